This design comes from an exercise in tuning for small area, a short achievable clock period and few clock cycles per item on the open sky130 flow, not from production work.
RTL that was checked went through simulation tests only; none was proved equivalent to the original.
Runs are listed by start time; runs that overlapped did not see each other's results, and the first one shown may already differ from the original design.
Not every run is shown, and edits may drop behaviour that the tests do not exercise.
The RTL of runs 3 to 8 was laid out without a check of its function.
Power and IR drop assume default switching activity.

**config.mk**
```make
export PLATFORM = sky130hd
export DESIGN_NAME = div_iter
export DESIGN_NICKNAME = div_iter
export VERILOG_FILES = /design/flow/design.v
export SDC_FILE = /design/flow/constraint.sdc
export NUM_CORES = 4
export LEC_CHECK = 0
export CAP_MARGIN = 20
export CORE_MARGIN = 2
export CORE_UTILIZATION = 40
export SLEW_MARGIN = 20
```
**constraint.sdc**
```tcl
create_clock -name core_clock -period 5.0 [get_ports {div_clk}]
set_input_delay 1.0000 -clock core_clock [delete_from_list [all_inputs] [get_ports {div_clk}]]
set_output_delay 1.0000 -clock core_clock [all_outputs]
set_load 0.01 [all_outputs]
```
**design.v**
```verilog
`timescale 1ns / 1ps
module div_iter (
  input div_clk,
  input resetn,
  input div,
  input div_signed,
  input [31:0] x,
  input [31:0] y,
  output [31:0]s,
  output [31:0] r,
  output reg complete
  );
  wire s_sign;
  wire r_sign;
  wire [31:0] x_abs;
  wire [31:0] y_abs;
  assign s_sign = div_signed ? (x[31] ^ y[31]) : 1'b0;
  assign r_sign = div_signed ? x[31] : 1'b0;
  assign x_abs  = div_signed ? (x[31] ? ~x + 32'd1 : x) : x;
  assign y_abs  = div_signed ? (y[31] ? ~y + 32'd1 : y) : y;
  wire [63:0] op_x_tmp;
  wire [32:0] op_x_high;
  wire        op_x_update;
  wire [32:0] sub_res;
  wire [31:0] r_tmp;
  wire [31:0] s_tmp1;
  reg  [63:0] op_x;
  reg  [32:0] op_y;
  reg  [5:0]  count;
  reg  [31:0] s_tmp;
  always @ ( posedge div_clk )
  begin
    if(!resetn)
    begin
      complete <= 1'b0;
      count    <= 6'd0;
      s_tmp    <= 32'd0;
    end
    else if(div&&!complete)
    begin
      if(count == 6'd0)
      begin
        op_x <= {32'd0,x_abs};
        op_y <= {1'b0,y_abs};
      end
      else if(op_x_update)
      begin
        op_x <= {sub_res,op_x_tmp[30:0]};
      end
      else if(!op_x_update)
        op_x <= op_x_tmp;
      count <= count == 6'd32 ? 6'd0 : count + 6'd1;
      complete <= count == 6'd32 ? 1'b1 : complete;
      s_tmp <= {s_tmp1[31:1],op_x_update};
    end
    else if(complete)
      complete <= 1'b0;
  end
assign s_tmp1 = (count == 6'd0) ? s_tmp : s_tmp << 1;
assign op_x_tmp = (count == 6'd0 || count == 6'd1) ? op_x : op_x << 1;
assign op_x_high = op_x_tmp[63:31];
assign sub_res = op_x_high + ~op_y + 1;
assign op_x_update = ~sub_res[32];
assign r_tmp = complete ? op_x[62:31] : 32'd0;
assign s = div_signed ? (s_sign ? ~s_tmp + 32'd1 : s_tmp) : s_tmp;
assign r = div_signed ? (r_sign ? ~r_tmp + 32'd1 : r_tmp) : r_tmp;
endmodule  
```
**run.sh**
```bash
#!/bin/bash
# synth_recipe.tcl (not shown) runs the flow's synth.tcl, then flattens the netlist and writes it again
# the make line also repeats each setting of config.mk as NAME=value (left out here)
make -C /OpenROAD-flow-scripts/flow DESIGN_CONFIG=/design/flow/config.mk WORK_HOME=/design/flow/orfs CLKGATE_MAP_FILE= SYNTH_SCRIPT=/design/flow/synth_recipe.tcl finish
```
==> results_dict.tcl, run 1 <==
set metrics [dict create \
    grt_usage_pct 20.5 \
    finalHoldViolCount 0 \
    drc 0 \
    core_area_mm2 0.0253 \
    routabilityCongestion 0.904 \
    synth_cells 1236 \
    std_cell_rows 58 \
    reg2reg_depth 16 \
    cts_root_buf "clkbuf_16" \
    path_clk_slew_ns 0.06 \
    syn_nets 1344 \
    synth-seq-cells 135 \
    die_w_um 165 \
    yosysUniqueCellTypes 60 \
    final_nets 1459 \
    diodes 0 \
    multi_input_area_mm2 0.00624 \
    tightestPinTransition_ns 1.05 \
    required_ns 5.17 \
    grtUsageMet1_pct 30.4 \
    cts_buffer_depth 2 \
    grt-ovfl-total 0 \
    initial_utilization_pct 40.9 \
    cts_max_level 4 \
    grt_pass1_vias 8561 \
    timing.rr.start "count[0]$_SDFFE_PN0P_" \
    ys_seq_area_share_pct 35.4 \
    synthFlopType "edfxtp_1" \
    grt_use_met3_pct 3.59 \
    insertion_delay_ns 0.42 \
    post_route_cells_drive_above_1_share_pct 7.84 \
    synth-async-reset-ratio_pct 0 \
    p_switching_mw 1.32 \
    critPathCaptureType "register" \
    area.sequential_mm2 0.00366 \
    grt_max_degree 58 \
    seqPwrFrac_pct 35.0 \
    dieHeight_um 165 \
    startpoint_type "register" \
    rsz0062_at_grt "no" \
    ir_drop_mv 0.215 \
    pwr-share-comb_pct 33.7 \
    grt_pass1_wl_um 44600 \
    syn_avg_cell_area_um2 8.36 \
    cts_tree "done" \
    cts_buffers 17 \
    min_period_ns 4.63 \
    finalSetupTns_ns 0 \
    antenna_found_initial 0 \
    cap_violations 0 \
    finalMaxSlewViolations 0 \
    synth-edff-count 96 \
    wl_um 27500 \
    gr-usage-met2_pct 31.1 \
    dr.pass1.iters 5 \
    drt_first_iter_violations 765 \
    crit_start "count[0]$_SDFFE_PN0P_" \
    cp_max_fo 20 \
    hold_buffers 0 \
    crit_arrival_ns 4.80 \
    r2r_end "op_x[60]$_SDFFCE_PP0P_" \
    finClkSkew_ns 0.0115 \
    ios 133 \
    fmax_mhz 216 \
    clkPwrFrac_pct 31.3 \
    syn_to_final_growth_pct 22.3 \
    avgRoutedWirePerCell_um 16.2 \
    grt-busiest-layer "met2" \
    status "no timing/DRC/antenna violations" \
    nFillCells 2466 \
    dieArea_mm2 0.0271 \
    finalSetupViolations 0 \
    p_leak_nw 4.71 \
    min_path_type "register to register" \
    crit_end "op_x[60]$_SDFFCE_PP0P_" \
    p_per_area_mw_per_mm2 306 \
    ant_nets 0 \
    vias_per_cell 5.46 \
    critPathKind "register to register" \
    hold_ws_ns 0.489 \
    numPortBuffers 132 \
    reg2reg_slack_ns 0.37 \
    p_sw_share_pct 34.2 \
    clkSinkCount 135 \
    p_int_mw 2.55 \
    slew_headroom_pct 28.5 \
    dpl.hpwl_um 20500 \
    dr_total_vias 9242 \
    yosys_warnings 1 \
    syn-cell-area_mm2 0.0103 \
    min_period_over_period_pct 92.5 \
]
## cell families (layout without fill, tap and decap cells)
family	count (synthesis)	count (layout)	synth area share, %
buffers and inverters	117	245	4.48
AOI/OAI and AO/OA	315	315	18.6
muxes	51	51	5.51
xor gates and xnor gates	135	135	11.4
adders and majority gates	40	40	4.92
and+or+nand+nor	443	443	19.6
DFF	135	135	35.4
## layer usage
metal | part of all wire (%) | routed length (um) | vias to the layer above
li1 | - | - | 4648
met1 | 50 | 13700 | 4309
met2 | 43 | 11800 | 265
met3 | 5.9 | 1620 | 20
met4 | 1.2 | 324 | 0
met5 | 0 | 0 | -
## cell usage after synthesis (all sizes together), types with 9 or more instances
master | n | area share (%)
a21boi | 32 | 2.3
a21oi | 103 | 5.0
a31oi | 14 | 0.85
clkbuf | 54 | 2.0
dfxtp | 39 | 7.6
edfxtp | 96 | 28
ha | 39 | 4.7
inv | 55 | 2.0
mux2 | 34 | 3.7
mux2i | 17 | 1.8
nand2 | 173 | 6.3
nand2b | 12 | 0.73
nand3 | 35 | 1.7
nand4 | 9 | 0.54
nor2 | 116 | 4.2
nor3 | 21 | 1.1
nor4 | 19 | 1.2
o21ai | 84 | 4.1
o31ai | 25 | 1.8
o41ai | 14 | 1.2
or3 | 13 | 0.79
xnor2 | 70 | 5.9
xor2 | 65 | 5.5
## flip-flops by register name (all words and copies together) (netlist names)
| name | cells |
|---|---|
| s_tmp | 32 |
| count | 6 |
| complete | 1 |
| op_x | 64 |
| op_y | 32 |
## critical path, stage by stage, from the launching register on
cell,delay [ns]
dfxtp_1,0.41
inv_1,0.07
ha_1,0.24
nand3b_1,0.12
and2_4,0.32
buf_4,0.22
mux2_2,0.36
ha_1,0.36
o211ai_1,0.12
a21o_1,0.20
a31o_2,0.23
a2111oi_0,0.93
o21a_1,0.25
a31o_2,0.16
a21oi_1,0.07
xnor2_1,0.16
o2bb2ai_1,0.14
## cell usage in the layout (no fill, tap or decap), types with 55 or more instances in the layout
cell	count
nand2_1	173
clkdlybuf4s50_1	132
nor2_1	111
a21oi_1	103
edfxtp_1	96
o21ai_0	78
xnor2_1	70
xor2_1	65
inv_1	55
## cell type report
cell class	instances	share of cell area (%)
clock inverters	11	0.673
well taps	330	3.27
multi-input cells	984	49.4
repair buffers	158	12.3
flip-flops and latches	135	29.0
inverters	55	1.63
clock buffers	21	3.82
## power groups by stage
stage,combinational (mW),sequential [mW],clock [mW]
after floorplan,0.915,1.36,0
after detailed placement,1.28,1.38,0
after global placement,1.27,1.37,0
after global routing,1.45,1.36,1.29
after CTS,1.29,1.35,1.25
final,1.31,1.35,1.21
## through the flow
step	area, um2	worst slack [ns]	total power [mW]	instances	util, %
after global routing	12600	0.0673	4.10	1694	50.0
after global placement	12000	0.299	2.64	1661	47.6
after detailed placement	12000	0.218	2.65	1661	47.6
final	12600	0.373	3.87	1694	50.0
after CTS	12600	0.158	3.89	1693	49.9
after floorplan	10300	0.437	2.27	1236	-
## worst min path at each step
stage | start | endpoint | slack (ns) | cells past startpoint
global route | s_tmp[31]$_SDFFE_PN0P_ | s_tmp[31]$_SDFFE_PN0P_ | 0.52 | 2
floorplan | s_tmp[31]$_SDFFE_PN0P_ | s_tmp[31]$_SDFFE_PN0P_ | 0.46 | 2
global placement | s_tmp[31]$_SDFFE_PN0P_ | s_tmp[31]$_SDFFE_PN0P_ | 0.47 | 2
finish | s_tmp[31]$_SDFFE_PN0P_ | s_tmp[31]$_SDFFE_PN0P_ | 0.49 | 2
CTS | s_tmp[31]$_SDFFE_PN0P_ | s_tmp[31]$_SDFFE_PN0P_ | 0.49 | 2
detailed placement | s_tmp[31]$_SDFFE_PN0P_ | s_tmp[31]$_SDFFE_PN0P_ | 0.48 | 2
## timing repair
item	4_1_cts	5_1_grt
setup endpoints to repair	0	13
endpoints found under the hold margin	0	0
buffers inserted	0	0
resized for setup	0	3
Testbench counts, summed over its fixed seeds: cycles 163,192, divs 4,800.
==> run 2, diff against run 1 <==
==> design.v (replaced) <==
`timescale 1ns / 1ps
module div_iter (
  input div_clk,
  input resetn,
  input div,
  input div_signed,
  input [31:0] x,
  input [31:0] y,
  output [31:0] s,
  output [31:0] r,
  output reg complete
  );
  localparam IDLE = 2'd0, ALIGN = 2'd1, ITER = 2'd2, FIX = 2'd3;
  reg [1:0]  st;
  reg [31:0] R;
  reg [31:0] Q;
  reg [32:0] D;
  reg [5:0]  xl;
  reg [5:0]  yl;
  reg [4:0]  cnt;
  wire xneg = div_signed & x[31];
  wire yneg = div_signed & y[31];
  wire sneg = xneg ^ yneg;
  wire [31:0] x_abs = xneg ? (~x + 32'd1) : x;
  wire [31:0] y_abs = yneg ? (~y + 32'd1) : y;
  wire [31:0] x_c   = xneg ? ~x : x;
  wire [31:0] y_c   = yneg ? ~y : y;
  function [5:0] blen;
    input [31:0] v;
    integer i;
    begin
      blen = 6'd0;
      for (i = 0; i < 32; i = i + 1)
        if (v[i]) blen = i + 1;
    end
  endfunction
  wire [5:0] xl_in = blen(x_c) + {5'd0, xneg};
  wire [5:0] yl_in = blen(y_c) | {5'd0, yneg & ~|y_c};
  wire [6:0] kdiff = {1'b0, xl} - {1'b0, yl};
  wire       q_zero = kdiff[6];
  wire       y_zero = (yl == 6'd0) & ~yneg;
  wire [4:0] k = kdiff[4:0];
  wire [33:0] t = {2'b00, R} - {1'b0, D};
  wire        qbit = ~t[33];
  wire [31:0] r_neg = ~R + 32'd1;
  wire [31:0] q_neg = ~Q + 32'd1;
  always @(posedge div_clk) begin
    if (!resetn) begin
      st       <= IDLE;
      complete <= 1'b0;
    end else begin
      complete <= 1'b0;
      case (st)
        IDLE: begin
          if (div) begin
            R  <= x_abs;
            D  <= {1'b0, y_abs};
            xl <= xl_in;
            yl <= yl_in;
            st <= ALIGN;
          end
        end
        ALIGN: begin
          Q   <= 32'd0;
          cnt <= k;
          if (y_zero) begin
            R        <= x;
            Q        <= sneg ? 32'd1 : 32'hffffffff;
            complete <= 1'b1;
            st       <= IDLE;
          end else if (q_zero) begin
            R        <= x;
            complete <= 1'b1;
            st       <= IDLE;
          end else begin
            D  <= D << k;
            st <= ITER;
          end
        end
        ITER: begin
          if (qbit) R <= t[31:0];
          Q   <= {Q[30:0], qbit};
          D   <= D >> 1;
          cnt <= cnt - 5'd1;
          if (cnt == 5'd0) begin
            if (xneg | sneg) st <= FIX;
            else begin
              complete <= 1'b1;
              st       <= IDLE;
            end
          end
        end
        FIX: begin
          if (xneg) R <= r_neg;
          if (sneg) Q <= q_neg;
          complete <= 1'b1;
          st       <= IDLE;
        end
      endcase
    end
  end
  assign s = Q;
  assign r = R;
endmodule
==> run 2 against run 1 <==
  * Still clean
  * Power rose by 42%
  * Design area rose by 19%
  * Non-clock buffer count rose by 4
  * Synthesized cell count rose by 31%
  * Clock-buffer cell count did not move
  * Critical endpoint is now R[24]$_DFFE_PP_
  * Largest power group is now combinational cells
==> results_dict.tcl, run 2 <==
set metrics [dict create \
    grt_pass1_vias 11900 \
    layout_common_cells "161 x nand2_1, 145 x a21oi_1, 139 x nor2_1" \
    ir_drop_mv 0.297 \
    grt_pass1_wl_um 64100 \
    hold_buffers 0 \
    status "no timing/DRC/antenna violations" \
    ios 133 \
    path_clk_slew_ns 0.07 \
    final_nets 1796 \
    cts_root_buf "clkbuf_16" \
    min_period_ns 4.14 \
    antenna_found_initial 0 \
    dr.pass1.iters 6 \
    std_cell_rows 65 \
    required_ns 5.28 \
    drc 0 \
    post_route_cells_drive_above_1_share_pct 6.28 \
    dieArea_mm2 0.0335 \
    grt_max_degree 88 \
    grt-ovfl-total 0 \
    avgRoutedWirePerCell_um 19.4 \
    critPathKind "register to register" \
    ctsResizeCount 0 \
    finalHoldViolCount 0 \
    layout_commonest_cell "nand2_1" \
    initial_utilization_pct 40.7 \
    yosysUniqueCellTypes 73 \
    syn_nets 1745 \
    yosys_warnings 1 \
    final_cells 2091 \
    diodes 0 \
    crit_arrival_ns 4.42 \
    reg2reg_slack_ns 0.86 \
    cp_max_fo 5 \
    setup_ws_ns 0.864 \
    tightestPinTransition_ns 0.971 \
    dr_total_vias 12800 \
    syn_to_final_growth_pct 17.5 \
    largest_register_ffs 33 \
    top_register "D" \
    synth-edff-count 114 \
    clkSinkCount 117 \
    cts_buffers 17 \
    p_int_mw 3.21 \
    finalMaxSlewViolations 0 \
    synth_cells 1625 \
    syn-cell-area_mm2 0.0128 \
    min_to "st[0]$_SDFFE_PN0P_" \
    fmax_mhz 242 \
    synth.area.top_cells "edfxtp_1 27%, xnor2_1 6.7%, a21oi_1 5.7%" \
    min_path_cells 1 \
    core_area_mm2 0.0316 \
    dpl.hpwl_um 30100 \
    place_ws_ns 0.703 \
    synthFlopType "edfxtp_1" \
    ant_nets 0 \
    syn_avg_cell_area_um2 7.90 \
    wl_um 40500 \
    r2r_end "R[24]$_DFFE_PP_" \
    finClkSkew_ns 0.0171 \
    cts_max_level 4 \
    die_w_um 183 \
    synth_commonest_cells "161 x nand2_1, 146 x a21oi_1, 140 x nor2_1, 118 x o21ai_0, 116 x clkbuf_1" \
    min_period_over_period_pct 82.7 \
    min_path_type "register to register" \
    critPathCaptureType "register" \
    timing.rr.start "R[0]$_DFFE_PP_" \
    reg2reg_depth 15 \
    synth-seq-cells 117 \
    drt_first_iter_violations 1035 \
    p_switching_mw 2.30 \
    synth.most_common_cell "nand2_1" \
    finalSetupViolations 0 \
    vias_per_cell 6.11 \
    p_per_area_mw_per_mm2 365 \
    clkPwrFrac_pct 23.3 \
    pwr-share-comb_pct 48.7 \
    rsz0062_at_grt "no" \
    routabilityCongestion 0.931 \
    grt_usage_pct 23.8 \
    largestRegisters "D (33), Q (32), R (32)" \
    p_sw_share_pct 41.8 \
    p_leak_nw 5.56 \
    insertion_delay_ns 0.44 \
    startpoint_type "register" \
    hp-start "st[0]$_SDFFE_PN0P_" \
    seqPwrFrac_pct 28.0 \
    cts_tree "done" \
    dieHeight_um 183 \
    dp_cells 2059 \
    synth-async-reset-ratio_pct 0 \
    slew_headroom_pct 35.2 \
    ys_seq_area_share_pct 27.1 \
    cap_violations 0 \
    post-route-util_pct 47.8 \
    post-synth-top-area-fraction_pct 26.7 \
    cts_buffer_depth 2 \
    numPortBuffers 132 \
    finalSetupTns_ns 0 \
    yosysTopAreaCell "edfxtp_1" \
    cts_setup_buffers 0 \
]
## run 2: worst max-delay path, stage by stage, from the launching register on
cell       delay [ns]
edfxtp_1         0.44
inv_1            0.12
ha_1             0.18
inv_1            0.06
fa_1             0.39
a21o_1           0.20
a21oi_1          0.21
o21ai_0          0.11
a21oi_1          0.33
o21ai_0          0.23
a221oi_1         0.45
o21ai_0          0.31
a2111oi_0        0.47
a41o_1           0.14
o21ai_0          0.14
a22oi_1          0.22
## run 2: power by group through the flow
stage / logic, mW / clock network, mW / registers, mW
after global routing: 2.95 / 1.34 / 1.57
after CTS: 2.65 / 1.29 / 1.55
after floorplan: 1.83 / 0 / 1.51
final: 2.68 / 1.28 / 1.54
after global placement: 2.61 / 0 / 1.56
after detailed placement: 2.63 / 0 / 1.57
## run 2: worst max-delay path by stage
stage                         startpoint              end  slack [ns]  cells after the start
after global placement             x[31]  xl[4]$_DFFE_PP_        0.72                     14
final                     R[0]$_DFFE_PP_  R[24]$_DFFE_PP_        0.86                     15
after floorplan                    x[31]   R[0]$_DFFE_PP_        0.36                     10
after detailed placement           x[31]  xl[4]$_DFFE_PP_        0.70                     14
after global routing      R[0]$_DFFE_PP_  R[24]$_DFFE_PP_        0.42                     15
after CTS                 R[0]$_DFFE_PP_  R[24]$_DFFE_PP_        0.88                     15
## run 2: routing by layer
| metal | vias to the layer above | track usage (%) | share of wire [%] |
|---|---|---|---|
| met5 | - | 0 | 0 |
| met4 | 0 | 5.98 | 1.7 |
| met3 | 41 | 3.18 | 5.1 |
| met2 | 415 | 40.3 | 48 |
| met1 | 6155 | 32.2 | 45 |
| li1 | 6160 | - | - |
## run 2: per-stage QoR
stage                     hold slack, ns  area, um2  power, mW
final                              0.609      15100       5.50
after global routing               0.639      15100       5.85
after CTS                          0.603      15100       5.49
after detailed placement           0.588      14500       4.20
after global placement             0.561      14500       4.17
after floorplan                    0.527      12800       3.34
## run 2: final cells by class
class	instances	area, um2
Clock inverter	11	153
Sequential cell	117	3480
Tap cell	402	503
Clock buffer	21	440
Inverter	89	334
Timing Repair Buffer	162	1550
Fill cell	3122	16500
Multi-Input combinational cell	1289	8620
## run 2: cell families after synthesis
kind of cell | synth area share (%)
compound gates | 26.6
simple gates | 19.8
buf+inv | 6.42
xor+xnor | 9.62
fa+ha+maj | 5.19
flops | 27.1
mux | 5.23
Testbench counts for the RTL of run 2, summed over its fixed seeds: cycles 40,093, divs 4,800.
==> run 3, diff against run 2 <==
==> design.v (replaced) <==
`timescale 1ns / 1ps
module div_iter (
  input div_clk,
  input resetn,
  input div,
  input div_signed,
  input [31:0] x,
  input [31:0] y,
  output [31:0] s,
  output [31:0] r,
  output reg complete
  );
  localparam IDLE = 3'd0, ALIGN = 3'd1, ITER = 3'd2, FIX1 = 3'd3, FIX2 = 3'd4;
  reg [2:0]  st;
  reg [31:0] R;
  reg [31:0] Q;
  reg [32:0] D;      
  reg [5:0]  xl;
  reg [5:0]  yl;
  reg [4:0]  cnt;
  reg        xn;     
  reg        sn;     
  reg        yp;     
  reg        sp;     
  wire xneg = div_signed & x[31];
  wire yneg = div_signed & y[31];
  wire [31:0] x_c = xneg ? ~x : x;
  wire [31:0] y_c = yneg ? ~y : y;
  function [5:0] blen;
    input [31:0] v;
    integer i;
    begin
      blen = 6'd0;
      for (i = 0; i < 32; i = i + 1)
        if (v[i]) blen = i + 1;
    end
  endfunction
  wire [5:0] xl_in = blen(x_c);
  wire [5:0] yl_in = blen(y_c) | {5'd0, yneg & ~|y_c};
  wire [6:0] kdiff = {1'b0, xl} - {1'b0, yl};
  wire       q_zero = kdiff[6] & ~(xn & (&kdiff));    
  wire       k_neg = kdiff[6];
  wire       y_zero = (yl == 6'd0) & yp;
  wire [4:0] k = kdiff[4:0];
  wire [32:0] d1 = k[0] ? {D[31:0], yp}         : D;
  wire [32:0] d2 = k[1] ? {d1[30:0], {2{yp}}}   : d1;
  wire [32:0] d3 = k[2] ? {d2[28:0], {4{yp}}}   : d2;
  wire [32:0] d4 = k[3] ? {d3[24:0], {8{yp}}}   : d3;
  wire [32:0] d5 = k[4] ? {d4[16:0], {16{yp}}}  : d4;
  wire [33:0] t = {2'b00, R} + {1'b1, D} + {33'd0, yp};
  wire        qbit = ~t[33];
  wire        special = &t;
  wire [31:0] q_fix = (Q ^ {32{sn}}) + {31'd0, sn ^ sp};
  always @(posedge div_clk) begin
    if (!resetn) begin
      st       <= IDLE;
      complete <= 1'b0;
    end else begin
      complete <= 1'b0;
      case (st)
        IDLE: begin
          if (div) begin
            R  <= x_c;
            D  <= {1'b1, y ^ {32{~yneg}}};
            xl <= xl_in;
            yl <= yl_in;
            xn <= xneg;
            sn <= xneg ^ yneg;
            yp <= ~yneg;
            sp <= 1'b0;
            st <= ALIGN;
          end
        end
        ALIGN: begin
          Q   <= 32'd0;
          cnt <= k;
          if (y_zero) begin
            R        <= x;
            Q        <= sn ? 32'd1 : 32'hffffffff;
            complete <= 1'b1;
            st       <= IDLE;
          end else if (q_zero) begin
            R        <= x;
            complete <= 1'b1;
            st       <= IDLE;
          end else if (k_neg) begin
            st <= FIX1;
          end else begin
            D  <= d5;
            st <= ITER;
          end
        end
        ITER: begin
          if (qbit) R <= t[31:0];
          Q   <= {Q[30:0], qbit};
          cnt <= cnt - 5'd1;
          if (cnt != 5'd0)
            D <= {1'b1, D[32:1]};
          else if (xn)
            st <= FIX1;
          else if (sn)
            st <= FIX2;
          else begin
            complete <= 1'b1;
            st       <= IDLE;
          end
        end
        FIX1: begin
          R  <= special ? 32'd0 : ~R;
          sp <= special;
          if (special | sn)
            st <= FIX2;
          else begin
            complete <= 1'b1;
            st       <= IDLE;
          end
        end
        default: begin
          Q        <= q_fix;
          complete <= 1'b1;
          st       <= IDLE;
        end
      endcase
    end
  end
  assign s = Q;
  assign r = R;
endmodule
--- a/config.mk
+++ b/config.mk
@@ -9,3 +9,4 @@
 export CORE_MARGIN = 2
 export CORE_UTILIZATION = 40
+export SETUP_SLACK_MARGIN = 2.5
 export SLEW_MARGIN = 20
==> run 3 against run 2 <==
  * Die area increased by 2.9%
  * Combinational power increased by about 20%
  * Largest cell class unchanged
  * Highest routed layer unchanged
  * Sequential power decreased by 4%
==> results_dict.tcl, run 3 <==
set metrics [dict create \
    grt-ovfl-total 0 \
    rsz0062_at_grt "yes" \
    ios 133 \
    synth-edff-count 118 \
    p_leak_nw 7.21 \
    critPathCaptureType "register" \
    largest_register_ffs 33 \
    met1_length_um 22400 \
    initial_utilization_pct 40.6 \
    final_nets 1991 \
    finClkSkew_ns 0.0140 \
    yosysUniqueCellTypes 82 \
    p_switching_mw 2.52 \
    setup_ws_ns 0.652 \
    ant_nets 0 \
    fmax_mhz 230 \
    status "no timing/DRC/antenna violations" \
    fin_area_mm2 0.0187 \
    grt_usage_pct 28.8 \
    finalSetupViolations 0 \
    min_path_type "register to register" \
    p_per_area_mw_per_mm2 321 \
    cp_max_fo 9 \
    grt_max_degree 40 \
    syn_avg_cell_area_um2 8.01 \
    antenna_found_initial 0 \
    std_cell_rows 66 \
    synth_cells 1649 \
    min_period_over_period_pct 87.0 \
    path_clk_slew_ns 0.07 \
    syn_to_final_growth_pct 41.4 \
    cts_max_level 4 \
    grt_pass1_vias 13100 \
    cap_violations 0 \
    nFillCells 2947 \
    critPathTopFamily "compound AO/OA/AOI/OAI gates" \
    cts_root_buf "clkbuf_16" \
    die_w_um 186 \
    synth.most_common_cell "nand2_1" \
    syn-cell-area_mm2 0.0132 \
    finalMaxSlewViolations 0 \
    yosys_warnings 1 \
    cts_buffers 17 \
    insertion_delay_ns 0.44 \
    slowest_stage "or4_4" \
    vias_per_cell 6.14 \
    yosysTopAreaCell "edfxtp_1" \
    crit_chain "fa_2, inv_2, fa_2, nor2b_4, o21ai_2, a21oi_2, o211ai_2, a21oi_2, o2111a_2, o31a_4, or2_4, xnor2_2, or4_4, nor4_4, buf_6, buf_6, buf_12, o31ai_1" \
    synth_commonest_cells "170 x nand2_1, 151 x nor2_1, 148 x a21oi_1, 121 x clkbuf_1, 118 x edfxtp_1" \
    ir_drop_mv 0.281 \
    routed-wl-met3_um 4200 \
    required_ns 5.17 \
    max_stage_delay_ns 0.54 \
    slew_headroom_pct 29.7 \
    drc 0 \
    cts_tree "done" \
    place_ws_ns 0.683 \
    seqPwrFrac_pct 24.8 \
    top_register "D" \
    startpoint_type "register" \
    tightestPinTransition_ns 1.05 \
    synth-async-reset-ratio_pct 0 \
    pwr-share-comb_pct 53.7 \
    synth-seq-cells 122 \
    avgRoutedWirePerCell_um 22.0 \
    clkPwrFrac_pct 21.5 \
    grt_pass1_wl_um 76300 \
    synth.area.top_cells "edfxtp_1 27%, xnor2_1 6.0%, a21oi_1 5.6%" \
    hold_buffers 0 \
    post_route_cells_drive_above_1_share_pct 30.8 \
    crit_arrival_ns 4.52 \
    cts_buffer_depth 2 \
    dr_total_vias 14300 \
    synthFlopType "edfxtp_1" \
    syn_nets 1761 \
    p_int_mw 3.47 \
    layout_commonest_cell "buf_4" \
    dieHeight_um 186 \
    finalSetupTns_ns 0 \
    finalPower_mw 5.99 \
    post-synth-top-area-fraction_pct 26.8 \
    drt_first_iter_violations 1447 \
    post-route-util_pct 57.4 \
    ys_seq_area_share_pct 27.4 \
    numPortBuffers 132 \
    routabilityCongestion 0.965 \
    largestRegisters "D (33), Q (32), R (32)" \
    dr.pass1.iters 6 \
    highest_layer "met4" \
    critical_path_buf_inv_count 4 \
    layout_common_cells "160 x buf_4, 142 x nand2_1, 128 x nor2_1" \
    wl_um 51500 \
    critPathKind "register to register" \
    finalHoldViolCount 0 \
    min_period_ns 4.35 \
    dieArea_mm2 0.0345 \
    clkSinkCount 122 \
    p_sw_share_pct 42.0 \
    wl_met2_um 23100 \
    dpl.hpwl_um 33600 \
    core_area_mm2 0.0325 \
    placed_cell_area_mm2 0.0151 \
]
[run 3: cell count changes after synthesis, sizes merged, moves of 10 or more]
cell and delta:
o31ai +25, a22oi +18, and3 +15, mux2i +10, a221oi -23, o32a +24, inv -53, mux2 +10
nor2 +11, a221o -18, nor4 -11
[run 3: final timing paths]
path | endpoint | slack [ns] | depth (start not counted) | from
min | cnt[0]$_DFFE_PP_ | 0.65 | 1 | cnt[0]$_DFFE_PP_
max reg2reg | R[31]$_DFFE_PP_ | 0.65 | 18 | yp$_DFFE_PP_
max | R[31]$_DFFE_PP_ | 0.65 | 18 | yp$_DFFE_PP_
min reg2reg | cnt[0]$_DFFE_PP_ | 0.65 | 1 | cnt[0]$_DFFE_PP_
[run 3: per-stage QoR]
stage	hold slack, ns	std cells
floorplan	0.578	1649
global placement	0.612	2110
detailed placement	0.638	2111
CTS	0.647	2272
global route	0.671	2334
finish	0.652	2335
[run 3: power groups by stage]
| stage | registers (mW) | clock network, mW | logic [mW] |
|---|---|---|---|
| 2_1_floorplan | 1.46 | 0 | 1.73 |
| 3_3_place_gp | 1.53 | 0 | 2.41 |
| 3_5_place_dp | 1.53 | 0 | 2.41 |
| 4_1_cts | 1.48 | 1.30 | 2.86 |
| 5_1_grt | 1.50 | 1.34 | 3.43 |
| 6_report | 1.48 | 1.29 | 3.22 |
[run 3: metal layers]
| metal | up-vias | track usage (%) |
|---|---|---|
| met1 | 6880 | 41.0 |
| met5 | - | 0 |
| li1 | 6632 | - |
| met4 | 0 | 9.23 |
| met3 | 116 | 3.50 |
| met2 | 707 | 45.2 |
[run 3: final cells by class]
class,count,area [um2],area share [%]
Inverter,38,184,0.984
Multi-Input combinational cell,1350,10400,55.7
Timing Repair Buffer,348,3320,17.7
Antenna cell,1,2.50,0.0134
Sequential cell,122,3620,19.4
Tap cell,442,553,2.96
Timing Repair inverter,2,17.5,0.0937
Clock buffer,18,429,2.30
Clock inverter,14,160,0.857
[run 3: repair_timing]
action                                 in CTS  in global routing
buffers inserted                          120                 59
setup endpoints to repair                 229                196
resized for setup                         333                190
endpoints found under the hold margin       0                  0
pin swaps                                  77                 97
cloned                                      9                  3
[run 3: cell families after synthesis]
logic type	synth area share, %
and+or+nand+nor	20.7
buffers and inverters	5.35
xor gates and xnor gates	8.62
muxes	5.33
AOI/OAI and AO/OA	28.3
DFF	27.4
adders and majority gates	4.34
==> run 4, diff against run 3 <==
--- a/config.mk
+++ b/config.mk
@@ -6,7 +6,7 @@
 export NUM_CORES = 4
 export LEC_CHECK = 0
+export ABC_CLOCK_PERIOD_IN_PS = 2500
 export CAP_MARGIN = 20
 export CORE_MARGIN = 2
 export CORE_UTILIZATION = 40
-export SETUP_SLACK_MARGIN = 2.5
 export SLEW_MARGIN = 20
==> run 4 against run 3 <==
  * Critical endpoint is now R[27]$_DFFE_PP_
  * Area after synthesis is the same
  * First-iteration DRC count shrank 15%
  * Register-to-register slack lost 0.19 ns
  * Clock skew shrank 0.0019 ns
  * Largest power group unchanged
  * Clock-buffer cell count shrank 1
  * Via count shrank 9.2%
  * Fmax shrank 4.3%
==> results_dict.tcl, run 4 <==
set metrics [dict create \
    ant_nets 0 \
    drt_first_iter_violations 1235 \
    p_per_area_mw_per_mm2 338 \
    yosys_warnings 1 \
    place_ws_ns 0.502 \
    ys_seq_area_share_pct 27.4 \
    rsz0062_at_grt "no" \
    synth_cells 1649 \
    grt_pass1_vias 11900 \
    setup_ws_ns 0.459 \
    reg2reg_slack_ns 0.46 \
    slowest_stage "or4_4" \
    syn_avg_cell_area_um2 8.01 \
    synth-seq-cells 122 \
    finalPower_mw 5.23 \
    cp_max_fo 35 \
    pwr-share-comb_pct 45.7 \
    dieArea_mm2 0.0345 \
    vias_per_cell 6.07 \
    startpoint_type "register" \
    max_stage_delay_ns 0.57 \
    slew_headroom_pct 24.4 \
    status "no timing/DRC/antenna violations" \
    clkPwrFrac_pct 25.4 \
    grt_max_degree 71 \
    critPathTopFamily "compound AO/OA/AOI/OAI gates" \
    tightestPinTransition_ns 1.13 \
    path_clk_slew_ns 0.06 \
    fmax_mhz 220 \
    grt_pass1_wl_um 69600 \
    initial_utilization_pct 40.6 \
    p_int_mw 3.08 \
    layout_common_cells "170 x nand2_1, 148 x nor2_1, 148 x a21oi_1" \
    critPathCaptureType "register" \
    hold_buffers 0 \
    ir_drop_mv 0.250 \
    synth.area.top_cells "edfxtp_1 27%, xnor2_1 6.0%, a21oi_1 5.6%" \
    finalMaxSlewViolations 0 \
    largest_register_ffs 33 \
    drc 0 \
    yosysUniqueCellTypes 82 \
    crit_chain "fa_1, inv_1, fa_1, nor2b_4, o21ai_2, a21oi_2, o211ai_2, a21oi_2, o2111a_2, o31a_4, or2_4, xnor2_1, or4_4, nor4_4, buf_12, o311ai_0" \
    numPortBuffers 132 \
    top_register "D" \
    cap_violations 0 \
    ctsResizeCount 0 \
    min_path_type "register to register" \
    diodes 0 \
    synth-async-reset-ratio_pct 0 \
    cts_max_level 4 \
    antenna_found_initial 0 \
    post-route-util_pct 47.5 \
    seqPwrFrac_pct 28.9 \
    core_area_mm2 0.0325 \
    synth_commonest_cells "170 x nand2_1, 151 x nor2_1, 148 x a21oi_1, 121 x clkbuf_1, 118 x edfxtp_1" \
    ios 133 \
    std_cell_rows 66 \
    grt-ovfl-total 0 \
    grt_usage_pct 26.0 \
    cts_buffers 17 \
    avgRoutedWirePerCell_um 21.1 \
    dpl.hpwl_um 32700 \
    dr_total_vias 13000 \
    cts_setup_buffers 0 \
    yosysTopAreaCell "edfxtp_1" \
    finClkSkew_ns 0.0121 \
    synth-edff-count 118 \
    cts_buffer_depth 2 \
    crit_arrival_ns 4.70 \
    p_sw_share_pct 41.1 \
    final_nets 1800 \
    p_leak_nw 5.64 \
    synthFlopType "edfxtp_1" \
    largestRegisters "D (33), Q (32), R (32)" \
    hold_ws_ns 0.625 \
    post-synth-top-area-fraction_pct 26.8 \
    finalSetupTns_ns 0 \
    routabilityCongestion 0.931 \
    p_switching_mw 2.15 \
    layout_commonest_cell "nand2_1" \
    insertion_delay_ns 0.44 \
    syn-cell-area_mm2 0.0132 \
    finalHoldViolCount 0 \
    wl_um 45300 \
    syn_nets 1761 \
    critPathKind "register to register" \
    min_period_over_period_pct 90.8 \
    critical_path_buf_inv_count 2 \
    cts_root_buf "clkbuf_16" \
    syn_to_final_growth_pct 17.1 \
    nFillCells 3227 \
    post_route_cells_drive_above_1_share_pct 9.05 \
    min_period_ns 4.54 \
    required_ns 5.16 \
    synth.most_common_cell "nand2_1" \
    dieHeight_um 186 \
    clkSinkCount 122 \
    finalSetupViolations 0 \
    die_w_um 186 \
    cts_tree "done" \
    dr.pass1.iters 7 \
]
==> run 4: cell counts after synthesis <==
No cell type changed its count.
==> run 4: worst reg2reg max path: cells and delay by family, from the launching register on <==
| family | cells | cell delay, ns |
|---|---|---|
| fa+ha+maj | 2 | 0.72 |
| flops | 1 | 0.52 |
| xor+xnor | 1 | 0.15 |
| compound gates | 7 | 1.28 |
| buf+inv | 2 | 0.38 |
| simple gates | 4 | 1.20 |
==> run 4: final cells by class <==
| type | count | area, um2 | area share (%) |
|---|---|---|---|
| inverter | 38 | 143 | 0.922 |
| tap | 442 | 553 | 3.57 |
| clock inverter | 15 | 185 | 1.20 |
| sequential | 122 | 3620 | 23.4 |
| clock buffer | 17 | 425 | 2.75 |
| multi-input combinational | 1345 | 8950 | 57.9 |
| timing repair buffer | 164 | 1590 | 10.3 |
==> run 4: power by group through the flow <==
stage | clock (mW) | combinational, mW | sequential, mW
after floorplan | 0 | 1.64 | 1.46
after global placement | 0 | 2.33 | 1.53
after detailed placement | 0 | 2.33 | 1.53
after CTS | 1.34 | 2.35 | 1.51
after global routing | 1.39 | 2.60 | 1.53
final | 1.33 | 2.39 | 1.51
==> run 4: path summary, 6_finish.rpt <==
check | start | end | cells after the start
worst max-delay path | D[0]$_DFFE_PP_ | R[27]$_DFFE_PP_ | 16
worst min-delay path | cnt[0]$_DFFE_PP_ | cnt[0]$_DFFE_PP_ | 1
worst max register to register | D[0]$_DFFE_PP_ | R[27]$_DFFE_PP_ | 16
worst min register to register | cnt[0]$_DFFE_PP_ | cnt[0]$_DFFE_PP_ | 1
==> run 4: metal layers <==
metal / up-vias / track usage, % / part of all wire [%]
met4: 0 / 8.54 / 2.8
met1: 6191 / 36.0 / 45
met2: 508 / 41.6 / 46
met3: 85 / 3.60 / 5.6
li1: 6234 / - / -
met5: - / 0 / 0
==> run 4: kinds of logic after synthesis <==
logic type               Yosys count  synth area share [%]
buffers and inverters            182                  5.35
adder cells (fa/ha/maj)           44                  4.34
multiplexers                      60                  5.33
XOR/XNOR                         130                  8.62
AO/OA/AOI/OAI                    544                  28.3
flip-flops                       122                  27.4
AND/OR/NAND/NOR                  567                  20.7
==> run 4: stage by stage <==
step           instance area (um2)  instances
2_1_floorplan                13200       1649
3_3_place_gp                 14900       2111
3_5_place_dp                 14900       2111
4_1_cts                      15500       2143
5_1_grt                      15500       2143
6_report                     15500       2143
==> run 5, diff against run 4 <==
--- a/design.v
+++ b/design.v
@@ -48,8 +48,42 @@
   wire [32:0] d4 = k[3] ? {d3[24:0], {8{yp}}}   : d3;
   wire [32:0] d5 = k[4] ? {d4[16:0], {16{yp}}}  : d4;
-  wire [33:0] t = {2'b00, R} + {1'b1, D} + {33'd0, yp};
+  wire [34:0] pa = {1'b1, D, 1'b0} ^ {2'b00, R, 1'b0};
+  wire [34:0] ga = ({1'b1, D, 1'b0} & {2'b00, R, 1'b0}) | {34'd0, yp};
+  wire [34:0] gl [0:6];
+  wire [34:0] pl [0:6];
+  assign gl[0] = ga;
+  assign pl[0] = pa;
+  genvar l, i;
+  generate
+    for (l = 0; l < 6; l = l + 1) begin : lvl
+      for (i = 0; i < 35; i = i + 1) begin : b_
+        if ((i >> l) & 1) begin : comb
+          assign gl[l+1][i] = gl[l][i] | (pl[l][i] & gl[l][((i >> l) << l) - 1]);
+          assign pl[l+1][i] = pl[l][i] & pl[l][((i >> l) << l) - 1];
+        end else begin : pass
+          assign gl[l+1][i] = gl[l][i];
+          assign pl[l+1][i] = pl[l][i];
+        end
+      end
+    end
+  endgenerate
+  wire [33:0] t = pa[34:1] ^ gl[6][33:0];
   wire        qbit = ~t[33];
   wire        special = &t;
-  wire [31:0] q_fix = (Q ^ {32{sn}}) + {31'd0, sn ^ sp};
+  wire [31:0] qv = Q ^ {32{sn}};
+  wire [32:0] al [0:5];
+  assign al[0] = {qv, sn ^ sp};
+  generate
+    for (l = 0; l < 5; l = l + 1) begin : ilvl
+      for (i = 0; i < 33; i = i + 1) begin : ib_
+        if ((i >> l) & 1) begin : comb
+          assign al[l+1][i] = al[l][i] & al[l][((i >> l) << l) - 1];
+        end else begin : pass
+          assign al[l+1][i] = al[l][i];
+        end
+      end
+    end
+  endgenerate
+  wire [31:0] q_fix = qv ^ al[5][31:0];
   always @(posedge div_clk) begin
     if (!resetn) begin
@@ -107,14 +141,9 @@
         end
         FIX1: begin
-          R  <= special ? 32'd0 : ~R;
           sp <= special;
-          if (special | sn)
-            st <= FIX2;
-          else begin
-            complete <= 1'b1;
-            st       <= IDLE;
-          end
+          st <= FIX2;
         end
         default: begin
+          if (xn) R <= sp ? 32'd0 : ~R;
           Q        <= q_fix;
           complete <= 1'b1;
==> run 5 against run 4 <==
  * First-iteration DRC count down 11%
  * Critical path type unchanged
  * Global-route usage up 0.58 points
  * Power down 7.5%
  * Sequential cell count unchanged
==> results_dict.tcl, run 5 <==
set metrics [dict create \
    finalPower_mw 4.84 \
    grt_max_degree 61 \
    p_leak_nw 5.32 \
    grt_usage_pct 26.6 \
    dieArea_mm2 0.0314 \
    fmax_mhz 212 \
    dr.pass1.iters 5 \
    synth_cells 1438 \
    place_ws_ns 0.109 \
    ir_drop_mv 0.245 \
    post-route-util_pct 48.5 \
    startpoint_type "register" \
    grt_use_met3_pct 2.90 \
    syn_to_final_growth_pct 19.7 \
    yosysTopAreaCell "edfxtp_1" \
    vias_per_cell 6.08 \
    critPathCaptureType "register" \
    syn_avg_cell_area_um2 8.35 \
    slowest_stage "fa_1" \
    p_sw_share_pct 40.2 \
    largest_register_ffs 33 \
    diodes 0 \
    ant_nets 0 \
    cts_buffers 17 \
    layout_commonest_cell "nand2_1" \
    synth-async-reset-ratio_pct 0 \
    grtUsageMet1_pct 35.5 \
    dr_total_vias 11700 \
    cp_max_fo 4 \
    p_per_area_mw_per_mm2 337 \
    cts_root_buf "clkbuf_16" \
    area.sequential_mm2 0.00362 \
    syn-cell-area_mm2 0.0120 \
    numPortBuffers 132 \
    drc 0 \
    setup_ws_ns 0.285 \
    dieHeight_um 177 \
    finalSetupViolations 0 \
    cts_tree "done" \
    synth.most_common_cell "nand2_1" \
    crit_chain "fa_2, a21o_1, a21o_1, a21o_1, a21o_1, a21oi_2, o21ai_2, nand4_1, a21oi_1, a211o_1, and2_1, nor2_2, fa_1, nor4_2, nand3_1, nor4_2, nand4_1, nor4_1, nand4_1, nor4_2" \
    dpl.hpwl_um 31000 \
    ios 133 \
    fin_area_mm2 0.0144 \
    multi_input_area_mm2 0.00789 \
    cap_violations 0 \
    crit_top_cell "a21o_1" \
    critPathTopFamily "simple AND/OR/NAND/NOR gates" \
    tightestPinTransition_ns 1.03 \
    synth-edff-count 118 \
    hold_ws_ns 0.634 \
    syn_nets 1556 \
    top_register "D" \
    avgRoutedWirePerCell_um 21.8 \
    synth_commonest_cells "138 x nand2_1, 132 x a21oi_1, 118 x edfxtp_1, 118 x o21ai_0, 112 x nor2_1" \
    finalHoldViolCount 0 \
    nFillCells 2905 \
    routabilityCongestion 0.943 \
    std_cell_rows 63 \
    clkPwrFrac_pct 26.7 \
    p_int_mw 2.90 \
    synthFlopType "edfxtp_1" \
    largestRegisters "D (33), Q (32), R (32)" \
    hold_buffers 0 \
    path_clk_slew_ns 0.07 \
    max_stage_delay_ns 0.47 \
    cts_max_level 4 \
    die_w_um 177 \
    placed_cell_area_mm2 0.0137 \
    cts_buffer_depth 2 \
    required_ns 5.25 \
    grt_pass1_wl_um 64300 \
    drt_first_iter_violations 1095 \
    clkSinkCount 122 \
    slew_headroom_pct 30.8 \
    grt-ovfl-total 0 \
    grt-busiest-layer "met2" \
    grt_pass1_vias 11000 \
    ys_seq_area_share_pct 30.2 \
    synth.area.top_cells "edfxtp_1 30%, a21oi_1 5.5%, xnor2_1 5.0%" \
    yosysUniqueCellTypes 85 \
    yosys_warnings 1 \
    post_route_cells_drive_above_1_share_pct 8.58 \
    synth-seq-cells 122 \
    initial_utilization_pct 40.5 \
    antenna_found_initial 0 \
    min_period_over_period_pct 94.3 \
    finalMaxSlewViolations 0 \
    p_switching_mw 1.94 \
    seqPwrFrac_pct 30.3 \
    critPathKind "register to register" \
    post-synth-top-area-fraction_pct 29.5 \
    critical_path_buf_inv_count 0 \
    min_path_type "register to register" \
    pwr-share-comb_pct 43.0 \
    status "no timing/DRC/antenna violations" \
    wl_um 42000 \
    insertion_delay_ns 0.44 \
    gr-usage-met2_pct 44.0 \
    finClkSkew_ns 0.0129 \
    final_nets 1643 \
    crit_arrival_ns 4.96 \
    layout_common_cells "138 x nand2_1, 132 x clkdlybuf4s50_1, 130 x a21oi_1" \
    core_area_mm2 0.0296 \
    min_period_ns 4.71 \
]
-- run 5: area by class of cell --
| class | instances | area share [%] |
|---|---|---|
| Clock buffer | 18 | 2.99 |
| Clock inverter | 14 | 1.12 |
| Sequential cell | 122 | 25.2 |
| Tap cell | 390 | 3.39 |
| Multi-Input combinational cell | 1173 | 54.9 |
| Inverter | 35 | 0.914 |
| Timing Repair Buffer | 176 | 11.5 |
-- run 5: power by group through the flow --
stage / logic, mW / clock network (mW) / registers (mW)
floorplan: 1.32 / 0 / 1.45
global placement: 2.02 / 0 / 1.48
detailed placement: 2.01 / 0 / 1.49
CTS: 2.03 / 1.30 / 1.47
global route: 2.26 / 1.34 / 1.48
finish: 2.08 / 1.29 / 1.47
-- run 5: worst register-to-register path, cell delays in order (launching register included) --
cell,delay [ns]
edfxtp_1,0.44
fa_2,0.39
a21o_1,0.16
a21o_1,0.20
a21o_1,0.18
a21o_1,0.20
a21oi_2,0.20
o21ai_2,0.11
nand4_1,0.17
a21oi_1,0.11
a211o_1,0.31
and2_1,0.21
nor2_2,0.13
fa_1,0.47
nor4_2,0.17
nand3_1,0.13
nor4_2,0.15
nand4_1,0.14
nor4_1,0.25
nand4_1,0.15
nor4_2,0.26
-- run 5: cell families (layout without fill, tap and decap cells) --
kind of cell | count (synthesis) | after routing | synth area share, %
buf+inv | 143 | 243 | 4.80
compound gates | 479 | 479 | 25.6
mux | 65 | 65 | 6.56
fa+ha+maj | 50 | 50 | 5.65
simple gates | 472 | 472 | 19.4
xor+xnor | 107 | 107 | 7.80
flops | 122 | 122 | 30.2
-- run 5: final timing paths --
kind                   startpoint          endpoint  slack (ns)  cells after the start
hold reg to reg   Q[26]$_DFFE_PP_   Q[27]$_DFFE_PP_        0.63                      2
setup / recovery   R[0]$_DFFE_PP_  sp$_SDFFCE_PN0P_        0.29                     20
hold / removal    Q[26]$_DFFE_PP_   Q[27]$_DFFE_PP_        0.63                      2
setup reg to reg   R[0]$_DFFE_PP_  sp$_SDFFCE_PN0P_        0.29                     20
-- run 5: what timing repair did --
action                     4_1_cts  5_1_grt
setup endpoints to repair        0        1
setup buffers                    0        9
gates resized for setup          0        8
-- run 5: through the flow --
step,instances,setup TNS (ns)
6_report,1928,0
5_1_grt,1928,-0.0660
4_1_cts,1919,0
3_5_place_dp,1887,0
3_3_place_gp,1887,0
2_1_floorplan,1438,0
-- run 5: routing by layer --
metal	up-vias	part of all wire [%]
met3	67	4.9
li1	5602	-
met5	-	0
met4	0	3.7
met1	5649	44
met2	398	48
==> run 6, diff against run 5 <==
--- a/config.mk
+++ b/config.mk
@@ -10,3 +10,4 @@
 export CORE_MARGIN = 2
 export CORE_UTILIZATION = 40
+export SETUP_SLACK_MARGIN = 2.2
 export SLEW_MARGIN = 20
==> run 6 against run 5 <==
  * Clock power up 3%
  * Design area increased by 21%
  * Critical path type unchanged
  * Fmax increased by 2.9%
  * Die area unchanged
  * Highest routed layer unchanged
  * Sequential share of layout area shrank 4.3 points
  * First-iteration DRC count up 23%
  * Wire length grew 14%
  * Still clean
  * Sequential cell count stayed put
  * Register-to-register slack better by 0.13 ns
  * Global-route usage up 2.0 points
  * Via count grew 11%
  * Combinational power increased by 48%
==> results_dict.tcl, run 6 <==
set metrics [dict create \
    status "no timing/DRC/antenna violations" \
    finClkSkew_ns 0.0109 \
    cp_max_fo 4 \
    syn_nets 1556 \
    synth-async-reset-ratio_pct 0 \
    synthAdderAreaFrac_pct 5.65 \
    reg2reg_slack_ns 0.42 \
    grt-ovfl-total 0 \
    min_to "cnt[0]$_DFFE_PP_" \
    core_area_mm2 0.0296 \
    synth.most_common_cell "nand2_1" \
    nFillCells 2560 \
    synth.area.top_cells "edfxtp_1 30%, a21oi_1 5.5%, xnor2_1 5.0%" \
    synthFlopType "edfxtp_1" \
    critPathKind "register to register" \
    min_period_ns 4.58 \
    yosys.area_share.simple_pct 19.4 \
    synth-seq-cells 122 \
    cts_root_buf "clkbuf_16" \
    finalSetupTns_ns 0 \
    yosys_warnings 1 \
    path_clk_slew_ns 0.06 \
    cts_buffer_depth 2 \
    synth_top_family_by_area "compound AO/OA/AOI/OAI gates" \
    synth-xor-area-share_pct 7.80 \
    avgRoutedWirePerCell_um 22.9 \
    cts_tree "done" \
    min_period_over_period_pct 91.6 \
    dieArea_mm2 0.0314 \
    slew_headroom_pct 35.8 \
    ios 133 \
    drc 0 \
    hold_ws_ns 0.626 \
    reg2reg_depth 20 \
    grt_usage_pct 28.6 \
    syn_to_final_growth_pct 44.3 \
    std_cell_rows 63 \
    top_register "D" \
    timing.rr.start "D[6]$_DFFE_PP_" \
    cts_max_level 4 \
    dr.pass1.iters 6 \
    final_cells 2087 \
    cts_buffers 17 \
    synth_commonest_cells "138 x nand2_1, 132 x a21oi_1, 118 x edfxtp_1, 118 x o21ai_0, 112 x nor2_1" \
    largest_register_ffs 33 \
    dpl.hpwl_um 30300 \
    finalSetupViolations 0 \
    initial_utilization_pct 40.5 \
    numPortBuffers 132 \
    post_route_cells_drive_above_1_share_pct 28.9 \
    yosysTopAreaCell "edfxtp_1" \
    p_leak_nw 6.62 \
    rsz0062_at_grt "yes" \
    syn_avg_cell_area_um2 8.35 \
    post-synth-top-area-fraction_pct 29.5 \
    p_per_area_mw_per_mm2 339 \
    finalMaxSlewViolations 0 \
    layout_common_cells "128 x nand2_1, 118 x edfxtp_1, 114 x buf_4" \
    ant_nets 0 \
    synth_cells 1438 \
    dieHeight_um 177 \
    synth-edff-count 118 \
    clkSinkCount 122 \
    min_path_type "register to register" \
    crit_arrival_ns 4.83 \
    synth_compound_area_share_pct 25.6 \
    min_path_cells 1 \
    tightestPinTransition_ns 0.964 \
    critPathCaptureType "register" \
    startpoint_type "register" \
    insertion_delay_ns 0.44 \
    fin_area_mm2 0.0173 \
    antenna_found_initial 0 \
    layout_commonest_cell "nand2_1" \
    cap_violations 0 \
    largestRegisters "D (33), Q (32), R (32)" \
    die_w_um 177 \
    diodes 0 \
    ys_seq_area_share_pct 30.2 \
    syn-cell-area_mm2 0.0120 \
    dr_total_vias 13000 \
    grt_pass1_wl_um 69300 \
    placed_cell_area_mm2 0.0138 \
    ir_drop_mv 0.251 \
    grt_pass1_vias 11900 \
    fmax_mhz 218 \
    vias_per_cell 6.22 \
    r2r_end "sp$_SDFFCE_PN0P_" \
    hp-start "cnt[0]$_DFFE_PP_" \
    yosysUniqueCellTypes 85 \
    grt_max_degree 65 \
    dp_cells 1886 \
    required_ns 5.25 \
    wl_um 47800 \
    drt_first_iter_violations 1350 \
    final_nets 1802 \
    routabilityCongestion 0.974 \
    finalHoldViolCount 0 \
    synth_mux_area_share_pct 6.56 \
]
==> run 6: cells by family after synthesis <==
kind of cell,after synthesis
compound gates,479
xor+xnor,107
fa+ha+maj,50
buf+inv,143
flops,122
mux,65
simple gates,472
==> run 6: timing repair <==
action	in CTS	in global routing
cloned	7	4
resized for setup	245	232
setup endpoints to repair	188	166
hold buffers	0	0
setup buffers	100	58
pin swaps	76	92
==> run 6: critical path, cell delays in order (launching register included) <==
cell      delay, ns
edfxtp_1       0.50
ha_1           0.27
a21o_1         0.18
a21o_1         0.17
a21o_1         0.21
a21o_1         0.19
a21oi_2        0.19
o21ai_4        0.10
nand4_1        0.14
a21oi_2        0.09
a211o_1        0.26
and2_4         0.16
nor2_4         0.10
fa_1           0.45
nor4_1         0.21
nand3_1        0.15
nor4_2         0.23
nand4_1        0.18
nor4_2         0.24
nand4_1        0.16
nor4_1         0.24
==> run 6: worst max-delay path by stage <==
stage	endpoint	from	depth (start not counted)	slack, ns
5_1_grt	sp$_SDFFCE_PN0P_	R[0]$_DFFE_PP_	20	0.28
3_5_place_dp	sp$_SDFFCE_PN0P_	D[0]$_DFFE_PP_	20	0.21
3_3_place_gp	sp$_SDFFCE_PN0P_	D[0]$_DFFE_PP_	20	0.31
2_1_floorplan	sp$_SDFFCE_PN0P_	yp$_DFFE_PP_	20	0.81
6_report	sp$_SDFFCE_PN0P_	D[6]$_DFFE_PP_	20	0.42
4_1_cts	sp$_SDFFCE_PN0P_	yp$_DFFE_PP_	20	0.57
==> run 6: where the power goes <==
group | internal, mW | switching (mW)
clock | 0.796 | 0.538
combinational | 1.40 | 1.67
sequential | 1.31 | 0.161
==> run 6: cell type report <==
cell class / count / area [um2] / share of cell area, %
Inverter: 35 / 150 / 0.866
Clock buffer: 18 / 429 / 2.48
Clock inverter: 14 / 183 / 1.05
Sequential cell: 122 / 3630 / 20.9
Multi-Input combinational cell: 1180 / 9240 / 53.3
Timing Repair Buffer: 328 / 3210 / 18.5
Tap cell: 390 / 488 / 2.82
==> run 6: per-layer routing <==
layer	vias up	track usage (%)	wire length [um]	part of all wire (%)
li1	5928	-	-	-
met1	6219	37.8	19200	40
met2	673	45.6	22300	47
met3	161	3.91	3650	7.6
met4	0	14.7	2660	5.6
met5	-	0	0	0
==> run 6: metrics by stage <==
| stage | total power [mW] | worst slack [ns] | utilization (%) |
|---|---|---|---|
| 4_1_cts | 5.30 | 0.567 | 54.0 |
| 3_5_place_dp | 3.51 | 0.205 | 46.5 |
| 2_1_floorplan | 2.81 | 0.806 | - |
| 5_1_grt | 6.09 | 0.285 | 58.5 |
| 3_3_place_gp | 3.51 | 0.306 | 46.5 |
| 6_report | 5.87 | 0.420 | 58.5 |
==> run 7, diff against run 6 <==
--- a/config.mk
+++ b/config.mk
@@ -6,8 +6,7 @@
 export NUM_CORES = 4
 export LEC_CHECK = 0
-export ABC_CLOCK_PERIOD_IN_PS = 2500
+export ABC_CLOCK_PERIOD_IN_PS = 1500
 export CAP_MARGIN = 20
 export CORE_MARGIN = 2
 export CORE_UTILIZATION = 40
-export SETUP_SLACK_MARGIN = 2.2
 export SLEW_MARGIN = 20
==> run 7 against run 6 <==
  * Highest routed layer unchanged
  * Fmax fell by 2.9%
  * Wire length fell by 12%
  * Clock skew rose by 0.0020 ns
  * First-iteration DRC count fell by 19%
  * Global-route usage fell by 2.0 points
  * Non-clock buffer count fell by 152
  * Sequential cell count did not move
  * Area after synthesis did not move
  * Register-to-register slack got worse by 0.13 ns
  * Synthesized cell count did not move
  * Die area did not move
  * Clock power fell by 3%
  * Still clean on timing, DRC and antenna
==> results_dict.tcl, run 7 <==
set metrics [dict create \
    routabilityCongestion 0.943 \
    critPathKind "register to register" \
    cts_buffers 17 \
    cp_max_fo 4 \
    grt_pass1_vias 11000 \
    yosys_warnings 1 \
    yosysUniqueCellTypes 85 \
    critPathTopFamily "simple AND/OR/NAND/NOR gates" \
    drt_first_iter_violations 1095 \
    min_path_cells 2 \
    finalHoldViolCount 0 \
    synth-edff-count 118 \
    antenna_found_initial 0 \
    p_int_mw 2.90 \
    synth.area.top_cells "edfxtp_1 30%, a21oi_1 5.5%, xnor2_1 5.0%" \
    drc 0 \
    critical_path_buf_inv_count 0 \
    p_per_area_mw_per_mm2 337 \
    die_w_um 177 \
    nFillCells 2905 \
    vias_per_cell 6.08 \
    crit_arrival_ns 4.96 \
    min_period_over_period_pct 94.3 \
    dp_cells 1887 \
    ant_nets 0 \
    largestRegisters "D (33), Q (32), R (32)" \
    synth_cells 1438 \
    yosysTopAreaCell "edfxtp_1" \
    tightestPinTransition_ns 1.03 \
    critPathCaptureType "register" \
    clkSinkCount 122 \
    p_sw_share_pct 40.2 \
    required_ns 5.25 \
    synth-async-reset-ratio_pct 0 \
    ir_drop_mv 0.245 \
    final_cells 1928 \
    slowest_stage "fa_1" \
    post-synth-top-area-fraction_pct 29.5 \
    fmax_mhz 212 \
    core_area_mm2 0.0296 \
    synth_commonest_cells "138 x nand2_1, 132 x a21oi_1, 118 x edfxtp_1, 118 x o21ai_0, 112 x nor2_1" \
    pwr-share-comb_pct 43.0 \
    finalSetupViolations 0 \
    grt_max_degree 61 \
    hold_buffers 0 \
    layout_commonest_cell "nand2_1" \
    dpl.hpwl_um 31000 \
    hold_ws_ns 0.634 \
    grt_usage_pct 26.6 \
    finClkSkew_ns 0.0129 \
    dieArea_mm2 0.0314 \
    syn_nets 1556 \
    grt-ovfl-total 0 \
    post_route_cells_drive_above_1_share_pct 8.58 \
    finalMaxSlewViolations 0 \
    dr.pass1.iters 5 \
    avgRoutedWirePerCell_um 21.8 \
    syn_to_final_growth_pct 19.7 \
    largest_register_ffs 33 \
    startpoint_type "register" \
    p_leak_nw 5.32 \
    min_period_ns 4.71 \
    crit_top_cell "a21o_1" \
    ys_seq_area_share_pct 30.2 \
    syn_avg_cell_area_um2 8.35 \
    top_register "D" \
    status "no timing/DRC/antenna violations" \
    area.sequential_mm2 0.00362 \
    synth-seq-cells 122 \
    reg2reg_depth 20 \
    cap_violations 0 \
    max_stage_delay_ns 0.47 \
    cts_buffer_depth 2 \
    worst-path-stages 20 \
    synthFlopType "edfxtp_1" \
    dr_total_vias 11700 \
    p_switching_mw 1.94 \
    layout_common_cells "138 x nand2_1, 132 x clkdlybuf4s50_1, 130 x a21oi_1" \
    multi_input_area_mm2 0.00789 \
    insertion_delay_ns 0.44 \
    path_clk_slew_ns 0.07 \
    final_nets 1643 \
    finalPower_mw 4.84 \
    initial_utilization_pct 40.5 \
    place_ws_ns 0.109 \
    seqPwrFrac_pct 30.3 \
    synth.most_common_cell "nand2_1" \
    ios 133 \
    numPortBuffers 132 \
    syn-cell-area_mm2 0.0120 \
    cts_root_buf "clkbuf_16" \
    dieHeight_um 177 \
    clkPwrFrac_pct 26.7 \
    wl_um 42000 \
    grt_pass1_wl_um 64300 \
    std_cell_rows 63 \
    crit_chain "fa_2, a21o_1, a21o_1, a21o_1, a21o_1, a21oi_2, o21ai_2, nand4_1, a21oi_1, a211o_1, and2_1, nor2_2, fa_1, nor4_2, nand3_1, nor4_2, nand4_1, nor4_1, nand4_1, nor4_2" \
    finalSetupTns_ns 0 \
    cts_tree "done" \
    min_path_type "register to register" \
    cts_max_level 4 \
    slew_headroom_pct 30.8 \
    setup_ws_ns 0.285 \
    diodes 0 \
]
## run 7: cell types whose count changed in the layout (fill, tap and decap cells not counted), sizes merged, moves of 2 or more
cell / before / now
dlygate4sd2: 10 / 0
clkdlybuf4s15: 3 / 0
clkdlybuf4s50: 96 / 132
buf: 200 / 44
xnor2: 71 / 69
o21a: 9 / 6
dlymetal6s2s: 7 / 0
clkbuf: 30 / 18
## run 7: layer usage
metal / global-route usage (%) / part of all wire [%] / routed length, um / vias to the layer above
li1: - / - / - / 5602
met1: 35.5 / 44 / 18300 / 5649
met2: 44.0 / 48 / 20100 / 398
met3: 2.90 / 4.9 / 2080 / 67
met4: 10.4 / 3.7 / 1540 / 0
met5: 0 / 0 / 0 / -
## run 7: cell type report
cell class / count / area share (%)
clock inverter: 14 / 1.12
multi-input combinational: 1173 / 54.9
clock buffer: 18 / 2.99
timing repair buffer: 176 / 11.5
tap: 390 / 3.39
inverter: 35 / 0.914
sequential: 122 / 25.2
## run 7: tightest hold or removal path, cell delays in order (launching register included)
cell and delay, ns:
edfxtp_1 0.39, a21oi_1 0.08, o21ai_0 0.06
## run 7: logic make-up (layout without fill, tap and decap cells)
family | after synthesis | after routing | synth area share, %
AO/OA/AOI/OAI | 479 | 479 | 25.6
XOR/XNOR | 107 | 107 | 7.80
adder cells (fa/ha/maj) | 50 | 50 | 5.65
buffers and inverters | 143 | 243 | 4.80
flip-flops | 122 | 122 | 30.2
multiplexers | 65 | 65 | 6.56
AND/OR/NAND/NOR | 472 | 472 | 19.4
## run 7: path summary, 6_finish.rpt
check / startpoint / to / slack [ns]
setup / recovery: R[0]$_DFFE_PP_ / sp$_SDFFCE_PN0P_ / 0.29
hold / removal: Q[26]$_DFFE_PP_ / Q[27]$_DFFE_PP_ / 0.63
setup reg to reg: R[0]$_DFFE_PP_ / sp$_SDFFCE_PN0P_ / 0.29
hold reg to reg: Q[26]$_DFFE_PP_ / Q[27]$_DFFE_PP_ / 0.63
## run 7: power groups by stage
stage	registers, mW	logic [mW]	clock network, mW
after floorplan	1.45	1.32	0
after global placement	1.48	2.02	0
after detailed placement	1.49	2.01	0
after CTS	1.47	2.03	1.30
after global routing	1.48	2.26	1.34
final	1.47	2.08	1.29
## run 7: repair_timing
item | in CTS | in global routing
buffers inserted | 0 | 9
gates resized for setup | 0 | 8
endpoints found under the setup margin | 0 | 1
## run 7: per-stage QoR
stage	instance area (um2)	util, %
after floorplan	12000	-
after global placement	13700	46.2
after detailed placement	13700	46.2
after CTS	14300	48.2
after global routing	14400	48.5
final	14400	48.5
==> run 8, diff against run 7 <==
--- a/config.mk
+++ b/config.mk
@@ -6,5 +6,5 @@
 export NUM_CORES = 4
 export LEC_CHECK = 0
-export ABC_CLOCK_PERIOD_IN_PS = 1500
+export ABC_CLOCK_PERIOD_IN_PS = 1000
 export CAP_MARGIN = 20
 export CORE_MARGIN = 2
==> run 8 against run 7 <==
  * Critical endpoint unchanged
  * Wire length unchanged
  * Highest routed layer unchanged
  * Design area stayed put
  * Combinational power about the same
  * Clock skew did not move
==> results_dict.tcl, run 8 <==
set metrics [dict create \
    setup_ws_ns 0.285 \
    final_nets 1643 \
    drt_first_iter_violations 1095 \
    ant_nets 0 \
    vias_per_cell 6.08 \
    post-synth-top-area-fraction_pct 29.5 \
    insertion_delay_ns 0.44 \
    critical_path_buf_inv_count 0 \
    synthAdderAreaFrac_pct 5.65 \
    syn_avg_cell_area_um2 8.35 \
    numPortBuffers 132 \
    grt_usage_pct 26.6 \
    synth-async-reset-ratio_pct 0 \
    dpl.hpwl_um 31000 \
    path_clk_slew_ns 0.07 \
    yosys.area_share.simple_pct 19.4 \
    min_period_ns 4.71 \
    cts_buffer_depth 2 \
    grt-ovfl-total 0 \
    synth-seq-cells 122 \
    crit_top_cell "a21o_1" \
    post-route-util_pct 48.5 \
    hold_buffers 0 \
    crit_arrival_ns 4.96 \
    post_route_cells_drive_above_1_share_pct 8.58 \
    layout_common_cells "138 x nand2_1, 132 x clkdlybuf4s50_1, 130 x a21oi_1" \
    synth.area.top_cells "edfxtp_1 30%, a21oi_1 5.5%, xnor2_1 5.0%" \
    dr.pass1.iters 5 \
    cts_buffers 17 \
    slowest_stage "fa_1" \
    yosysUniqueCellTypes 85 \
    synthFlopType "edfxtp_1" \
    yosys_warnings 1 \
    grt_pass1_wl_um 64300 \
    cp_max_fo 4 \
    die_w_um 177 \
    place_ws_ns 0.109 \
    critPathKind "register to register" \
    cts_root_buf "clkbuf_16" \
    antenna_found_initial 0 \
    largestRegisters "D (33), Q (32), R (32)" \
    synth.most_common_cell "nand2_1" \
    cts_tree "done" \
    fmax_mhz 212 \
    synth-xor-area-share_pct 7.80 \
    tightestPinTransition_ns 1.03 \
    slew_headroom_pct 30.8 \
    largest_register_ffs 33 \
    cap_violations 0 \
    dieArea_mm2 0.0314 \
    hold_ws_ns 0.634 \
    initial_utilization_pct 40.5 \
    finalSetupViolations 0 \
    max_stage_delay_ns 0.47 \
    synth_commonest_cells "138 x nand2_1, 132 x a21oi_1, 118 x edfxtp_1, 118 x o21ai_0, 112 x nor2_1" \
    layout_commonest_cell "nand2_1" \
    critPathCaptureType "register" \
    yosysTopAreaCell "edfxtp_1" \
    syn_nets 1556 \
    dr_total_vias 11700 \
    critPathTopFamily "simple AND/OR/NAND/NOR gates" \
    syn-cell-area_mm2 0.0120 \
    core_area_mm2 0.0296 \
    synth_cells 1438 \
    synth-edff-count 118 \
    cts_max_level 4 \
    std_cell_rows 63 \
    dieHeight_um 177 \
    synth_compound_area_share_pct 25.6 \
    min_path_type "register to register" \
    avgRoutedWirePerCell_um 21.8 \
    finalHoldViolCount 0 \
    wl_um 42000 \
    finalMaxSlewViolations 0 \
    required_ns 5.25 \
    syn_to_final_growth_pct 19.7 \
    ir_drop_mv 0.245 \
    synth_mux_area_share_pct 6.56 \
    startpoint_type "register" \
    p_leak_nw 5.32 \
    grt_max_degree 61 \
    clkSinkCount 122 \
    routabilityCongestion 0.943 \
    grt_pass1_vias 11000 \
    crit_chain "fa_2, a21o_1, a21o_1, a21o_1, a21o_1, a21oi_2, o21ai_2, nand4_1, a21oi_1, a211o_1, and2_1, nor2_2, fa_1, nor4_2, nand3_1, nor4_2, nand4_1, nor4_1, nand4_1, nor4_2" \
    top_register "D" \
    ys_seq_area_share_pct 30.2 \
    p_per_area_mw_per_mm2 337 \
    diodes 0 \
    synth_top_family_by_area "compound AO/OA/AOI/OAI gates" \
    ios 133 \
    status "no timing/DRC/antenna violations" \
    drc 0 \
    min_period_over_period_pct 94.3 \
    finClkSkew_ns 0.0129 \
]
[run 8: cell counts in the layout (fill, tap and decap cells not counted)]
No cell type changed its count.
[run 8: routing by layer]
metal	wire length (um)	global-route usage [%]	vias to the layer above
met3	2080	2.90	67
met5	0	0	-
met4	1540	10.4	0
met2	20100	44.0	398
li1	-	-	5602
met1	18300	35.5	5649
[run 8: tightest hold or removal path: cells and delay by family (launching register included)]
| kind | cells | cell delay (ns) |
|---|---|---|
| DFF | 1 | 0.39 |
| AOI/OAI and AO/OA | 2 | 0.14 |
[run 8: through the flow]
step | TNS (ns) | cells | area, um2 | power, mW
floorplan | 0 | 1438 | 12000 | 2.77
global route | -0.0660 | 1928 | 14400 | 5.09
global placement | 0 | 1887 | 13700 | 3.50
finish | 0 | 1928 | 14400 | 4.84
detailed placement | 0 | 1887 | 13700 | 3.50
CTS | 0 | 1919 | 14300 | 4.80
[run 8: cells by family (layout without fill, tap and decap cells)]
| family | count (synthesis) | after routing |
|---|---|---|
| AO/OA/AOI/OAI | 479 | 479 |
| AND/OR/NAND/NOR | 472 | 472 |
| flip-flops | 122 | 122 |
| adder cells (fa/ha/maj) | 50 | 50 |
| buffers and inverters | 143 | 243 |
| XOR/XNOR | 107 | 107 |
| multiplexers | 65 | 65 |
[run 8: cell type report]
cell class | instances | area [um2]
flip-flops and latches | 122 | 3620
clock buffers | 18 | 429
inverters | 35 | 131
well taps | 390 | 488
fillers | 2905 | 15300
repair buffers | 176 | 1650
multi-input cells | 1173 | 7890
clock inverters | 14 | 161
[run 8: power breakdown]
part           total [mW]  switching, mW  internal [mW]
clock network        1.29          0.547          0.747
logic                2.08           1.24          0.842
registers            1.47          0.159           1.31
total                4.84           1.94           2.90
[run 8: what timing repair did]
action	4_1_cts	5_1_grt
setup endpoints to repair	0	1
resized for setup	0	8
endpoints found under the hold margin	0	0
buffers inserted	0	9
[run 8: path summary, 6_finish.rpt]
path	end	start	slack [ns]	cells after the start
worst max-delay path	sp$_SDFFCE_PN0P_	R[0]$_DFFE_PP_	0.29	20
worst min-delay path	Q[27]$_DFFE_PP_	Q[26]$_DFFE_PP_	0.63	2
worst max register to register	sp$_SDFFCE_PN0P_	R[0]$_DFFE_PP_	0.29	20
worst min register to register	Q[27]$_DFFE_PP_	Q[26]$_DFFE_PP_	0.63	2
==> run 9, diff against run 8 <==
--- a/design.v
+++ b/design.v
@@ -12,40 +12,40 @@
   );
   localparam IDLE = 3'd0, ALIGN = 3'd1, ITER = 3'd2, FIX1 = 3'd3, FIX2 = 3'd4;
+  genvar l, i;
   reg [2:0]  st;
   reg [31:0] R;
   reg [31:0] Q;
   reg [32:0] D;      
-  reg [5:0]  xl;
-  reg [5:0]  yl;
-  reg [4:0]  cnt;
+  reg [5:0]  cnt;    
   reg        xn;     
   reg        sn;     
   reg        yp;     
+  reg        yz;     
   reg        sp;     
   wire xneg = div_signed & x[31];
   wire yneg = div_signed & y[31];
-  wire [31:0] x_c = xneg ? ~x : x;
-  wire [31:0] y_c = yneg ? ~y : y;
+  wire [31:0] x_c = x ^ {32{xneg}};
+  wire [31:0] y_c = y ^ {32{yneg}};
   function [5:0] blen;
     input [31:0] v;
-    integer i;
+    integer j;
     begin
       blen = 6'd0;
-      for (i = 0; i < 32; i = i + 1)
-        if (v[i]) blen = i + 1;
+      for (j = 0; j < 32; j = j + 1)
+        if (v[j]) blen = j + 1;
     end
   endfunction
-  wire [5:0] xl_in = blen(x_c);
-  wire [5:0] yl_in = blen(y_c) | {5'd0, yneg & ~|y_c};
+  wire [5:0] xl = blen(x_c);
+  wire [5:0] yl = blen(y_c) | {5'd0, yneg & ~|y_c};
   wire [6:0] kdiff = {1'b0, xl} - {1'b0, yl};
-  wire       q_zero = kdiff[6] & ~(xn & (&kdiff));    
-  wire       k_neg = kdiff[6];
-  wire       y_zero = (yl == 6'd0) & yp;
-  wire [4:0] k = kdiff[4:0];
-  wire [32:0] d1 = k[0] ? {D[31:0], yp}         : D;
-  wire [32:0] d2 = k[1] ? {d1[30:0], {2{yp}}}   : d1;
-  wire [32:0] d3 = k[2] ? {d2[28:0], {4{yp}}}   : d2;
-  wire [32:0] d4 = k[3] ? {d3[24:0], {8{yp}}}   : d3;
-  wire [32:0] d5 = k[4] ? {d4[16:0], {16{yp}}}  : d4;
+  wire [6:0] kq    = {1'b0, xl} + {6'd0, xneg} - {1'b0, yl};
+  wire [4:0]  k  = cnt[4:0] & {5{~cnt[5]}};
+  wire        yf = ~yneg;
+  wire [32:0] d0 = {1'b1, y ^ {32{yf}}};
+  wire [32:0] d1 = k[0] ? {d0[31:0], yf}        : d0;
+  wire [32:0] d2 = k[1] ? {d1[30:0], {2{yf}}}   : d1;
+  wire [32:0] d3 = k[2] ? {d2[28:0], {4{yf}}}   : d2;
+  wire [32:0] d4 = k[3] ? {d3[24:0], {8{yf}}}   : d3;
+  wire [32:0] d5 = k[4] ? {d4[16:0], {16{yf}}}  : d4;
   wire [34:0] pa = {1'b1, D, 1'b0} ^ {2'b00, R, 1'b0};
   wire [34:0] ga = ({1'b1, D, 1'b0} & {2'b00, R, 1'b0}) | {34'd0, yp};
@@ -54,5 +54,4 @@
   assign gl[0] = ga;
   assign pl[0] = pa;
-  genvar l, i;
   generate
     for (l = 0; l < 6; l = l + 1) begin : lvl
@@ -95,39 +94,40 @@
         IDLE: begin
           if (div) begin
-            R  <= x_c;
-            D  <= {1'b1, y ^ {32{~yneg}}};
-            xl <= xl_in;
-            yl <= yl_in;
-            xn <= xneg;
-            sn <= xneg ^ yneg;
-            yp <= ~yneg;
-            sp <= 1'b0;
-            st <= ALIGN;
+            R   <= x;
+            Q   <= 32'd0;
+            cnt <= kdiff[5:0];
+            xn  <= xneg;
+            sn  <= xneg ^ yneg;
+            yp  <= ~yneg;
+            yz  <= ~|y;
+            sp  <= 1'b0;
+            if (kq[6]) begin
+              complete <= 1'b1;
+              st       <= IDLE;
+            end else
+              st <= ALIGN;
           end
         end
         ALIGN: begin
-          Q   <= 32'd0;
-          cnt <= k;
-          if (y_zero) begin
-            R        <= x;
-            Q        <= sn ? 32'd1 : 32'hffffffff;
-            complete <= 1'b1;
-            st       <= IDLE;
-          end else if (q_zero) begin
-            R        <= x;
-            complete <= 1'b1;
-            st       <= IDLE;
-          end else if (k_neg) begin
+          R <= x_c;
+          D <= d5;
+          if (yz) begin
+            Q <= 32'hffffffff;
+            if (sn)
+              st <= FIX2;
+            else begin
+              complete <= 1'b1;
+              st       <= IDLE;
+            end
+          end else if (cnt[5])
             st <= FIX1;
-          end else begin
-            D  <= d5;
+          else
             st <= ITER;
-          end
         end
         ITER: begin
           if (qbit) R <= t[31:0];
           Q   <= {Q[30:0], qbit};
-          cnt <= cnt - 5'd1;
-          if (cnt != 5'd0)
+          cnt <= cnt - 6'd1;
+          if (cnt != 6'd0)
             D <= {1'b1, D[32:1]};
           else if (xn)
--- a/config.mk
+++ b/config.mk
@@ -6,7 +6,7 @@
 export NUM_CORES = 4
 export LEC_CHECK = 0
-export ABC_CLOCK_PERIOD_IN_PS = 1000
 export CAP_MARGIN = 20
 export CORE_MARGIN = 2
 export CORE_UTILIZATION = 40
+export SETUP_SLACK_MARGIN = 1.5
 export SLEW_MARGIN = 20
==> run 9 against run 8 <==
  * Now fails the layout checks on negative setup slack
  * Register-to-register slack worse by 0.39 ns
  * Die area is 2.7% lower
  * Clock skew is 0.0047 ns higher
  * Via count is 2.0% higher
  * Core utilization is 6.0 points higher
  * Sequential power is 11% lower
  * First-iteration DRC count is 14% lower
  * Combinational power is 2% higher
  * Non-clock buffer count is 172 higher
  * Critical path depth is 2 higher
  * Cell count is 8.0% higher
  * Critical endpoint unchanged
==> results_dict.tcl, run 9 <==
set metrics [dict create \
    cp_max_fo 2 \
    largest_register_ffs 33 \
    syn_to_final_growth_pct 33.9 \
    dieArea_mm2 0.0306 \
    synth.area.top_cells "edfxtp_1 28%, a21oi_1 8.2%, xnor2_1 6.2%" \
    post_route_cells_drive_above_1_share_pct 21.3 \
    yosys_warnings 1 \
    synth_commonest_cells "192 x a21oi_1, 158 x nand2_1, 142 x nor2_1, 108 x edfxtp_1, 97 x clkbuf_1" \
    std_cell_rows 62 \
    finalMaxSlewViolations 0 \
    avgRoutedWirePerCell_um 18.3 \
    cts_max_level 3 \
    crit_end "sp$_SDFFCE_PN0P_" \
    wl_um 38100 \
    reg2reg_slack_ns -0.11 \
    diodes 0 \
    finalSetupViolations 1 \
    synth_cells 1451 \
    synthFlopType "edfxtp_1" \
    synth.most_common_cell "a21oi_1" \
    grt_max_degree 48 \
    yosysUniqueCellTypes 75 \
    insertion_delay_ns 0.37 \
    cap_violations 0 \
    max_stage_delay_ns 0.50 \
    finalSetupTns_ns -0.109 \
    timing.rr.start "D[0]$_DFFE_PP_" \
    reg2reg_depth 22 \
    p_leak_nw 6.00 \
    vias_per_cell 5.74 \
    cts_buffer_depth 2 \
    drt_first_iter_violations 937 \
    setup_ws_ns -0.109 \
    layout_common_cells "187 x a21oi_1, 171 x buf_4, 155 x nand2_1" \
    core_area_mm2 0.0287 \
    ys_seq_area_share_pct 28.5 \
    routabilityCongestion 0.908 \
    critical_path_buf_inv_count 1 \
    numPortBuffers 132 \
    fmax_mhz 196 \
    ant_nets 0 \
    path_clk_slew_ns 0.08 \
    critPathTopFamily "compound AO/OA/AOI/OAI gates" \
    initial_utilization_pct 40.7 \
    top_register "D" \
    slew_headroom_pct 34.6 \
    slowest_stage "fa_2" \
    status "finished with violations" \
    grt_pass1_wl_um 59500 \
    startpoint_type "register" \
    r2r_end "sp$_SDFFCE_PN0P_" \
    synth-edff-count 108 \
    dr.pass1.iters 8 \
    grt_usage_pct 24.1 \
    largestRegisters "D (33), Q (32), R (32)" \
    clkSinkCount 112 \
    grt-ovfl-total 0 \
    min_period_ns 5.11 \
    syn_avg_cell_area_um2 8.05 \
    dieHeight_um 175 \
    syn_nets 1577 \
    cts_buffers 9 \
    critPathKind "register to register" \
    cts_root_buf "clkbuf_16" \
    crit_chain "fa_2, a21o_1, a21o_1, a21oi_2, o21ai_2, a21oi_4, o41ai_4, a41oi_2, o21ai_2, o31a_1, o21ai_2, nor2b_4, fa_2, nor4_2, buf_4, nand4_1, nor4_1, nand4_1, nor4_2, nand4_1, nor3_2, and4_4" \
    syn-cell-area_mm2 0.0117 \
    dp_cells 2020 \
    die_w_um 175 \
    drc 0 \
    placed_cell_area_mm2 0.0144 \
    crit_arrival_ns 5.32 \
    layout_commonest_cell "a21oi_1" \
    dpl.hpwl_um 27700 \
    p_per_area_mw_per_mm2 265 \
    post-synth-top-area-fraction_pct 27.8 \
    tightestPinTransition_ns 0.979 \
    yosysTopAreaCell "edfxtp_1" \
    fin_area_mm2 0.0156 \
    dr_total_vias 12000 \
    critPathCaptureType "register" \
    finalHoldViolCount 0 \
    rsz0062_at_grt "yes" \
    crit_start "D[0]$_DFFE_PP_" \
    finClkSkew_ns 0.0176 \
    so.violations "negative setup slack" \
    min_period_over_period_pct 102 \
    cts_tree "done" \
    required_ns 5.21 \
    synth-seq-cells 112 \
    worst-path-stages 22 \
    synth-async-reset-ratio_pct 0 \
    min_path_type "register to register" \
    ios 133 \
    final_nets 1820 \
    grt_pass1_vias 11100 \
    hold_ws_ns 0.588 \
    antenna_found_initial 1 \
    final_cells 2083 \
    ir_drop_mv 0.229 \
]
-- run 9: cell types whose count changed after synthesis, moves of 10 or more --
cell and delta:
nor2_1 +30, a22oi_1 -14, a21oi_1 +60, a221o_1 -21
o21ai_0 -26, edfxtp_1 -10, xnor2_1 +14, mux4_2 +10
nand2_1 +20, and3_1 -12, mux2i_1 -24
-- run 9: power breakdown --
group	leakage (nW)	total [mW]	switching, mW	internal [mW]
registers	1.05	1.31	0.116	1.20
clock network	0.127	0.706	0.364	0.342
logic	4.83	2.12	1.13	0.986
total	6.00	4.14	1.61	2.53
-- run 9: layout make-up --
cell class	count	area (um2)
clock buffer	10	229
clock inverter	6	45.0
fill	2702	13100
multi-input combinational	1188	8280
tap	384	480
timing repair buffer	348	3140
inverter	35	136
sequential	112	3320
-- run 9: worst min-delay path by stage --
stage	startpoint	endpoint	slack (ns)	cells after the start
2_1_floorplan	D[6]$_DFFE_PP_	D[5]$_DFFE_PP_	0.52	2
3_3_place_gp	D[4]$_DFFE_PP_	D[3]$_DFFE_PP_	0.56	2
3_5_place_dp	D[5]$_DFFE_PP_	D[4]$_DFFE_PP_	0.57	1
4_1_cts	D[5]$_DFFE_PP_	D[4]$_DFFE_PP_	0.59	1
5_1_grt	D[5]$_DFFE_PP_	D[4]$_DFFE_PP_	0.61	1
6_report	D[4]$_DFFE_PP_	D[3]$_DFFE_PP_	0.59	2
-- run 9: metrics by stage --
step	total power [mW]	util (%)	setup slack, ns
final	4.14	54.5	-0.109
after global routing	4.38	54.5	-0.301
after CTS	4.04	53.2	-0.0448
after detailed placement	3.21	50.1	-0.846
after global placement	3.18	50.1	-0.800
after floorplan	2.49	-	0.438
-- run 9: tightest hold or removal path: cells and delay by family (launching register included) --
family           cells  cell delay (ns)
AO/OA/AOI/OAI        1             0.06
AND/OR/NAND/NOR      1             0.05
flip-flops           1             0.37
-- run 9: timing repair --
action | in CTS | in global routing
gates resized for setup | 159 | 54
cloned | 0 | 2
endpoints found under the setup margin | 69 | 51
pin swaps | 65 | 46
hold buffers | 0 | 0
buffers inserted | 31 | 14
-- run 9: per-layer routing --
| layer | up-vias | track usage [%] | share of wire (%) |
|---|---|---|---|
| li1 | 5844 | - | - |
| met1 | 5726 | 33.7 | 46 |
| met2 | 333 | 39.4 | 47 |
| met3 | 50 | 2.74 | 5.2 |
| met4 | 2 | 6.70 | 2.3 |
| met5 | - | 0 | 0.034 |
-- run 9: cell families after synthesis --
logic type                 after synthesis  synth area share (%)
and+or+nand+nor                        492                  20.0
AOI/OAI and AO/OA                      469                  24.5
buffers and inverters                  151                  4.93
adders and majority gates               58                  6.86
DFF                                    112                  28.5
muxes                                   42                  5.76
xor gates and xnor gates               127                  9.53
Testbench counts for the RTL of run 9, summed over its fixed seeds: cycles 37,988, divs 4,800.
==> run 10, diff against run 9 <==
==> flow/run.sh (new file) <==
#!/bin/bash
# The standard layout, with the synthesis left to map adders as plain
# logic (no half/full adder cells), so that abc sees whole carry paths.
set -euo pipefail
bash standard.sh ADDER_MAP_FILE= finish > standard.log 2>&1
==> standard.sh (new file) <==
#!/bin/bash
# synth_recipe.tcl (not shown) runs the flow's synth.tcl, then flattens the netlist and writes it again
# the make line also repeats each setting of config.mk as NAME=value (left out here)
make -C /OpenROAD-flow-scripts/flow DESIGN_CONFIG=/design/flow/config.mk WORK_HOME=/design/flow/orfs CLKGATE_MAP_FILE= SYNTH_SCRIPT=/design/flow/synth_recipe.tcl "${@:-finish}"
removed: run.sh
==> run 10 against run 9 <==
  * Worst hold slack gained 0.085 ns
  * Sequential share of layout area is essentially flat
  * Setup slack gained 1.2 ns
  * Register-to-register slack gained 1.2 ns
  * Critical path depth shrank 10
  * Clock skew grew 0.0063 ns
  * Cell count grew 4.6%
  * Fmax grew 31%
  * Now clean on timing, DRC and antenna
  * Combinational power shrank 14%
==> results_dict.tcl, run 10 <==
set metrics [dict create \
    status "no timing/DRC/antenna violations" \
    avgRoutedWirePerCell_um 19.4 \
    nFillCells 2964 \
    synth_commonest_cells "227 x a21oi_1, 190 x nor2_1, 145 x nand2_1, 134 x o21ai_0" \
    dpl.hpwl_um 30200 \
    hold_buffers 0 \
    grt_pass1_wl_um 66800 \
    slew_headroom_pct 43.2 \
    grt_pass1_vias 12100 \
    path_clk_slew_ns 0.09 \
    synth-seq-cells 112 \
    synth-edff-count 108 \
    grt-ovfl-total 0 \
    min_period_ns 3.90 \
    cts_buffers 9 \
    rsz0062_at_grt "yes" \
    layout_commonest_cell "a21oi_1" \
    ios 133 \
    dieHeight_um 180 \
    required_ns 5.19 \
    cts_max_level 3 \
    seqPwrFrac_pct 34.0 \
    post-synth-top-area-fraction_pct 26.2 \
    drt_first_iter_violations 1372 \
    finalSetupTns_ns 0 \
    cts_buffer_depth 2 \
    core_area_mm2 0.0305 \
    p_switching_mw 1.59 \
    grt_max_degree 48 \
    crit_arrival_ns 4.08 \
    fmax_mhz 257 \
    layout_common_cells "214 x a21oi_1, 179 x nor2_1, 142 x nand2_1" \
    synth.area.top_cells "edfxtp_1 26%, a21oi_1 9.2%, xnor2_1 6.8%" \
    numPortBuffers 132 \
    synthFlopType "edfxtp_1" \
    antenna_found_initial 0 \
    yosys_warnings 1 \
    syn_avg_cell_area_um2 7.45 \
    dr.pass1.iters 5 \
    p_int_mw 2.33 \
    final_cells 2178 \
    syn_to_final_growth_pct 26.1 \
    cts_tree "done" \
    dr_total_vias 13300 \
    clkSinkCount 112 \
    ys_seq_area_share_pct 26.9 \
    initial_utilization_pct 40.6 \
    synth.most_common_cell "a21oi_1" \
    finClkSkew_ns 0.0239 \
    ir_drop_mv 0.177 \
    std_cell_rows 64 \
    finalMaxSlewViolations 0 \
    vias_per_cell 6.12 \
    dp_cells 2084 \
    p_leak_nw 5.53 \
    dieArea_mm2 0.0324 \
    min_period_over_period_pct 78.0 \
    yosysUniqueCellTypes 84 \
    top_register "D" \
    critPathCaptureType "register" \
    routabilityCongestion 0.930 \
    tightestPinTransition_ns 0.852 \
    pwr-share-comb_pct 46.6 \
    post_route_cells_drive_above_1_share_pct 16.3 \
    cp_max_fo 4 \
    startpoint_type "register" \
    insertion_delay_ns 0.38 \
    p_sw_share_pct 40.5 \
    die_w_um 180 \
    finalHoldViolCount 0 \
    synth_cells 1660 \
    wl_um 42400 \
    syn_nets 1728 \
    synth-async-reset-ratio_pct 0 \
    final_nets 1845 \
    drc 0 \
    grt_usage_pct 25.2 \
    largest_register_ffs 33 \
    p_per_area_mw_per_mm2 251 \
    largestRegisters "D (33), Q (32), R (32)" \
    reg2reg_slack_ns 1.10 \
    cts_root_buf "clkbuf_16" \
    yosysTopAreaCell "edfxtp_1" \
    syn-cell-area_mm2 0.0124 \
    finalSetupViolations 0 \
    clkPwrFrac_pct 19.4 \
    diodes 0 \
    cap_violations 0 \
    min_path_type "register to register" \
    ant_nets 0 \
    critPathKind "register to register" \
]
==> run 10: power groups by stage <==
| stage | clock network (mW) | logic [mW] | registers, mW |
|---|---|---|---|
| 2_1_floorplan | 0 | 1.14 | 1.30 |
| 3_3_place_gp | 0 | 1.58 | 1.35 |
| 3_5_place_dp | 0 | 1.59 | 1.36 |
| 4_1_cts | 0.773 | 1.74 | 1.33 |
| 5_1_grt | 0.804 | 2.00 | 1.35 |
| 6_report | 0.762 | 1.83 | 1.34 |
==> run 10: worst max-delay path, cell delays in order, from the launching register on <==
cell	delay, ns
edfxtp_1	0.43
maj3_2	0.34
o211a_4	0.26
o2111a_2	0.32
o311ai_4	0.33
a21oi_4	0.07
or3_4	0.38
a21o_1	0.21
xnor2_2	0.16
or4_4	0.53
nor4_4	0.31
nand4bb_1	0.15
nor4_2	0.23
==> run 10: final cells by class <==
class                           count  area, um2  area share, %
Multi-Input combinational cell   1376       9150           58.6
Sequential cell                   112       3320           21.3
Timing Repair Buffer              247       2220           14.2
Tap cell                          396        495           3.17
Clock buffer                        9        225           1.44
Inverter                           31        118          0.754
Clock inverter                      7       72.6          0.465
==> run 10: timing repair <==
action / 4_1_cts / 5_1_grt
gates cloned: 2 / 0
buffers inserted: 56 / 20
gates resized for setup: 179 / 79
endpoints found under the setup margin: 74 / 63
pin swaps: 50 / 47
==> run 10: cell families (layout without fill, tap and decap cells) <==
group	after synthesis	count (layout)	share of synthesized area, %
multiplexers	38	38	4.41
XOR/XNOR	145	145	10.3
AND/OR/NAND/NOR	579	580	22.3
flip-flops	112	112	26.9
buffers and inverters	173	294	5.51
AO/OA/AOI/OAI	601	601	29.6
adder cells (fa/ha/maj)	12	12	0.991
==> run 10: final timing paths <==
kind              cells after the start            from            endpoint
setup / recovery                     12  R[0]$_DFFE_PP_    sp$_SDFFCE_PN0P_
hold / removal                        3    xn$_DFFE_PP_  st[2]$_SDFFE_PN0P_
setup reg to reg                     12  R[0]$_DFFE_PP_    sp$_SDFFCE_PN0P_
hold reg to reg                       3    xn$_DFFE_PP_  st[2]$_SDFFE_PN0P_
==> run 10: layer usage <==
metal	GRT usage, %	routed length (um)	part of all wire [%]	vias to the layer above
met5	0	0	0	-
li1	-	-	-	6397
met3	2.53	3020	7.1	51
met2	39.9	19100	45	536
met1	36.9	19500	46	6355
met4	6.05	760	1.8	0
==> run 10: stage by stage <==
stage | hold WS [ns] | util, % | setup slack (ns) | area [um2] | power, mW
finish | 0.673 | 51.2 | 1.10 | 15600 | 3.92
global route | 0.717 | 51.2 | 0.984 | 15600 | 4.15
CTS | 0.657 | 49.6 | 1.19 | 15100 | 3.84
detailed placement | 0.649 | 46.0 | 0.302 | 14000 | 2.95
global placement | 0.645 | 46.0 | 0.386 | 14000 | 2.93
floorplan | 0.576 | - | 1.00 | 12500 | 2.44
==> run 11, diff against run 10 <==
--- a/design.v
+++ b/design.v
@@ -69,5 +69,5 @@
   wire [33:0] t = pa[34:1] ^ gl[6][33:0];
   wire        qbit = ~t[33];
-  wire        special = &t;
+  wire        special = &(pa[34:1] ^ ga[33:0]);
   wire [31:0] qv = Q ^ {32{sn}};
   wire [32:0] al [0:5];
--- a/config.mk
+++ b/config.mk
@@ -8,5 +8,5 @@
 export CAP_MARGIN = 20
 export CORE_MARGIN = 2
-export CORE_UTILIZATION = 40
+export CORE_UTILIZATION = 60
 export SETUP_SLACK_MARGIN = 1.5
 export SLEW_MARGIN = 20
==> run 11 against run 10 <==
  * Fmax is 5.3% higher
  * First-iteration DRC count is 33% higher
  * Cell count is 7.1% lower
  * Power is 2.4% higher
  * Wire length is 2.5% higher
  * Worst hold slack better by 0.019 ns
  * Sequential cell count stayed put
==> results_dict.tcl, run 11 <==
set metrics [dict create \
    status "no timing/DRC/antenna violations" \
    synth.most_common_cell "a21oi_1" \
    synth-edff-count 108 \
    initial_utilization_pct 60.9 \
    core_area_mm2 0.0202 \
    cts_buffer_depth 2 \
    clkSinkCount 112 \
    drt_first_iter_violations 1825 \
    post-synth-top-area-fraction_pct 26.4 \
    grt_pass1_vias 12000 \
    seqPwrFrac_pct 34.3 \
    p_switching_mw 1.66 \
    grt_usage_pct 37.0 \
    pwr-share-comb_pct 47.9 \
    synthAdderAreaFrac_pct 1.60 \
    yosysUniqueCellTypes 86 \
    avgRoutedWirePerCell_um 21.5 \
    finalPower_mw 4.02 \
    grt_pass1_wl_um 64900 \
    dr_total_vias 13900 \
    min_path_type "register to register" \
    antenna_found_initial 0 \
    finalSetupTns_ns 0 \
    crit_top_cell "maj3_2" \
    layout_common_cells "223 x a21oi_1, 197 x nor2_1, 130 x nand2_1" \
    clkPwrFrac_pct 17.8 \
    synth_top_family_by_area "compound AO/OA/AOI/OAI gates" \
    dr.pass1.iters 6 \
    critPathTopFamily "compound AO/OA/AOI/OAI gates" \
    min_path_cells 1 \
    vias_per_cell 6.86 \
    synth_cells 1642 \
    min_period_ns 3.70 \
    diodes 0 \
    ir_drop_mv 0.150 \
    synth-xor-area-share_pct 11.5 \
    post_route_cells_drive_above_1_share_pct 16.7 \
    cp_max_fo 8 \
    path_clk_slew_ns 0.08 \
    layout_commonest_cell "a21oi_1" \
    dieHeight_um 147 \
    yosysTopAreaCell "edfxtp_1" \
    synth_compound_area_share_pct 30.0 \
    synth-async-reset-ratio_pct 0 \
    synthFlopType "edfxtp_1" \
    synth_commonest_cells "232 x a21oi_1, 202 x nor2_1, 133 x nand2_1, 132 x clkbuf_1, 120 x o21ai_0" \
    die_w_um 147 \
    min_to "D[4]$_DFFE_PP_" \
    reg2reg_depth 13 \
    ant_nets 0 \
    std_cell_rows 52 \
    syn_nets 1710 \
    slowest_stage "edfxtp_1" \
    wl_um 43400 \
    min_period_over_period_pct 74.0 \
    finClkSkew_ns 0.0117 \
    timing.rr.start "yp$_DFFE_PP_" \
    post-route-util_pct 75.4 \
    r2r_end "R[31]$_DFFE_PP_" \
    fmax_mhz 270 \
    syn-cell-area_mm2 0.0123 \
    grt_max_degree 45 \
    cap_violations 0 \
    synth_mux_area_share_pct 3.76 \
    syn_avg_cell_area_um2 7.49 \
    cts_root_buf "clkbuf_16" \
    p_per_area_mw_per_mm2 264 \
    placed_cell_area_mm2 0.0137 \
    synth.area.top_cells "edfxtp_1 26%, a21oi_1 9.4%, xnor2_1 7.7%" \
    synth-seq-cells 112 \
    finalHoldViolCount 0 \
    max_stage_delay_ns 0.43 \
    fin_area_mm2 0.0152 \
    reg2reg_slack_ns 1.30 \
    cts_max_level 3 \
    cts_buffers 9 \
    p_int_mw 2.36 \
    routabilityCongestion 0.992 \
    top_register "D" \
    rsz0062_at_grt "yes" \
    grt-ovfl-total 0 \
    hold_buffers 0 \
    finalMaxSlewViolations 0 \
    largestRegisters "D (33), Q (32), R (32)" \
    p_sw_share_pct 41.3 \
    p_leak_nw 5.42 \
    numPortBuffers 132 \
    dieArea_mm2 0.0216 \
    required_ns 5.13 \
    yosys.area_share.simple_pct 20.2 \
    startpoint_type "register" \
    finalSetupViolations 0 \
    ios 133 \
    largest_register_ffs 33 \
    syn_to_final_growth_pct 23.7 \
    critPathCaptureType "register" \
    insertion_delay_ns 0.37 \
    critPathKind "register to register" \
    cts_tree "done" \
    hp-start "D[5]$_DFFE_PP_" \
    crit_chain "maj3_2, maj3_2, o211a_4, a211o_4, and4_4, or3_4, o2bb2ai_4, a2111oi_4, o31ai_2, a21oi_2, nor2_4, buf_12, buf_16" \
    ys_seq_area_share_pct 27.0 \
    final_nets 1818 \
    yosys_warnings 1 \
    dpl.hpwl_um 28800 \
    tightestPinTransition_ns 1.19 \
    critical_path_buf_inv_count 2 \
    slew_headroom_pct 20.7 \
    drc 0 \
    crit_arrival_ns 3.83 \
]
-- run 11: layer usage --
metal	track usage, %	vias up	routed length (um)
met3	5.81	162	5210
li1	-	6276	-
met2	57.7	994	19600
met5	0	-	0
met4	11.7	0	1520
met1	52.9	6462	17100
-- run 11: worst max path at each step --
stage                         from  cells past startpoint  slack, ns          endpoint
finish                yp$_DFFE_PP_                     13       1.30   R[31]$_DFFE_PP_
CTS                 R[0]$_DFFE_PP_                     11       1.39   R[30]$_DFFE_PP_
global route        R[0]$_DFFE_PP_                     13       1.24   R[22]$_DFFE_PP_
floorplan               div_signed                     14       1.33  cnt[5]$_DFFE_PP_
detailed placement      div_signed                     14       0.39  cnt[4]$_DFFE_PP_
global placement             x[31]                     13       0.46  cnt[5]$_DFFE_PP_
-- run 11: cells by family after synthesis --
family / Yosys count
simple gates: 531
xor+xnor: 162
fa+ha+maj: 19
compound gates: 594
flops: 112
buf+inv: 188
mux: 36
-- run 11: repair_timing --
action                                  4_1_cts  5_1_grt
endpoints found under the setup margin       77       72
resized for setup                           154      121
pin swaps                                    37       53
setup buffers                                41       43
cloned                                        5        4
-- run 11: area by class of cell --
class / count / area (um2)
clock inverters: 6 / 43.8
clock buffers: 9 / 225
fillers: 1541 / 4970
repair buffers: 251 / 2300
well taps: 270 / 338
multi-input cells: 1343 / 8850
inverters: 33 / 129
flip-flops and latches: 112 / 3320
-- run 11: through the flow --
stage                     hold WS (ns)  std cells  worst slack [ns]
final                            0.692       2024              1.30
after floorplan                  0.588       1642              1.33
after CTS                        0.674       1977              1.39
after detailed placement         0.657       1916             0.391
after global routing             0.693       2024              1.24
after global placement           0.653       1916             0.462
-- run 11: power groups by stage --
stage / clock network (mW) / logic, mW / registers (mW)
after global placement: 0 / 1.61 / 1.40
after global routing: 0.744 / 2.06 / 1.39
after floorplan: 0 / 1.18 / 1.32
after CTS: 0.710 / 1.75 / 1.37
final: 0.714 / 1.93 / 1.38
after detailed placement: 0 / 1.64 / 1.40
Testbench counts for the RTL of run 11, summed over its fixed seeds: cycles 37,988, divs 4,800.
==> run 12, diff against run 11 <==
--- a/design.v
+++ b/design.v
@@ -50,39 +50,16 @@
   wire [34:0] pa = {1'b1, D, 1'b0} ^ {2'b00, R, 1'b0};
   wire [34:0] ga = ({1'b1, D, 1'b0} & {2'b00, R, 1'b0}) | {34'd0, yp};
-  wire [34:0] gl [0:6];
-  wire [34:0] pl [0:6];
-  assign gl[0] = ga;
-  assign pl[0] = pa;
-  generate
-    for (l = 0; l < 6; l = l + 1) begin : lvl
-      for (i = 0; i < 35; i = i + 1) begin : b_
-        if ((i >> l) & 1) begin : comb
-          assign gl[l+1][i] = gl[l][i] | (pl[l][i] & gl[l][((i >> l) << l) - 1]);
-          assign pl[l+1][i] = pl[l][i] & pl[l][((i >> l) << l) - 1];
-        end else begin : pass
-          assign gl[l+1][i] = gl[l][i];
-          assign pl[l+1][i] = pl[l][i];
-        end
-      end
-    end
-  endgenerate
-  wire [33:0] t = pa[34:1] ^ gl[6][33:0];
+  wire [33:0] t = {2'b00, R} + {1'b1, D} + {33'd0, yp};
   wire        qbit = ~t[33];
   wire        special = &(pa[34:1] ^ ga[33:0]);
   wire [31:0] qv = Q ^ {32{sn}};
-  wire [32:0] al [0:5];
-  assign al[0] = {qv, sn ^ sp};
+  wire [32:0] qc;
+  assign qc[0] = sn ^ sp;
   generate
-    for (l = 0; l < 5; l = l + 1) begin : ilvl
-      for (i = 0; i < 33; i = i + 1) begin : ib_
-        if ((i >> l) & 1) begin : comb
-          assign al[l+1][i] = al[l][i] & al[l][((i >> l) << l) - 1];
-        end else begin : pass
-          assign al[l+1][i] = al[l][i];
-        end
-      end
+    for (i = 0; i < 32; i = i + 1) begin : inc_
+      assign qc[i+1] = qc[i] & qv[i];
     end
   endgenerate
-  wire [31:0] q_fix = qv ^ al[5][31:0];
+  wire [31:0] q_fix = qv ^ qc[31:0];
   always @(posedge div_clk) begin
     if (!resetn) begin
==> flow/run.sh (replaced) <==
#!/bin/bash
# The standard layout with two changes to how it is made:
# - synthesis maps adders as plain logic (no half/full adder cells), so that
#   abc sees and balances whole carry paths;
# - every port still gets a buffer, but the smallest plain buffer (buf_1)
#   rather than the delay buffer the resizer picks by default.
set -euo pipefail
bash standard.sh ADDER_MAP_FILE= "BUFFER_PORTS_ARGS=-buffer_cell sky130_fd_sc_hd__buf_1" finish > standard.log 2>&1
==> run 12 against run 11 <==
  * Critical path depth is 2 higher
  * Fmax is 3.2% higher
  * Cell count is 0.84% higher
==> results_dict.tcl, run 12 <==
set metrics [dict create \
    insertion_delay_ns 0.37 \
    finalSetupViolations 0 \
    critPathKind "register to register" \
    placed_cell_area_mm2 0.0129 \
    p_leak_nw 5.07 \
    synth.most_common_cell "a21oi_1" \
    grt-ovfl-total 0 \
    synth_commonest_cells "209 x a21oi_1, 187 x nor2_1, 159 x nand2_1, 115 x xnor2_1, 114 x clkbuf_1" \
    avgRoutedWirePerCell_um 19.6 \
    cts_max_level 3 \
    numPortBuffers 132 \
    synth_cells 1629 \
    grt_usage_pct 35.5 \
    cp_max_fo 16 \
    drt_first_iter_violations 1335 \
    dpl.hpwl_um 27600 \
    min_path_type "register to register" \
    syn_to_final_growth_pct 18.1 \
    initial_utilization_pct 60.8 \
    ant_nets 0 \
    syn_nets 1697 \
    wl_um 40100 \
    slew_headroom_pct 31.7 \
    syn_avg_cell_area_um2 7.53 \
    path_clk_slew_ns 0.08 \
    min_period_over_period_pct 71.7 \
    clkSinkCount 112 \
    p_per_area_mw_per_mm2 276 \
    dieHeight_um 147 \
    critPathCaptureType "register" \
    synthFlopType "edfxtp_1" \
    fin_area_mm2 0.0145 \
    finClkSkew_ns 0.0115 \
    yosysTopAreaCell "edfxtp_1" \
    top_register "D" \
    vias_per_cell 6.44 \
    post-route-util_pct 71.8 \
    finalHoldViolCount 0 \
    startpoint_type "register" \
    grt_max_degree 60 \
    synth-async-reset-ratio_pct 0 \
    largestRegisters "D (33), Q (32), R (32)" \
    tightestPinTransition_ns 1.02 \
    status "no timing/DRC/antenna violations" \
    post_route_cells_drive_above_1_share_pct 15.2 \
    std_cell_rows 52 \
    final_nets 1834 \
    post-synth-top-area-fraction_pct 26.4 \
    core_area_mm2 0.0202 \
    synth-seq-cells 112 \
    crit_top_cell "a21oi_4" \
    cts_root_buf "clkbuf_16" \
    dp_cells 1914 \
    required_ns 5.08 \
    cts_tree "done" \
    layout_common_cells "202 x a21oi_1, 185 x nor2_1, 155 x nand2_1" \
    grt_pass1_wl_um 62100 \
    min_period_ns 3.59 \
    synth.area.top_cells "edfxtp_1 26%, a21oi_1 8.5%, xnor2_1 8.2%" \
    cts_buffer_depth 2 \
    die_w_um 147 \
    final_cells 2041 \
    finalMaxSlewViolations 0 \
    layout_commonest_cell "a21oi_1" \
    dr_total_vias 13100 \
    max_stage_delay_ns 0.43 \
    ys_seq_area_share_pct 27.1 \
    dieArea_mm2 0.0216 \
    grt_pass1_vias 11600 \
    cap_violations 0 \
    yosys_warnings 1 \
    yosysUniqueCellTypes 83 \
    crit_chain "buf_4, xnor2_2, nor3_2, o21ai_4, a21oi_4, a21o_1, o2111ai_1, and4_4, nor3b_4, a211oi_2, o21a_2, a211oi_4, o21ai_2, a21oi_4, buf_12" \
    syn-cell-area_mm2 0.0123 \
    antenna_found_initial 1 \
    ir_drop_mv 0.164 \
    hold_ws_ns 0.675 \
    ios 133 \
    synth-edff-count 108 \
    routabilityCongestion 0.992 \
    crit_arrival_ns 3.67 \
    hold_buffers 0 \
    drc 0 \
    finalSetupTns_ns 0 \
    fmax_mhz 279 \
    slowest_stage "edfxtp_1" \
    dr.pass1.iters 5 \
    largest_register_ffs 33 \
    cts_buffers 9 \
    diodes 0 \
    nFillCells 1682 \
    rsz0062_at_grt "yes" \
]
==> run 12: changes by cell type after synthesis, moves of 10 or more <==
| cell | previous run | this run |
|---|---|---|
| o21ai_0 | 120 | 106 |
| clkbuf_1 | 132 | 114 |
| nand2b_1 | 19 | 29 |
| a21oi_1 | 232 | 209 |
| a211oi_1 | 37 | 19 |
| o221ai_1 | 10 | 26 |
| nor2_1 | 202 | 187 |
| a221oi_1 | 13 | 2 |
| nand3_1 | 22 | 47 |
| nand2_1 | 133 | 159 |
==> run 12: layout make-up <==
cell class | instances | area [um2] | share of cell area (%)
Clock buffer | 9 | 225 | 1.55
Clock inverter | 7 | 78.8 | 0.544
Inverter | 32 | 120 | 0.829
Multi-Input combinational cell | 1345 | 8760 | 60.4
Sequential cell | 112 | 3320 | 22.9
Tap cell | 270 | 338 | 2.33
Timing Repair Buffer | 266 | 1650 | 11.4
==> run 12: report_power, final <==
part,total [mW],switching (mW),internal [mW]
clock,0.782,0.386,0.396
sequential,1.35,0.160,1.19
combinational,1.87,1.10,0.765
total,4.00,1.65,2.35
==> run 12: kinds of logic (layout without fill, tap and decap cells) <==
kind of cell / Yosys count / in the layout / synth area share, %
buffers and inverters: 174 / 314 / 5.44
adder cells (fa/ha/maj): 20 / 20 / 1.71
AND/OR/NAND/NOR: 577 / 579 / 22.2
AO/OA/AOI/OAI: 542 / 542 / 27.8
XOR/XNOR: 166 / 166 / 12.0
flip-flops: 112 / 112 / 27.1
multiplexers: 38 / 38 / 3.81
==> run 12: path summary, 6_finish.rpt <==
kind	startpoint	to	slack [ns]	depth (start not counted)
max reg2reg	D[4]$_DFFE_PP_	R[16]$_DFFE_PP_	1.41	15
min reg2reg	Q[4]$_DFFE_PP_	Q[5]$_DFFE_PP_	0.68	2
max	D[4]$_DFFE_PP_	R[16]$_DFFE_PP_	1.41	15
min	Q[4]$_DFFE_PP_	Q[5]$_DFFE_PP_	0.68	2
==> run 12: metal layers <==
layer | wire length [um] | global-route usage (%) | share of wire (%) | vias up
met1 | 17100 | 50.7 | 43 | 6211
met3 | 3410 | 5.06 | 8.5 | 75
li1 | - | - | - | 6244
met2 | 18700 | 56.2 | 47 | 612
met5 | 13 | 0 | 0.032 | -
met4 | 919 | 10.4 | 2.3 | 2
==> run 12: critical path, delay by kind of cell, from the launching register on <==
family,cells,cell delay [ns]
buffers and inverters,2,0.39
AO/OA/AOI/OAI,9,1.62
XOR/XNOR,1,0.17
flip-flops,1,0.43
AND/OR/NAND/NOR,3,0.68
==> run 12: repair_timing <==
action                                  4_1_cts  5_1_grt
buffers inserted                             69       37
endpoints found under the setup margin       52       62
cloned                                        3        1
hold endpoints to repair                      0        0
resized for setup                            35       73
pin swaps                                    36       35
==> run 12: through the flow <==
stage	power, mW	worst slack (ns)
finish	4.00	1.41
global route	4.20	1.28
CTS	3.86	1.46
detailed placement	2.96	0.569
global placement	2.94	0.654
floorplan	2.53	1.33
Testbench counts for the RTL of run 12, summed over its fixed seeds: cycles 37,988, divs 4,800.
==> run 13, diff against run 12 <==
--- a/design.v
+++ b/design.v
@@ -17,5 +17,5 @@
   reg [31:0] Q;
   reg [32:0] D;      
-  reg [5:0]  cnt;    
+  reg [4:0]  cnt;    
   reg        xn;     
   reg        sn;     
@@ -40,5 +40,5 @@
   wire [6:0] kdiff = {1'b0, xl} - {1'b0, yl};
   wire [6:0] kq    = {1'b0, xl} + {6'd0, xneg} - {1'b0, yl};
-  wire [4:0]  k  = cnt[4:0] & {5{~cnt[5]}};
+  wire [4:0]  k  = cnt;
   wire        yf = ~yneg;
   wire [32:0] d0 = {1'b1, y ^ {32{yf}}};
@@ -73,5 +73,5 @@
             R   <= x;
             Q   <= 32'd0;
-            cnt <= kdiff[5:0];
+            cnt <= kdiff[4:0] & {5{~kdiff[6]}};
             xn  <= xneg;
             sn  <= xneg ^ yneg;
@@ -97,7 +97,5 @@
               st       <= IDLE;
             end
-          end else if (cnt[5])
-            st <= FIX1;
-          else
+          end else
             st <= ITER;
         end
@@ -105,6 +103,6 @@
           if (qbit) R <= t[31:0];
           Q   <= {Q[30:0], qbit};
-          cnt <= cnt - 6'd1;
-          if (cnt != 6'd0)
+          cnt <= cnt - 5'd1;
+          if (cnt != 5'd0)
             D <= {1'b1, D[32:1]};
           else if (xn)
==> flow/run.sh (replaced) <==
#!/bin/bash
# The standard layout with these changes to how it is made:
# - synthesis maps adders as plain logic (no half/full adder cells), so that
#   abc sees and balances whole carry paths;
# - abc maps with flow/abc.script (see flow/synth.tcl): the logic is
#   balanced for depth and then mapped with the delay-oriented mapper;
# - every port still gets a buffer, but the smallest plain buffer (buf_1)
#   rather than the delay buffer the resizer picks by default.
# Everything else, including the registers, is the standard synthesis and
# layout.
set -euo pipefail
here=$(pwd)
bash standard.sh ADDER_MAP_FILE= "BUFFER_PORTS_ARGS=-buffer_cell sky130_fd_sc_hd__buf_1" SYNTH_SCRIPT="$here/flow/synth.tcl" finish > standard.log 2>&1
==> flow/abc.script (new file) <==
strash
&get -n
&st
&dch
&nf
&st
&syn2
&if -g -K 6
&synch2
&nf
&st
&syn2
&if -g -K 6
&synch2
&put
dch -f
map
buffer -c
topo
upsize -c
dnsize -c
==> flow/synth.tcl (new file) <==
proc synth {args} { yosys synth -nofsm -noshare {*}$args }
# Technology mapping with our own abc script (flow/abc.script beside this
# file): balance the logic, then the delay-oriented classic mapper.
set ::my_abc_script [file join [file dirname [file normalize [info script]]] abc.script]
proc abc {args} {
  set i [lsearch -exact $args -script]
  if { $i >= 0 } { set args [lreplace $args $i [expr {$i + 1}] -script $::my_abc_script] }
  yosys abc {*}$args
}
source $::env(SCRIPTS_DIR)/synth.tcl
# left out here: clear keep_hierarchy, flatten, clean up, hide names made inside functions, write 1_2_yosys.v
==> run 13 against run 12 <==
  * Sequential power fell by 4%
  * Combinational power fell by 13%
  * Critical endpoint is now cnt[1]$_DFFE_PP_
  * Non-clock buffer count fell by 109
  * Clock skew rose by 0.012 ns
  * Via count rose by 9.2%
  * Worst hold slack got worse by 0.027 ns
  * Die area barely moved
  * Clock-buffer cell count did not move
==> results_dict.tcl, run 13 <==
set metrics [dict create \
    synth.area.top_cells "edfxtp_1 26%, nand2_1 11%, o21ai_0 8.2%" \
    area.sequential_mm2 0.00329 \
    crit_chain "clkbuf_4, buf_8, and2_4, buf_4, nor3_2, a22oi_1, a21oi_1, a21oi_1, o22ai_2, nand2_1, nand3b_1, nand2_1, nand2_2, nand3_2, a31oi_4, o32ai_2" \
    min_period_ns 3.43 \
    synth_cells 1843 \
    largest_register_ffs 33 \
    setup_ws_ns 1.57 \
    syn_nets 1911 \
    yosys_warnings 1 \
    syn-cell-area_mm2 0.0123 \
    hold_ws_ns 0.648 \
    syn_to_final_growth_pct 9.80 \
    finalSetupViolations 0 \
    final_nets 2008 \
    grt_usage_pct 39.8 \
    final_cells 2215 \
    fin_area_mm2 0.0135 \
    cts_max_level 3 \
    die_w_um 147 \
    required_ns 5.08 \
    placed_cell_area_mm2 0.0129 \
    synthFlopType "edfxtp_1" \
    ios 133 \
    startpoint_type "input pin" \
    r2r_end "R[22]$_DFFE_PP_" \
    vias_per_cell 6.48 \
    place_ws_ns 0.796 \
    finalPower_mw 3.74 \
    wl_um 44700 \
    insertion_delay_ns 0.38 \
    cap_violations 0 \
    reg2reg_slack_ns 1.68 \
    grt_max_degree 75 \
    drt_first_iter_violations 1807 \
    crit_arrival_ns 3.51 \
    diodes 0 \
    dr.pass1.iters 8 \
    cts_buffers 9 \
    slew_headroom_pct 25.7 \
    dieArea_mm2 0.0216 \
    dr_total_vias 14400 \
    path_clk_slew_ns 0.10 \
    dieHeight_um 147 \
    std_cell_rows 52 \
    drc 0 \
    ir_drop_mv 0.167 \
    synth-async-reset-ratio_pct 0 \
    syn_avg_cell_area_um2 6.66 \
    p_leak_nw 5.49 \
    avgRoutedWirePerCell_um 20.2 \
    initial_utilization_pct 60.8 \
    multi_input_area_mm2 0.00786 \
    grt_pass1_wl_um 68300 \
    ys_seq_area_share_pct 26.8 \
    cts_tree "done" \
    synth-edff-count 107 \
    max_stage_delay_ns 0.27 \
    post-synth-top-area-fraction_pct 26.2 \
    layout_common_cells "350 x nand2_1, 236 x inv_1, 198 x o21ai_0" \
    p_per_area_mw_per_mm2 278 \
    dp_cells 2190 \
    finalSetupTns_ns 0 \
    grt_pass1_vias 12800 \
    finalMaxSlewViolations 0 \
    numPortBuffers 132 \
    status "no timing/DRC/antenna violations" \
    clkSinkCount 111 \
    yosysTopAreaCell "edfxtp_1" \
    yosysUniqueCellTypes 87 \
    grt-ovfl-total 0 \
    cp_max_fo 9 \
    min_path_type "register to register" \
    dpl.hpwl_um 34000 \
    layout_commonest_cell "nand2_1" \
    tightestPinTransition_ns 1.11 \
    synth_commonest_cells "350 x nand2_1, 237 x inv_1, 200 x o21ai_0, 199 x nor2_1, 147 x a21oi_1" \
    largestRegisters "D (33), Q (32), R (32)" \
    crit_end "cnt[1]$_DFFE_PP_" \
    ant_nets 0 \
    nFillCells 1856 \
    slowest_stage "a31oi_4" \
    finalHoldViolCount 0 \
    synth.most_common_cell "nand2_1" \
    min_period_over_period_pct 68.6 \
    routabilityCongestion 1.03 \
    rsz0062_at_grt "yes" \
    crit_start "div_signed" \
    cts_buffer_depth 2 \
    top_register "D" \
    post_route_cells_drive_above_1_share_pct 6.94 \
    critPathCaptureType "register" \
    timing.rr.start "st[1]$_SDFFE_PN0P_" \
    antenna_found_initial 0 \
    finClkSkew_ns 0.0233 \
    synth-seq-cells 111 \
    cts_root_buf "clkbuf_16" \
    fmax_mhz 291 \
    critPathKind "input pin to register" \
    post-route-util_pct 66.8 \
    core_area_mm2 0.0202 \
    reg2reg_depth 8 \
]
[run 13: cell count changes after synthesis, moves of 62 or more]
cell	before	now
clkbuf_1	114	49
xnor2_1	115	7
inv_1	32	237
nand2_1	159	350
a21oi_1	209	147
o21ai_0	106	200
[run 13: area by class of cell]
cell class                      instances  area share (%)
Multi-Input combinational cell       1417            58.3
Clock inverter                          7           0.817
Clock buffer                            9            1.67
Tap cell                              270            2.51
Timing Repair Buffer                  157            5.27
Inverter                              244            6.99
Sequential cell                       111            24.4
[run 13: metal layers]
layer,part of all wire (%),vias to the layer above,wire length (um),GRT usage (%)
met4,4.1,0,1840,14.4
met2,45,975,19900,62.3
met5,0,-,0,0
met1,38,6560,17100,53.2
li1,-,6682,-,-
met3,13,133,5890,10.7
[run 13: where the power goes]
part           total (mW)  internal [mW]  switching, mW
logic                1.63          0.493           1.13
registers            1.29           1.18          0.118
clock network       0.821          0.411          0.410
[run 13: cells by family after synthesis]
kind of cell / Yosys count / synth area share, %
muxes: 3 / 0.245
DFF: 111 / 26.8
AOI/OAI and AO/OA: 604 / 31.0
xor gates and xnor gates: 76 / 5.42
and+or+nand+nor: 732 / 26.0
buffers and inverters: 317 / 10.4
[run 13: critical path: cells and delay by family]
family	cells	cell delay (ns)
compound gates	6	0.98
simple gates	7	0.97
buf+inv	3	0.55
[run 13: what timing repair did]
action	4_1_cts	5_1_grt
endpoints found under the setup margin	55	39
pin swaps	1	5
gates resized for setup	6	31
cloned	0	2
hold buffers	0	0
setup buffers	1	6
[run 13: worst min-delay path by stage]
| stage | from | slack, ns | endpoint | depth (start not counted) |
|---|---|---|---|---|
| after global placement | D[7]$_DFFE_PP_ | 0.60 | D[6]$_DFFE_PP_ | 2 |
| after CTS | D[6]$_DFFE_PP_ | 0.64 | D[5]$_DFFE_PP_ | 2 |
| final | D[7]$_DFFE_PP_ | 0.65 | D[6]$_DFFE_PP_ | 2 |
| after global routing | D[7]$_DFFE_PP_ | 0.69 | D[6]$_DFFE_PP_ | 2 |
| after floorplan | st[2]$_SDFFE_PN0P_ | 0.54 | complete$_SDFF_PN0_ | 2 |
| after detailed placement | D[6]$_DFFE_PP_ | 0.62 | D[5]$_DFFE_PP_ | 2 |
Testbench counts for the RTL of run 13, summed over its fixed seeds: cycles 38,018, divs 4,800.
==> run 14, diff against run 13 <==
--- a/config.mk
+++ b/config.mk
@@ -9,4 +9,4 @@
 export CORE_MARGIN = 2
 export CORE_UTILIZATION = 60
-export SETUP_SLACK_MARGIN = 1.5
+export SETUP_SLACK_MARGIN = 2.0
 export SLEW_MARGIN = 20
==> run 14 against run 13 <==
  * Sequential power barely moved
  * Largest power group unchanged
  * Sequential cell count did not move
  * Critical path depth fell by 2
  * Still clean on timing, DRC and antenna
  * Synthesized cell count did not move
  * Largest cell class unchanged
  * Cell count rose by 3.2%
  * Register-to-register slack improved by 0.34 ns
  * Sequential share of layout area fell by 1.9 points
==> results_dict.tcl, run 14 <==
set metrics [dict create \
    largestRegisters "D (33), Q (32), R (32)" \
    cp_max_fo 28 \
    synth-seq-cells 111 \
    dp_cells 2189 \
    finalSetupViolations 0 \
    antenna_found_initial 0 \
    initial_utilization_pct 60.8 \
    post-synth-top-area-fraction_pct 26.2 \
    synth.most_common_cell "nand2_1" \
    pwr-share-comb_pct 46.5 \
    synth-async-reset-ratio_pct 0 \
    dieArea_mm2 0.0216 \
    wl_um 46900 \
    yosys_warnings 1 \
    routabilityCongestion 1.02 \
    layout_commonest_cell "nand2_1" \
    slew_headroom_pct 26.0 \
    grt_pass1_vias 13100 \
    drt_first_iter_violations 2042 \
    dpl.hpwl_um 33400 \
    reg2reg_slack_ns 2.02 \
    min_period_ns 2.98 \
    avgRoutedWirePerCell_um 20.5 \
    hold_buffers 0 \
    fin_area_mm2 0.0146 \
    min_path_cells 2 \
    p_int_mw 2.13 \
    p_switching_mw 1.75 \
    layout_common_cells "336 x nand2_1, 226 x inv_1, 189 x o21ai_0" \
    post_route_cells_drive_above_1_share_pct 14.9 \
    synth_cells 1843 \
    ios 133 \
    insertion_delay_ns 0.38 \
    core_area_mm2 0.0202 \
    grt-ovfl-total 0 \
    nFillCells 1691 \
    vias_per_cell 6.51 \
    p_per_area_mw_per_mm2 266 \
    synth-edff-count 107 \
    min_path_type "register to register" \
    rsz0062_at_grt "yes" \
    cts_tree "done" \
    synth_commonest_cells "350 x nand2_1, 237 x inv_1, 200 x o21ai_0, 199 x nor2_1, 147 x a21oi_1" \
    synthFlopType "edfxtp_1" \
    std_cell_rows 52 \
    finalHoldViolCount 0 \
    ant_nets 0 \
    cts_buffers 9 \
    finalPower_mw 3.88 \
    min_to "D[6]$_DFFE_PP_" \
    numPortBuffers 132 \
    hp-start "D[7]$_DFFE_PP_" \
    post-route-util_pct 72.4 \
    highest_layer "met4" \
    finalSetupTns_ns 0 \
    setup_ws_ns 2.02 \
    largest_register_ffs 33 \
    grt_usage_pct 40.7 \
    critPathKind "register to register" \
    area.sequential_mm2 0.00329 \
    startpoint_type "register" \
    dr.pass1.iters 8 \
    path_clk_slew_ns 0.10 \
    reg2reg_depth 14 \
    final_cells 2286 \
    hold_ws_ns 0.634 \
    tightestPinTransition_ns 1.11 \
    place_ws_ns 0.521 \
    top_register "D" \
    syn-cell-area_mm2 0.0123 \
    wl_met2_um 21000 \
    ir_drop_mv 0.200 \
    met1_length_um 17800 \
    drc 0 \
    placed_cell_area_mm2 0.0129 \
    min_period_over_period_pct 59.6 \
    finalMaxSlewViolations 0 \
    seqPwrFrac_pct 33.4 \
    fmax_mhz 335 \
    yosysUniqueCellTypes 87 \
    crit_arrival_ns 3.10 \
    finClkSkew_ns 0.0201 \
    clkPwrFrac_pct 20.1 \
    routed-wl-met3_um 5970 \
    dieHeight_um 147 \
    critPathCaptureType "register" \
    timing.rr.start "sn$_DFFE_PP_" \
    required_ns 5.12 \
    cts_root_buf "clkbuf_16" \
    cts_max_level 3 \
    grt_pass1_wl_um 70200 \
    syn_to_final_growth_pct 19.0 \
    r2r_end "Q[29]$_DFFE_PP_" \
    final_nets 2079 \
    synth.area.top_cells "edfxtp_1 26%, nand2_1 11%, o21ai_0 8.2%" \
    diodes 0 \
    multi_input_area_mm2 0.00829 \
    ys_seq_area_share_pct 26.8 \
    cts_buffer_depth 2 \
    p_leak_nw 5.98 \
    die_w_um 147 \
    status "no timing/DRC/antenna violations" \
    yosysTopAreaCell "edfxtp_1" \
    syn_nets 1911 \
    syn_avg_cell_area_um2 6.66 \
    grt_max_degree 52 \
    p_sw_share_pct 45.0 \
    clkSinkCount 111 \
    dr_total_vias 14900 \
    cap_violations 0 \
]
run 14: cell types whose count changed in the layout (fill, tap and decap cells not counted), sizes merged:
cell,change
clkbuf,+14
inv,+4
bufinv,-1
buf,+55
clkinv,-2
bufbuf,+1
run 14: critical path, stage by stage (launching register included):
cell and delay (ns):
edfxtp_1 0.43, buf_12 0.18, clkinv_16 0.08, nand2_2 0.08
o41ai_4 0.47, nand4_4 0.18, nor2_4 0.21, nand3_4 0.12
nor2_4 0.17, o211ai_4 0.15, buf_6 0.19, nor2_1 0.09
nor2_1 0.06, o21ai_0 0.20, a21oi_1 0.11
run 14: area by class of cell:
class / count / area share (%)
Sequential cell: 111 / 22.5
Clock inverter: 7 / 0.540
Multi-Input combinational cell: 1417 / 56.8
Clock buffer: 9 / 1.54
Timing Repair inverter: 1 / 0.0600
Timing Repair Buffer: 227 / 9.66
Inverter: 244 / 6.57
Tap cell: 270 / 2.31
run 14: worst max-delay path by stage:
stage                        to  slack, ns            start
3_5_place_dp   cnt[1]$_DFFE_PP_       0.52       div_signed
3_3_place_gp   cnt[1]$_DFFE_PP_       0.62       div_signed
4_1_cts        cnt[4]$_DFFE_PP_       2.01            x[18]
5_1_grt        cnt[4]$_DFFE_PP_       1.89       div_signed
6_report        Q[29]$_DFFE_PP_       2.02     sn$_DFFE_PP_
2_1_floorplan    R[0]$_DFFE_PP_       2.01  R[11]$_DFFE_PP_
run 14: cell families (layout without fill, tap and decap cells):
group / count (synthesis) / after routing / share of synthesized area, %
multiplexers: 3 / 3 / 0.245
AO/OA/AOI/OAI: 604 / 604 / 31.0
AND/OR/NAND/NOR: 732 / 734 / 26.0
flip-flops: 111 / 111 / 26.8
XOR/XNOR: 76 / 76 / 5.42
buffers and inverters: 317 / 488 / 10.4
run 14: power by group through the flow:
stage	sequential [mW]	clock (mW)	combinational (mW)
4_1_cts	1.29	0.771	1.62
5_1_grt	1.30	0.803	1.94
3_5_place_dp	1.32	0	1.51
6_report	1.29	0.781	1.80
2_1_floorplan	1.30	0	1.06
3_3_place_gp	1.32	0	1.49
run 14: metal layers:
layer	global-route usage (%)	vias to the layer above
met5	0	-
met4	17.0	0
met3	8.73	164
met2	64.4	1073
met1	54.4	6830
li1	-	6808
run 14: repair_timing:
| item | CTS | global route |
|---|---|---|
| cloned | 5 | 2 |
| endpoints found under the setup margin | 126 | 102 |
| resized for setup | 67 | 123 |
| setup buffers | 29 | 45 |
| pin swaps | 12 | 47 |
| hold endpoints to repair | 0 | 0 |
==> run 15, diff against run 14 <==
--- a/flow/abc.script
+++ b/flow/abc.script
@@ -16,4 +16,7 @@
 dch -f
 map
+strash
+dch -f
+map
 buffer -c
 topo
==> run 15 against run 14 <==
  * Power shrank 3.4%
  * Design area shrank 1.0%
  * Fmax shrank 2.1%
  * Clock-buffer cell count is the same
  * Area after synthesis shrank 1.0%
  * Core utilization shrank 0.26 points
  * Clock skew is essentially flat
  * Combinational power shrank 5%
  * Critical path depth shrank 1
  * Synthesized cell count grew 0.81%
  * Sequential cell count is the same
  * Worst hold slack lost 0.017 ns
==> results_dict.tcl, run 15 <==
set metrics [dict create \
    status "no timing/DRC/antenna violations" \
    yosysTopAreaCell "edfxtp_1" \
    path_clk_slew_ns 0.09 \
    ys_seq_area_share_pct 27.1 \
    required_ns 5.08 \
    largest_register_ffs 33 \
    dieHeight_um 146 \
    slowest_stage "a21oi_2" \
    vias_per_cell 6.56 \
    hold_buffers 0 \
    clkSinkCount 111 \
    min_period_ns 3.05 \
    syn-cell-area_mm2 0.0121 \
    finalSetupTns_ns 0 \
    ant_nets 0 \
    rsz0062_at_grt "yes" \
    ios 133 \
    p_sw_share_pct 44.5 \
    ir_drop_mv 0.179 \
    slew_headroom_pct 25.9 \
    syn_nets 1926 \
    final_cells 2302 \
    die_w_um 146 \
    tightestPinTransition_ns 1.11 \
    yosys_warnings 1 \
    drt_first_iter_violations 2074 \
    finalMaxSlewViolations 0 \
    p_int_mw 2.08 \
    p_leak_nw 5.91 \
    post_route_cells_drive_above_1_share_pct 13.4 \
    syn_to_final_growth_pct 19.0 \
    cts_buffers 9 \
    largestRegisters "D (33), Q (32), R (32)" \
    insertion_delay_ns 0.38 \
    synth.area.top_cells "edfxtp_1 26%, nand2_1 11%, o21ai_0 9.6%" \
    critPathCaptureType "register" \
    dieArea_mm2 0.0214 \
    wl_um 46800 \
    layout_common_cells "347 x nand2_1, 221 x inv_1, 220 x o21ai_0" \
    p_switching_mw 1.67 \
    grt_max_degree 54 \
    dr.pass1.iters 7 \
    seqPwrFrac_pct 34.1 \
    cts_root_buf "clkbuf_16" \
    nFillCells 1760 \
    finalHoldViolCount 0 \
    grt_usage_pct 39.8 \
    synth-async-reset-ratio_pct 0 \
    cts_buffer_depth 2 \
    fmax_mhz 328 \
    numPortBuffers 132 \
    routabilityCongestion 1.01 \
    grt_pass1_vias 12700 \
    finClkSkew_ns 0.0200 \
    initial_utilization_pct 60.6 \
    yosysUniqueCellTypes 79 \
    synth_cells 1858 \
    finalSetupViolations 0 \
    final_nets 2094 \
    startpoint_type "input pin" \
    crit_chain "buf_1, inv_1, nand2_1, o21ai_0, o221ai_1, a21oi_2, o22ai_2, a21oi_2, nor2_1, nor2_1, nand2_1, nand3_1, o32ai_2" \
    crit_arrival_ns 3.13 \
    synth_commonest_cells "357 x nand2_1, 232 x o21ai_0, 230 x inv_1, 212 x nor2_1, 136 x a21oi_1" \
    std_cell_rows 52 \
    max_stage_delay_ns 0.26 \
    syn_avg_cell_area_um2 6.54 \
    dpl.hpwl_um 33200 \
    synth.most_common_cell "nand2_1" \
    core_area_mm2 0.0200 \
    layout_commonest_cell "nand2_1" \
    dp_cells 2203 \
    cts_tree "done" \
    min_path_type "register to register" \
    clkPwrFrac_pct 20.4 \
    grt_pass1_wl_um 68000 \
    cp_max_fo 5 \
    min_period_over_period_pct 60.9 \
    post-route-util_pct 72.2 \
    synth-seq-cells 111 \
    critPathKind "input pin to register" \
    hold_ws_ns 0.617 \
    antenna_found_initial 3 \
    avgRoutedWirePerCell_um 20.3 \
    cts_max_level 3 \
    post-synth-top-area-fraction_pct 26.5 \
    synth-edff-count 107 \
    synthFlopType "edfxtp_1" \
    p_per_area_mw_per_mm2 259 \
    finalPower_mw 3.75 \
    pwr-share-comb_pct 45.5 \
    dr_total_vias 15100 \
    grt-ovfl-total 0 \
    cap_violations 0 \
    drc 0 \
    top_register "D" \
]
## run 15: power groups by stage
stage                     combinational [mW]  sequential (mW)  clock (mW)
after global routing                    1.83             1.29       0.787
after detailed placement                1.43             1.30           0
after CTS                               1.50             1.28       0.752
after global placement                  1.41             1.30           0
final                                   1.71             1.28       0.764
after floorplan                         1.00             1.28           0
## run 15: final timing paths
check | start | to | slack (ns) | cells past startpoint
min reg2reg | D[2]$_DFFE_PP_ | D[1]$_DFFE_PP_ | 0.62 | 2
min | D[2]$_DFFE_PP_ | D[1]$_DFFE_PP_ | 0.62 | 2
max | x[19] | cnt[1]$_DFFE_PP_ | 1.95 | 13
max reg2reg | R[17]$_DFFE_PP_ | R[1]$_DFFE_PP_ | 2.02 | 14
## run 15: what timing repair did
| item | in CTS | in global routing |
|---|---|---|
| pin swaps | 12 | 40 |
| hold endpoints to repair | 0 | 0 |
| setup buffers | 16 | 59 |
| setup endpoints to repair | 125 | 115 |
| resized for setup | 45 | 125 |
| gates cloned | 2 | 5 |
## run 15: area by class of cell
type                       instances  area, um2  share of cell area (%)
timing repair inverter             1       5.00                  0.0346
clock buffer                       9        225                    1.56
antenna                            1       2.50                  0.0173
clock inverter                     7       78.8                   0.545
timing repair buffer             228       1440                    9.96
multi-input combinational       1436       8150                    56.4
tap                              270        338                    2.34
inverter                         239        925                    6.39
sequential                       111       3290                    22.8
## run 15: worst max-delay path, delay by kind of cell
family / cells / cell delay (ns)
buffers and inverters: 2 / 0.37
AND/OR/NAND/NOR: 5 / 0.68
AO/OA/AOI/OAI: 6 / 1.08
## run 15: cells by family (layout without fill, tap and decap cells)
group           after synthesis  in the layout  share of synthesized area, %
buf+inv                     313            484                          10.2
simple gates                755            757                          26.6
xor+xnor                     52             52                          3.75
mux                           5              5                         0.412
other cells                   0              1                             0
flops                       111            111                          27.1
compound gates              622            622                          31.9
## run 15: metrics by stage
step           setup WS, ns  area [um2]
2_1_floorplan          2.02       12200
3_3_place_gp           1.02       12800
6_report               1.95       14500
3_5_place_dp          0.931       12800
5_1_grt                1.84       14500
4_1_cts                1.99       13500
## run 15: per-layer routing
layer / GRT usage, % / vias up / wire, um
met2: 60.9 / 1159 / 20500
met4: 16.3 / 4 / 2140
met1: 54.2 / 6829 / 17600
met3: 10.0 / 221 / 6480
met5: 0 / - / 26
li1: - / 6897 / -

[static timing again, ports no longer ideal]
The results above use ideal ports. As a check the final layouts listed here were re-extracted and re-timed, cells and wires unchanged.
Step 1 sets driving cells, clkbuf_16 on the clock port and buf_2 on the other inputs (assumed; they add their load-dependent delay and slew).
Step 2 adds t to the input delays and takes it off the output delays; t is the mean of the earliest and latest rising clock arrival at the registers after step 1. Input paths then give back, and output paths get back, about the clock's delay inside the block.
Slacks: ideal / step 1 / step 2; pairs: ideal / step 1.
run | t, ns | slack for setup (ns) | latest minus earliest clock arrival (ns)
run 1 | 0.461 | 0.373 / 0.359 / 0.373 | 0.012 / 0.012
run 2 | 0.483 | 0.864 / 0.864 / 0.543 | 0.017 / 0.017
run 3 | 0.484 | 0.652 / 0.652 / 0.652 | 0.014 / 0.014
run 4 | 0.485 | 0.459 / 0.459 / 0.459 | 0.015 / 0.014
run 5 | 0.477 | 0.285 / 0.285 / 0.285 | 0.013 / 0.013
run 6 | 0.483 | 0.420 / 0.420 / 0.420 | 0.012 / 0.011
run 7 | 0.477 | 0.285 / 0.285 / 0.285 | 0.013 / 0.013
run 8 | 0.477 | 0.285 / 0.285 / 0.285 | 0.013 / 0.013
run 9 | 0.406 | -0.109 / -0.109 / -0.206 | 0.018 / 0.018
run 10 | 0.412 | 1.102 / 1.102 / 0.895 | 0.024 / 0.024
run 11 | 0.411 | 1.299 / 1.299 / 1.040 | 0.014 / 0.014
run 12 | 0.412 | 1.413 / 1.413 / 1.085 | 0.012 / 0.011
run 13 | 0.413 | 1.569 / 1.598 / 1.185 | 0.024 / 0.024
run 14 | 0.420 | 2.018 / 2.009 / 1.588 | 0.023 / 0.023
run 15 | 0.420 | 1.953 / 1.974 / 1.554 | 0.022 / 0.022
For run 14, which loses most, drivers alone change the setup slack by -0.009 ns; drivers and shift together by -0.430 ns.
